This design comes from an exercise in tuning for small area on the open sky130 flow, not from production work.
Only simulation tests tie the RTL to the original design; equivalence was not proved.
The runs stand in the order in which they began. Some may have run side by side, so a run need not build on the results above it, and the first need not be the original design.
Some runs may be left out. An edit can pass the tests and still lose a function that they never use.

==> design/flow/design.v <==
module sysArr #(parameter COL = 16, bit_width = 8, acc_width = 16 ,data_width = 8 * COL,
   weight_width = 8 * COL, sum_width = 16 * COL)
(
    input clk,
    input active,
    input [data_width-1:0] datain,  
    input [weight_width-1:0] win,  
    input [sum_width-1:0] sumin,
    input [COL-1:0] wwrite,
    output wire [sum_width-1:0] maccout,
    output wire [COL-1:0] wwriteout,
    output wire [COL-1:0] activeout,
    output [data_width-1:0] dataout
);
    reg [2*COL-2:0] act_d;
    always @(posedge clk) act_d <= {act_d[2*COL-3:0], active};
    assign activeout = act_d[2*COL-2:COL-1];
    wire [11:0] s_now;
    reg [11:0] s_d [0:COL-2];
    genvar r, c, k;
    generate
        wire [11:0] tap [0:COL-1];
        for (r = 0; r < COL; r = r + 1) begin : row
            reg [7:0] dd [0:COL-2];    
            reg [7:0] dout;
            always @(posedge clk) begin
                dd[0] <= datain[8*r +: 8];
                if (act_d[COL-2+r]) dout <= dd[COL-2];
            end
            for (k = 1; k < COL-1; k = k + 1) begin : sh
                always @(posedge clk) dd[k] <= dd[k-1];
            end
            assign dataout[8*r +: 8] = dout;
            if (r == COL-1) begin : last
                assign tap[r] = {4'd0, datain[8*r +: 8]};
            end else begin : mid
                assign tap[r] = {4'd0, dd[COL-2-r]};
            end
        end
        wire [11:0] part [0:COL-1];
        assign part[0] = tap[0];
        for (r = 1; r < COL; r = r + 1) begin : acc
            assign part[r] = part[r-1] + tap[r];
        end
        assign s_now = part[COL-1];
        always @(posedge clk) s_d[0] <= s_now;
        for (k = 1; k < COL-1; k = k + 1) begin : sdl
            always @(posedge clk) s_d[k] <= s_d[k-1];
        end
        for (c = 0; c < COL; c = c + 1) begin : col
            reg [COL-1:0] wwr;         
            reg [7:0] w0;              
            reg [7:0] wd [0:COL-2];    
            reg [15:0] acc;
            wire [11:0] s = (c == 0) ? s_now : s_d[(c == 0) ? 0 : c-1];
            wire [15:0] prod = wd[COL-2] * s;
            always @(posedge clk) begin
                wwr <= {wwr[COL-2:0], wwrite[c]};
                if (wwrite[c] | wwr[0]) w0 <= win[8*c +: 8];
                wd[0] <= w0;
                if (act_d[COL-2+c]) acc <= prod;
            end
            for (k = 1; k < COL-1; k = k + 1) begin : sh
                always @(posedge clk) wd[k] <= wd[k-1];
            end
            assign wwriteout[c] = wwr[COL-1];
            assign maccout[16*c +: 16] = acc;
        end
    endgenerate
endmodule
==> design/flow/run.sh <==
#!/bin/bash
# synth_recipe.tcl (not shown) runs the flow's synth.tcl, then flattens the netlist and writes it again
# the make line also repeats each setting of config.mk as NAME=value (left out here)
make -C /OpenROAD-flow-scripts/flow DESIGN_CONFIG=/design/flow/config.mk WORK_HOME=/design/flow/orfs CLKGATE_MAP_FILE= SYNTH_SCRIPT=/design/flow/synth_recipe.tcl finish
==> design/flow/config.mk <==
export PLATFORM = sky130hd
export DESIGN_NAME = sysArr
export DESIGN_NICKNAME = sysArr
export VERILOG_FILES = /design/flow/design.v
export SDC_FILE = /design/flow/constraint.sdc
export NUM_CORES = 8
export LEC_CHECK = 0
export CAP_MARGIN = 20
export CORE_MARGIN = 2
export CORE_UTILIZATION = 50
export SLEW_MARGIN = 20
==> design/flow/constraint.sdc <==
create_clock -name core_clock -period 6.0 [get_ports {clk}]
set_input_delay 1.2000 -clock core_clock [delete_from_list [all_inputs] [get_ports {clk}]]
set_output_delay 1.2000 -clock core_clock [all_outputs]
set_load 0.01 [all_outputs]
==> flow_summary_export.csv, run 1 <==
group,metric,value,unit
outcome,status,"finished with violations",
outcome,so_faults,"negative setup slack",
place,hpwlAfterDp,195000,um
grt,grt_overflow,0,
worst_setup_path,cp_top_family,"adder cells",
synthesis,synth_top_cell_area_share,59.3,%
sta,setup_violations,13,
route,routedWlPerCell,17.5,um
final_layout,nFillCells,22200,
worst_setup_path,cp.required,6680,ps
sta,max_freq,0.113,GHz
worst_setup_path,critical_path.max_fanout,3,
final_layout,layout.nets,13000,
worst_setup_path,cp_slowest_stage_delay,630,ps
sta,hold_violations,0,
route,first_pass_iters,5,
sta,slew_violations,0,
final_layout,regArea,0.102,mm2
synthesis,synth_edf_count,512,
synthesis,syn-num-nets,11900,
worst_setup_path,slowest_stage,"fa_2",
synthesis,synth_commonest_cells,"dfxtp_1, inv_1, fa_1",
synthesis,yosys_most_used_dff,"dfxtp_1",
worst_setup_path,crit_top_cell,"fa_1",
sta,max_slew_margin,33.3,%
synthesis,yosysTopAreaCell,"dfxtp_1",
synthesis,synth_seq_cells,4819,
sta,tightest_slew,1000,ps
synthesis,yosysWarnings,34,
worst_setup_path,cp_data_arrival_time,9530,ps
hold_path,hold_path.class,"register to register",
worst_setup_path,worst_setup_path_start_kind,"input pin",
grt,gr-usage-all-layers,18.4,%
worst_setup_path,crit_type,"input pin to register",
synthesis,synth.avg_cell_area,14.6,um2
flow_run,cap_violations,0,
clock_tree,cts_max_level,5,
clock_tree,clock_path_buffers,4,
synthesis,synth_cells,9957,
worst_setup_path,rrSetupSlack,-2810,ps
sta,fin_ws,-2850,ps
worst_setup_path,endpoint_kind,"register",
floorplan,ios,946,
clock_tree,cts_tree,"built",
place,place.gp.congestion,0.825,
clock_tree,ctsHoldBuffers,0,
grt,grt_max_degree,27,
grt,grt_pass1_vias,72700,
place,dp_cells,14500,
sta,rsz0062_at_grt,"yes",
final_layout,drive_gt1_share,8.65,%
route,drt-initial-drc-count,3020,
synthesis,ys_top_cells_by_area,"dfxtp_1, fa_1, edfxtp_1",
floorplan,start_util,50.1,%
sta,fin_crit,8850,ps
final_layout,area_growth,19.1,%
route,vias,68400,
sta,post-route-period-util,147,%
clock_tree,path_clk_slew,60,ps
synthesis,async_flop_share,0,%
worst_setup_path,cp.buffers_inverters,6,
synthesis,synth_most_common_cell,"dfxtp_1",
floorplan,rows,198,
floorplan,design.die.area,0.295,mm2
sta,clock_skew,67.0,ps
route,viasPerCell,4.46,
clock_tree,cts_sinks,4819,
route,drt.antenna.violating_nets,0,
route,wirelength,269000,um
clock_tree,clk_latency,950,ps
synthesis,ys_seq_area_share,69.8,%
clock_tree,cts_made_buffers,437,
floorplan,die_w,543,um
route,drcViolationCount,0,
grt,grt_pass1_wl,416000,um
floorplan,core_area,0.290,mm2
synthesis,syn_area,0.145,mm2
grt,antenna_found_initial,19,
final_layout,final_cells,15300,
final_layout,multi_input_area,0.0394,mm2
clock_tree,cts-root-buf,"clkbuf_16",
synthesis,synth_cell_types,56,
floorplan,die_h,543,um
place,io_buffers,689,
-- cell usage in the layout (no fill, tap or decap), drive strengths merged, types with 35 or more instances in the layout --
master	n
nor2	114
clkbuf	609
fa	988
bufinv	35
o21ai	73
a21oi	91
nand2	824
inv	1164
and2	711
buf	111
clkdlybuf4s50	682
dfxtp	4307
xor2	42
clkinv	125
edfxtp	512
xnor2	234
nor2b	39
ha	453
-- area by class of cell --
| cell class | instances | share of cell area, % |
|---|---|---|
| Clock inverter | 216 | 1.52 |
| Multi-Input combinational cell | 3853 | 22.7 |
| Inverter | 1126 | 2.44 |
| Sequential cell | 4819 | 58.7 |
| Antenna cell | 10 | 0.0144 |
| Timing Repair Buffer | 797 | 4.48 |
| Clock buffer | 608 | 7.33 |
| Tap cell | 3900 | 2.82 |
-- state kept, by name, indices dropped and copies added (netlist names) --
| signal | count |
|---|---|
| col.wd | 1920 |
| row.dd | 1920 |
| col.acc | 256 |
| col.wwr | 256 |
| s_d | 180 |
| col.w0 | 128 |
| row.dout | 128 |
| act_d | 31 |
-- path summary, 6_finish.rpt --
path | cells after the start | start | end
max | 28 | datain[127] | col[0].acc[15]
min | 0 | col[15].wd[3][3] | col[15].wd[4][3]
max reg2reg | 31 | row[8].dd[6][2] | col[0].acc[15]
min reg2reg | 0 | col[15].wd[3][3] | col[15].wd[4][3]
-- cell families (layout without fill, tap and decap cells) --
kind of cell	after synthesis	count (layout)	share of synthesized area [%]
flops	4819	4819	69.8
simple gates	1821	1821	6.20
fa+ha+maj	1441	1441	17.5
buf+inv	1285	2747	3.40
compound gates	310	310	1.35
xor+xnor	278	278	1.70
mux	3	3	0.0206
other cells	0	10	0
-- worst register-to-register path: cells and delay by family, from the launching register on --
family | cells | cell delay, ps
simple gates | 2 | 240
flops | 1 | 330
xor+xnor | 3 | 520
compound gates | 4 | 790
buf+inv | 9 | 720
fa+ha+maj | 13 | 5990
-- per-layer routing --
metal	track usage [%]	wire length, um
met3	2.65	11400
met1	23.1	113000
met5	0	0
met4	6.78	9240
met2	32.3	135000
-- through the flow --
stage	setup slack, ps	TNS, ps	hold slack, ps	cell area (um2)	util [%]
after floorplan	-3030	-26830	310	146000	-
after global placement	-4680	-52250	310	157000	54.3
after CTS	-2970	-26080	280	173000	59.7
final	-2850	-26390	273	173000	59.7
after global routing	-3140	-28970	281	173000	59.7
after detailed placement	-4690	-51820	312	157000	54.3
-- what timing repair did --
action	4_1_cts	5_1_grt
endpoints found under the setup margin	15	13
buffers inserted	14	7
pin swaps	45	49
resized for setup	78	40
Power of run 1 is left out: the tool's default activity adds up to more than one toggle a clock period on the data nets, which glitch-free logic cannot reach.
==> inputs of run 2 (changes only) <==
--- a/design/flow/design.v
+++ b/design/flow/design.v
@@ -17,3 +17,5 @@
     assign activeout = act_d[2*COL-2:COL-1];
-    wire [11:0] s_now;
+    reg  [11:0] tr;
+    wire [7:0]  x15 = datain[8*(COL-1) +: 8];
+    wire [11:0] s_now = tr + {4'd0, x15};
     reg [11:0] s_d [0:COL-2];
@@ -21,3 +23,3 @@
     generate
-        wire [11:0] tap [0:COL-1];
+        wire [11:0] tap [0:COL-2];
         for (r = 0; r < COL; r = r + 1) begin : row
@@ -33,14 +35,14 @@
             assign dataout[8*r +: 8] = dout;
-            if (r == COL-1) begin : last
+            if (r == COL-2) begin : nx_in
                 assign tap[r] = {4'd0, datain[8*r +: 8]};
-            end else begin : mid
-                assign tap[r] = {4'd0, dd[COL-2-r]};
+            end else if (r < COL-2) begin : nx_reg
+                assign tap[r] = {4'd0, dd[COL-3-r]};
             end
         end
-        wire [11:0] part [0:COL-1];
+        wire [11:0] part [0:COL-2];
         assign part[0] = tap[0];
-        for (r = 1; r < COL; r = r + 1) begin : acc
+        for (r = 1; r < COL-1; r = r + 1) begin : psum
             assign part[r] = part[r-1] + tap[r];
         end
-        assign s_now = part[COL-1];
+        always @(posedge clk) tr <= part[COL-2];
         always @(posedge clk) s_d[0] <= s_now;
@@ -54,4 +56,8 @@
             reg [15:0] acc;
-            wire [11:0] s = (c == 0) ? s_now : s_d[(c == 0) ? 0 : c-1];
-            wire [15:0] prod = wd[COL-2] * s;
+            wire [15:0] prod;
+            if (c == 0) begin : c0
+                assign prod = wd[COL-2] * tr + wd[COL-2] * x15;
+            end else begin : cn
+                assign prod = wd[COL-2] * s_d[c-1];
+            end
             always @(posedge clk) begin
==> run 2 against run 1 <==
  * Critical path depth down 9
  * Sequential share of layout area down 0.84 points
  * Setup slack better by 3000 ps
  * Utilization down 0.31 points
  * Count of clock-buffer cells in the layout up 11
  * Now clean on timing, DRC and antenna
  * Final area up 1.7%
  * Sequential cell count up 12
==> flow_summary_export.csv, run 2 <==
group,metric,value,unit
grt,grt_overflow,0,
sta,hold_violations,0,
final_layout,layout_commonest_cell,"dfxtp_1",
route,drt-initial-drc-count,3554,
floorplan,die_h,550,um
worst_setup_path,slowest_stage,"clkdlybuf4s50_1",
clock_tree,cts_max_level,5,
route,viasPerCell,4.53,
worst_setup_path,cp_slowest_stage_delay,550,ps
place,place.gp.congestion,0.841,
grt,gr-usage-all-layers,18.8,%
worst_setup_path,crit_path_cell_trace,"clkdlybuf4s50_1 > inv_1 > fa_1 > inv_1 > fa_1 > fa_1 > fa_1 > inv_1 > fa_1 > inv_1 > fa_1 > ha_1 > fa_1 > a21o_1 > a21oi_1 > nor2b_1 > o21a_1 > o41a_1 > xor2_1",
final_layout,area_growth,18.4,%
sta,hold_slack,256,ps
clock_tree,ctsHoldBuffers,0,
final_layout,most-common-layout-cells,"dfxtp_1, inv_1, fa_1",
synthesis,synth_edf_count,512,
synthesis,synth_most_common_cell,"dfxtp_1",
route,dr_wl_met3,13000,um
place,io_buffers,689,
clock_tree,cts_tree,"built",
worst_setup_path,cp.required,6790,ps
synthesis,synth_top_cell_area_share,58.1,%
final_layout,drive_gt1_share,7.71,%
sta,rsz0062_at_grt,"no",
route,wirelength,280000,um
synthesis,syn_area,0.149,mm2
floorplan,ios,946,
route,drcViolationCount,0,
route,drt-met1-wl,118000,um
route,met2_wirelength,139000,um
sta,fin_crit,5820,ps
floorplan,die_w,550,um
synthesis,async_flop_share,0,%
synthesis,synth.avg_cell_area,14.4,um2
synthesis,synth_cell_types,66,
worst_setup_path,worst_setup_path_start_kind,"input pin",
grt,antenna_found_initial,34,
grt,grt_pass1_vias,76300,
synthesis,ys_top_cells_by_area,"dfxtp_1, fa_1, edfxtp_1",
worst_setup_path,critical_path.max_fanout,2,
final_layout,top_regs,"col.wd: 1920 flops, row.dd: 1920 flops",
clock_tree,cts_made_buffers,439,
clock_tree,cts-root-buf,"clkbuf_16",
clock_tree,clk_latency,960,ps
worst_setup_path,crit_type,"input pin to register",
sta,clock_skew,92.9,ps
clock_tree,clock_path_buffers,4,
clock_tree,ctsResizeCount,0,
floorplan,start_util,50.2,%
route,routedWlPerCell,17.8,um
synthesis,syn-num-nets,12400,
floorplan,core_area,0.297,mm2
final_layout,final_core_util,59.4,%
clock_tree,post_cts_buffers,0,
worst_setup_path,r2r_cells,19,
synthesis,synth_seq_cells,4831,
floorplan,rows,200,
sta,setup_tns,0,ps
hold_path,whs_path_depth,0,
synthesis,yosysTopAreaCell,"dfxtp_1",
worst_setup_path,crit_top_cell,"fa_1",
grt,grt_pass1_wl,434000,um
sta,max_slew_margin,34.3,%
synthesis,synth_cells,10300,
synthesis,ys_seq_area_share,68.4,%
final_layout,layout.nets,13400,
route,vias,71100,
synthesis,yosys_most_used_dff,"dfxtp_1",
sta,post-route-period-util,97.0,%
place,hpwlAfterDp,204000,um
synthesis,yosysWarnings,34,
sta,setup_violations,0,
sta,slew_violations,0,
worst_setup_path,cp_data_arrival_time,6610,ps
route,highest_layer,"met5",
sta,tightest_slew,986,ps
synthesis,synth_commonest_cells,"dfxtp_1, inv_1, fa_1",
grt,grt_max_degree,27,
route,first_pass_iters,5,
route,drt.antenna.violating_nets,0,
final_layout,nFillCells,23000,
hold_path,hold_path.class,"register to register",
floorplan,design.die.area,0.302,mm2
worst_setup_path,endpoint_kind,"register",
clock_tree,cts_sinks,4831,
outcome,status,"timing/DRC/antenna clean",
flow_run,cap_violations,0,
sta,max_freq,0.172,GHz
clock_tree,path_clk_slew,60,ps
-- run 2: cell types whose count changed in the layout (fill, tap and decap cells not counted), sizes merged, moves of 12 or more --
| cell | change |
|---|---|
| a21boi | -26 |
| a21oi | +34 |
| xor2 | +14 |
| ha | +37 |
| fa | +52 |
| a21o | +13 |
| nor2 | -13 |
| and2 | +16 |
| nor3 | +22 |
| dfxtp | +12 |
| buf | -16 |
| o21a | +43 |
| inv | +46 |
| o31ai | +15 |
-- run 2: cells by family (layout without fill, tap and decap cells) --
logic type	Yosys count	in the layout	share of synthesized area (%)
flip-flops	4831	4831	68.4
AND/OR/NAND/NOR	1881	1881	6.34
adder cells (fa/ha/maj)	1530	1530	18.1
buffers and inverters	1347	2780	3.48
AO/OA/AOI/OAI	421	421	1.92
XOR/XNOR	294	294	1.73
other	0	11	0
-- run 2: worst paths after layout --
check	startpoint	slack, ps	to
setup / recovery	datain[113]	180	tr[10]
hold / removal	col[0].wd[1][4]	260	col[0].wd[2][4]
hold reg to reg	col[0].wd[1][4]	260	col[0].wd[2][4]
setup reg to reg	col[0].wd[14][3]	310	col[0].acc[15]
-- run 2: final cells by class --
cell class / count / area [um2] / share of cell area [%]
Tap cell: 3939 / 4930 / 2.80
Sequential cell: 4831 / 102000 / 57.8
Multi-Input combinational cell: 4126 / 41800 / 23.7
Inverter: 1170 / 4390 / 2.49
Clock inverter: 207 / 2500 / 1.42
Clock buffer: 619 / 13000 / 7.35
Timing Repair Buffer: 784 / 7670 / 4.36
Antenna cell: 11 / 27.5 / 0.0156
-- run 2: per-layer routing --
layer	track usage [%]	vias up
met1	23.6	35100
met5	0	-
li1	-	34000
met3	3.42	518
met4	6.39	14
met2	32.5	1464
-- run 2: worst max-delay path: cells and delay by family --
| family | cells | cell delay [ps] |
|---|---|---|
| fa+ha+maj | 8 | 3450 |
| compound gates | 4 | 880 |
| buf+inv | 5 | 840 |
| xor+xnor | 1 | 150 |
| simple gates | 1 | 70 |
-- run 2: per-stage QoR --
| step | cells | instance area (um2) | setup WS, ps |
|---|---|---|---|
| floorplan | 10300 | 149000 | 10.3 |
| global placement | 14900 | 161000 | -840 |
| detailed placement | 14900 | 161000 | -910 |
| CTS | 15700 | 176000 | 91.5 |
| global route | 15700 | 176000 | 21.3 |
| finish | 15700 | 176000 | 180 |
Power of run 2 is left out for the same reason.
==> inputs of run 3 (changes only) <==
==> design/flow/flow/run.sh (new file) <==
#!/bin/bash
# Standard ORFS flow with smaller port buffers and a clock tree without dummy loads.
set -euo pipefail
export BUFFER_PORTS_ARGS="-buffer_cell sky130_fd_sc_hd__buf_1"
export CTS_ARGS="-sink_clustering_enable -repair_clock_nets -dont_use_dummy_load"
bash standard.sh > standard.log 2>&1
==> design/flow/standard.sh (new file) <==
#!/bin/bash
# synth_recipe.tcl (not shown) runs the flow's synth.tcl, then flattens the netlist and writes it again
# the make line also repeats each setting of config.mk as NAME=value (left out here)
make -C /OpenROAD-flow-scripts/flow DESIGN_CONFIG=/design/flow/config.mk WORK_HOME=/design/flow/orfs CLKGATE_MAP_FILE= SYNTH_SCRIPT=/design/flow/synth_recipe.tcl "${@:-finish}"
removed: design/flow/run.sh
==> run 3 against run 2 <==
  * Global-route usage fell by 0.54 points
  * Sequential cell count did not move
  * Worst hold slack got worse by 5.4 ps
  * Routed wire length fell by 2.6%
  * Maximum frequency rose by 1.7%
  * Die area did not move
  * Critical endpoint is now col[0].acc[15]
  * Via count fell by 1.2%
  * Sequential share of layout area rose by 3.0 points
  * Final area fell by 5.0%
  * Setup slack improved by 100 ps
  * Critical path depth did not move
  * Clock skew rose by 17 ps
==> flow_summary_export.csv, run 3 <==
group,metric,value,unit
clock_tree,cts_tree,"built",
grt,antenna_found_initial,27,
sta,setup_violations,0,
final_layout,final_cells,15300,
route,drt-initial-drc-count,3322,
synthesis,ys_top_cells_by_area,"dfxtp_1, fa_1, edfxtp_1",
final_layout,layout.nets,13400,
final_layout,layout_commonest_cell,"dfxtp_1",
clock_tree,ctsHoldBuffers,0,
sta,post-route-period-util,95.3,%
floorplan,die_w,550,um
hold_path,whs_endpoint,"col[14].wd[5][0]",
synthesis,synth_most_common_cell,"dfxtp_1",
worst_setup_path,endpoint_kind,"register",
synthesis,synth_edf_count,512,
sta,hold_violations,0,
synthesis,synth_commonest_cells,"dfxtp_1, inv_1, fa_1",
worst_setup_path,worst_setup_path_start_kind,"register",
route,routedWlPerCell,17.8,um
flow_run,cap_violations,0,
hold_path,whs_path_depth,0,
worst_setup_path,crit_type,"register to register",
synthesis,async_flop_share,0,%
synthesis,yosysTopAreaCell,"dfxtp_1",
synthesis,yosysWarnings,34,
worst_setup_path,cp.required,6610,ps
sta,rsz0062_at_grt,"no",
final_layout,drive_gt1_share,5.25,%
worst_setup_path,rr_endpoint,"col[0].acc[15]",
final_layout,nFillCells,23900,
synthesis,syn_area,0.149,mm2
clock_tree,cts_max_level,5,
sta,max_slew_margin,30.6,%
final_layout,area_growth,12.4,%
clock_tree,cts_made_buffers,441,
worst_setup_path,critical_path.max_fanout,7,
place,io_buffers,689,
route,drcViolationCount,0,
synthesis,yosys_most_used_dff,"dfxtp_1",
grt,grt_pass1_wl,422000,um
synthesis,ys_seq_area_share,68.4,%
place,place.gp.congestion,0.848,
synthesis,synth_cells,10300,
sta,tightest_slew,1040,ps
grt,grt_pass1_vias,74700,
place,hpwlAfterDp,200000,um
route,first_pass_iters,8,
worst_setup_path,r2r_cells,19,
grt,grt_overflow,0,
route,wirelength,273000,um
clock_tree,path_clk_slew,60,ps
floorplan,ios,946,
synthesis,synth.avg_cell_area,14.4,um2
worst_setup_path,cp_data_arrival_time,6330,ps
synthesis,syn-num-nets,12400,
clock_tree,ctsResizeCount,0,
clock_tree,clock_path_buffers,4,
clock_tree,clk_latency,920,ps
floorplan,start_util,50.2,%
floorplan,die_h,550,um
synthesis,synth_cell_types,66,
hold_path,hold_path.class,"register to register",
grt,grt_max_degree,27,
synthesis,synth_top_cell_area_share,58.1,%
hold_path,hp-start,"col[14].wd[4][0]",
final_layout,most-common-layout-cells,"dfxtp_1, inv_1, fa_1",
sta,clock_skew,110,ps
clock_tree,post_cts_buffers,0,
place,dp_cells,14800,
worst_setup_path,rrSetupSlack,280,ps
outcome,status,"timing/DRC/antenna clean",
worst_setup_path,crit_top_cell,"fa_1",
floorplan,design.die.area,0.302,mm2
clock_tree,cts-root-buf,"clkbuf_16",
floorplan,rows,200,
worst_setup_path,r2r-start,"tr[5]",
synthesis,synth_seq_cells,4831,
route,vias,70200,
worst_setup_path,slowest_stage,"dfxtp_1",
route,viasPerCell,4.59,
sta,fin_crit,5720,ps
sta,max_freq,0.175,GHz
route,drt.antenna.violating_nets,0,
floorplan,core_area,0.297,mm2
clock_tree,cts_sinks,4831,
worst_setup_path,crit_path_cell_trace,"nand2_1 > fa_1 > inv_1 > fa_1 > inv_1 > fa_1 > inv_1 > fa_1 > fa_1 > inv_1 > fa_1 > inv_1 > ha_1 > o21ai_0 > nor2_1 > a41oi_1 > a21o_1 > o21ai_1 > xnor2_1",
final_layout,top_regs,"col.wd: 1920 flops, row.dd: 1920 flops",
worst_setup_path,cp_slowest_stage_delay,670,ps
sta,slew_violations,0,
grt,gr-usage-all-layers,18.2,%
[run 3: worst max-delay path: cells and delay by family, from the launching register on]
family	cells	cell delay, ps
adder cells (fa/ha/maj)	7	3210
flip-flops	1	670
AND/OR/NAND/NOR	2	270
AO/OA/AOI/OAI	4	840
XOR/XNOR	1	140
buffers and inverters	5	300
[run 3: layout make-up]
type,count,area [um2],share of cell area (%)
Sequential cell,4831,102000,60.9
Multi-Input combinational cell,4126,41800,25.0
Clock buffer,441,11000,6.59
Tap cell,3939,4930,2.95
Inverter,1170,4390,2.62
Timing Repair Buffer,777,3280,1.96
Antenna cell,9,22.5,0.0135
[run 3: how the worst max path moves through the flow]
stage	start	end	slack, ps	cells past startpoint
6_report	tr[5]	col[0].acc[15]	280	19
3_5_place_dp	datain[114]	tr[10]	-500	19
5_1_grt	tr[5]	col[0].acc[15]	20	19
4_1_cts	col[0].wd[14][5]	col[0].acc[15]	130	17
3_3_place_gp	datain[114]	tr[10]	-510	19
2_1_floorplan	datain[114]	tr[10]	10	18
[run 3: through the flow]
step,setup TNS [ps],area [um2],utilization (%),hold slack [ps],setup slack (ps)
2_1_floorplan,0,149000,-,310,10.3
3_3_place_gp,-3070,156000,52.7,310,-505
3_5_place_dp,-3180,156000,52.7,312,-498
4_1_cts,0,167000,56.4,237,130
5_1_grt,0,167000,56.4,249,16.2
6_report,0,167000,56.4,250,279
[run 3: per-layer routing]
layer  vias up  GRT usage (%)  share of wire [%]
met2      1463           31.2                 49
met1     34600           23.1                 43
li1      33700              -                  -
met5         -              0              0.030
met3       486           3.03                4.4
met4        12           6.84                3.6
[run 3: cells by family after synthesis]
family          synth area share, %
compound gates                 1.92
simple gates                   6.34
flops                          68.4
xor+xnor                       1.73
fa+ha+maj                      18.1
buf+inv                        3.48
Power of run 3 is left out for the same reason.
==> inputs of run 4 (changes only) <==
==> design/flow/run.sh (new file) <==
#!/bin/bash
# synth_recipe.tcl (not shown) runs the flow's synth.tcl, then flattens the netlist and writes it again
# the make line also repeats each setting of config.mk as NAME=value (left out here)
make -C /OpenROAD-flow-scripts/flow DESIGN_CONFIG=/design/flow/config.mk WORK_HOME=/design/flow/orfs CLKGATE_MAP_FILE= SYNTH_SCRIPT=/design/flow/synth_recipe.tcl finish
--- a/design/flow/config.mk
+++ b/design/flow/config.mk
@@ -10,2 +10,3 @@
 export CORE_UTILIZATION = 50
+export CTS_BUF_LIST = sky130_fd_sc_hd__clkbuf_4 sky130_fd_sc_hd__clkbuf_8
 export SLEW_MARGIN = 20
removed: design/flow/flow/run.sh
removed: design/flow/standard.sh
==> run 4 against run 3 <==
  * Highest routed layer unchanged
  * Maximum frequency down 0.68%
  * Synthesized cell count unchanged
  * Clock skew increased by 4.8 ps
  * Synthesized area stayed put
  * Global-route usage grew 0.74 points
  * Still clean on timing, DRC and antenna
  * Via count increased by 3.5%
  * Worst hold slack improved by 3.7 ps
  * Sequential cell count unchanged
  * Non-clock buffer count up 7
  * Die area unchanged
  * Final cell count grew 5.6%
  * Critical path depth unchanged
==> flow_summary_export.csv, run 4 <==
group,metric,value,unit
grt,grt_max_degree,27,
synthesis,yosysTopAreaCell,"dfxtp_1",
final_layout,top_regs,"col.wd: 1920 flops, row.dd: 1920 flops",
floorplan,core_area,0.297,mm2
clock_tree,path_clk_slew,60,ps
synthesis,synth_most_common_cell,"dfxtp_1",
worst_setup_path,r2r_cells,17,
worst_setup_path,cp.required,7040,ps
synthesis,ys_seq_area_share,68.4,%
synthesis,syn_area,0.149,mm2
route,drt-initial-drc-count,3245,
sta,tightest_slew,1020,ps
floorplan,design.die.area,0.302,mm2
worst_setup_path,cp_top_family,"adder cells",
floorplan,ios,946,
synthesis,synth.avg_cell_area,14.4,um2
clock_tree,clk_latency,1210,ps
hold_path,hp-start,"row[6].dd[11][6]",
worst_setup_path,crit_top_cell,"fa_1",
final_layout,final_cells,16200,
worst_setup_path,rrSetupSlack,340,ps
sta,hold_slack,254,ps
outcome,status,"timing/DRC/antenna clean",
place,dp_cells,14900,
clock_tree,cts_sinks,4831,
synthesis,synth_edf_count,512,
hold_path,whs_path_depth,0,
worst_setup_path,worst_setup_path_start_kind,"input pin",
final_layout,nFillCells,23300,
route,first_pass_iters,5,
route,highest_layer,"met5",
sta,setup_violations,0,
floorplan,die_w,550,um
final_layout,layout.nets,13700,
sta,max_slew_margin,32.2,%
route,drcViolationCount,0,
sta,clock_skew,115,ps
route,vias,72700,
sta,hold_violations,0,
synthesis,yosysWarnings,34,
hold_path,whs_endpoint,"row[6].dd[12][6]",
grt,grt_pass1_wl,440000,um
clock_tree,cts_tree,"built",
synthesis,synth_top_cell_area_share,58.1,%
floorplan,die_h,550,um
synthesis,syn-num-nets,12400,
clock_tree,clock_path_buffers,4,
sta,rsz0062_at_grt,"no",
worst_setup_path,crit_type,"input pin to register",
clock_tree,cts_max_level,6,
route,met2_wirelength,141000,um
worst_setup_path,rr_endpoint,"col[0].acc[15]",
synthesis,synth_cell_types,66,
synthesis,yosys_most_used_dff,"dfxtp_1",
sta,setup_tns,0,ps
route,routedWlPerCell,17.5,um
synthesis,synth_commonest_cells,"dfxtp_1, inv_1, fa_1",
grt,grt_pass1_vias,79200,
synthesis,ys_top_cells_by_area,"dfxtp_1, fa_1, edfxtp_1",
worst_setup_path,cp.buffers_inverters,5,
synthesis,async_flop_share,0,%
final_layout,area_growth,18.6,%
worst_setup_path,endpoint_kind,"register",
synthesis,synth_cells,10300,
flow_run,cap_violations,0,
grt,gr-usage-all-layers,19.0,%
floorplan,rows,200,
sta,post-route-period-util,96.0,%
place,io_buffers,689,
sta,max_freq,0.174,GHz
synthesis,synth_seq_cells,4831,
grt,grt_overflow,0,
worst_setup_path,crit_path_cell_trace,"clkdlybuf4s50_1 > inv_1 > fa_1 > inv_1 > fa_1 > fa_1 > fa_1 > inv_1 > fa_1 > inv_1 > fa_1 > ha_1 > fa_1 > a21o_1 > a21oi_1 > nor2b_1 > o21a_1 > o41a_1 > xor2_1",
route,drt-met1-wl,118000,um
place,place.gp.congestion,0.841,
sta,slew_violations,0,
final_layout,layout_commonest_cell,"dfxtp_1",
sta,fin_crit,5760,ps
worst_setup_path,cp_slowest_stage_delay,620,ps
final_layout,most-common-layout-cells,"dfxtp_1, inv_1, fa_1",
clock_tree,cts_made_buffers,710,
route,drt.antenna.violating_nets,0,
route,dr_wl_met3,13600,um
route,wirelength,283000,um
worst_setup_path,r2r-start,"col[0].wd[14][3]",
grt,antenna_found_initial,31,
final_layout,drive_gt1_share,11.8,%
worst_setup_path,critical_path.max_fanout,2,
floorplan,start_util,50.2,%
worst_setup_path,slowest_stage,"clkdlybuf4s50_1",
worst_setup_path,cp_data_arrival_time,6800,ps
place,hpwlAfterDp,204000,um
hold_path,hold_path.class,"register to register",
clock_tree,cts-root-buf,"clkbuf_8",
route,viasPerCell,4.50,
-- run 4: per-layer routing --
metal | vias up | track usage (%)
met5 | - | 0
met4 | 12 | 7.50
met3 | 613 | 3.83
met2 | 1674 | 32.8
met1 | 35700 | 23.2
li1 | 34700 | -
-- run 4: layout make-up --
cell class                 instances  area (um2)  share of cell area (%)
antenna                           15        37.5                  0.0213
clock buffer                    1100       13600                    7.69
clock inverter                   185        2210                    1.25
inverter                        1170        4390                    2.49
multi-input combinational       4126       41800                    23.7
sequential                      4831      102000                    57.7
tap                             3939        4930                    2.79
timing repair buffer             784        7670                    4.35
-- run 4: timing repair --
item / in CTS / in global routing
setup endpoints to repair: 0 / 1
hold buffers: 0 / 0
endpoints found under the hold margin: 0 / 0
gates resized for setup: 0 / 1
buffers inserted: 0 / 0
-- run 4: worst max-delay path by stage --
stage | startpoint | endpoint | slack, ps | depth (start not counted)
floorplan | datain[114] | tr[10] | 10 | 18
global placement | datain[114] | tr[10] | -840 | 19
detailed placement | datain[114] | tr[10] | -910 | 19
CTS | col[0].wd[14][2] | col[0].acc[15] | 270 | 17
global route | col[0].wd[14][3] | col[0].acc[15] | 20 | 17
finish | datain[114] | tr[10] | 240 | 19
-- run 4: cells by family (layout without fill, tap and decap cells) --
logic type,Yosys count,after routing,share of synthesized area (%)
adders and majority gates,1530,1530,18.1
buffers and inverters,1347,3239,3.48
and+or+nand+nor,1881,1881,6.34
DFF,4831,4831,68.4
other,0,15,0
AOI/OAI and AO/OA,421,421,1.92
xor gates and xnor gates,294,294,1.73
-- run 4: per-stage QoR --
| step | setup WS (ps) | util, % | area [um2] |
|---|---|---|---|
| after detailed placement | -910 | 54.2 | 161000 |
| after global placement | -840 | 54.2 | 161000 |
| after floorplan | 10.3 | - | 149000 |
| after CTS | 274 | 59.5 | 176000 |
| final | 240 | 59.5 | 176000 |
| after global routing | 16.1 | 59.5 | 176000 |
Power of run 4 is left out for the same reason.
==> inputs of run 5 (changes only) <==
==> design/flow/flow/run.sh (new file) <==
#!/bin/bash
# Standard ORFS flow with smaller port buffers and a leaner clock tree.
set -euo pipefail
export BUFFER_PORTS_ARGS="-buffer_cell sky130_fd_sc_hd__buf_1"
export CTS_ARGS="-sink_clustering_enable -repair_clock_nets -dont_use_dummy_load -sink_clustering_size 20 -sink_clustering_max_diameter 50 -buf_list sky130_fd_sc_hd__clkbuf_8"
bash standard.sh > standard.log 2>&1
==> design/flow/standard.sh (new file) <==
#!/bin/bash
# synth_recipe.tcl (not shown) runs the flow's synth.tcl, then flattens the netlist and writes it again
# the make line also repeats each setting of config.mk as NAME=value (left out here)
make -C /OpenROAD-flow-scripts/flow DESIGN_CONFIG=/design/flow/config.mk WORK_HOME=/design/flow/orfs CLKGATE_MAP_FILE= SYNTH_SCRIPT=/design/flow/synth_recipe.tcl "${@:-finish}"
--- a/design/flow/config.mk
+++ b/design/flow/config.mk
@@ -10,3 +10,2 @@
 export CORE_UTILIZATION = 50
-export CTS_BUF_LIST = sky130_fd_sc_hd__clkbuf_4 sky130_fd_sc_hd__clkbuf_8
 export SLEW_MARGIN = 20
removed: design/flow/run.sh
==> run 5 against run 4 <==
  * Still clean on timing, DRC and antenna
  * Sequential share of layout area grew 5.4 points
  * Non-clock buffer count fell by 7
  * Utilization shrank 5.1 points
  * Die area unchanged
  * Worst hold slack got worse by 50 ps
  * Final area decreased by 8.5%
  * Via count down 4.4%
  * Synthesized cell count is the same
  * Clock skew increased by 15 ps
  * Final cell count shrank 5.7%
==> flow_summary_export.csv, run 5 <==
group,metric,value,unit
synthesis,ys_top_cells_by_area,"dfxtp_1, fa_1, edfxtp_1",
clock_tree,cts_tree,"built",
grt,grt_overflow,0,
final_layout,drive_gt1_share,4.73,%
route,drcViolationCount,0,
sta,hold_violations,0,
hold_path,hp-start,"datain[56]",
flow_run,cap_violations,0,
place,place.gp.congestion,0.848,
clock_tree,path_clk_slew,110,ps
route,drt-initial-drc-count,3359,
floorplan,rows,200,
place,io_buffers,689,
synthesis,synth_edf_count,512,
sta,post-route-period-util,95.1,%
place,dp_cells,14800,
final_layout,area_growth,8.50,%
route,first_pass_iters,6,
floorplan,start_util,50.2,%
worst_setup_path,r2r_cells,19,
synthesis,synth_cells,10300,
sta,max_freq,0.175,GHz
final_layout,final_core_util,54.5,%
worst_setup_path,rr_endpoint,"col[0].acc[15]",
place,hpwlAfterDp,200000,um
route,viasPerCell,4.56,
final_layout,layout.nets,13300,
sta,rsz0062_at_grt,"no",
clock_tree,clk_latency,1040,ps
grt,grt_pass1_vias,73400,
final_layout,nFillCells,24500,
worst_setup_path,crit_type,"register to register",
synthesis,ys_seq_area_share,68.4,%
synthesis,yosysWarnings,34,
worst_setup_path,cp.required,6740,ps
final_layout,most-common-layout-cells,"dfxtp_1, inv_1, fa_1",
synthesis,syn-num-nets,12400,
worst_setup_path,cp_data_arrival_time,6440,ps
sta,slew_violations,0,
grt,antenna_found_initial,27,
final_layout,layout_commonest_cell,"dfxtp_1",
synthesis,synth_most_common_cell,"dfxtp_1",
sta,fin_crit,5710,ps
synthesis,synth_cell_types,66,
sta,max_slew_margin,30.9,%
outcome,status,"timing/DRC/antenna clean",
grt,grt_max_degree,27,
hold_path,whs_path_depth,1,
clock_tree,cts-root-buf,"clkbuf_8",
worst_setup_path,endpoint_kind,"register",
floorplan,ios,946,
clock_tree,post_cts_buffers,0,
floorplan,die_h,550,um
place,dp_slack,-498,ps
place,dpl_cell_area,0.156,mm2
grt,grt_pass1_wl,415000,um
clock_tree,ctsHoldBuffers,0,
clock_tree,clock_path_buffers,4,
sta,tightest_slew,1040,ps
synthesis,syn_area,0.149,mm2
hold_path,hold_path.class,"input pin to register",
floorplan,core_area,0.297,mm2
synthesis,yosys_most_used_dff,"dfxtp_1",
synthesis,synth_top_cell_area_share,58.1,%
route,routedWlPerCell,17.6,um
sta,setup_violations,0,
synthesis,async_flop_share,0,%
sta,clock_skew,130,ps
synthesis,yosysTopAreaCell,"dfxtp_1",
synthesis,synth_seq_cells,4831,
final_layout,final_cells,15200,
worst_setup_path,rrSetupSlack,290,ps
floorplan,die_w,550,um
final_layout,final_cell_area,0.161,mm2
grt,gr-usage-all-layers,17.9,%
route,vias,69500,
clock_tree,cts_sinks,4831,
synthesis,synth_commonest_cells,"dfxtp_1, inv_1, fa_1",
sta,fin_ws,295,ps
synthesis,synth.avg_cell_area,14.4,um2
worst_setup_path,critical_path.max_fanout,7,
clock_tree,cts_made_buffers,375,
hold_path,whs_endpoint,"row[7].dd[0][0]",
route,drt.antenna.violating_nets,0,
clock_tree,cts_max_level,5,
floorplan,design.die.area,0.302,mm2
final_layout,top_regs,"col.wd: 1920 flops, row.dd: 1920 flops",
route,wirelength,269000,um
worst_setup_path,worst_setup_path_start_kind,"register",
worst_setup_path,r2r-start,"tr[5]",
## run 5: critical path, cell delays in order (launching register included)
cell and delay, ps:
dfxtp_1 670, nand2_1 160, fa_1 560, inv_1 60
fa_1 530, inv_1 70, fa_1 380, inv_1 70
fa_1 430, fa_1 550, inv_1 50, fa_1 480
inv_1 50, ha_1 280, o21ai_0 260, nor2_1 110
a41oi_1 320, a21o_1 180, o21ai_1 90, xnor2_1 140
## run 5: cell families after synthesis
family	after synthesis	share of synthesized area, %
flops	4831	68.4
simple gates	1881	6.34
fa+ha+maj	1530	18.1
buf+inv	1347	3.48
compound gates	421	1.92
xor+xnor	294	1.73
## run 5: timing repair
action / 4_1_cts / 5_1_grt
setup endpoints to repair: 0 / 5
resized for setup: 0 / 7
hold endpoints to repair: 0 / 0
## run 5: cell type report
type / count / area [um2] / area share (%)
multi-input combinational: 4126 / 41800 / 25.9
clock buffer: 375 / 5160 / 3.20
sequential: 4831 / 102000 / 63.1
antenna: 18 / 45.0 / 0.0279
tap: 3939 / 4930 / 3.05
timing repair buffer: 777 / 3280 / 2.03
inverter: 1170 / 4390 / 2.72
## run 5: worst max-delay path by stage
stage                                 from             end  slack (ps)  cells after the start
after detailed placement       datain[114]          tr[10]        -500                     19
after floorplan                datain[114]          tr[10]          10                     18
after global routing                 tr[5]  col[0].acc[15]          40                     19
after global placement         datain[114]          tr[10]        -510                     19
after CTS                 col[0].wd[14][1]  col[0].acc[15]         140                     17
final                                tr[5]  col[0].acc[15]         290                     19
## run 5: routing by layer
layer  share of wire, %  track usage, %  vias up
li1                   -               -    33400
met1                 43            23.0    34200
met2                 49            30.7     1378
met3                4.4            2.99      474
met4                3.5            6.41       12
met5              0.032               0        -
## run 5: through the flow
stage / hold slack [ps] / setup TNS (ps)
2_1_floorplan: 310 / 0
3_3_place_gp: 310 / -3070
3_5_place_dp: 312 / -3180
4_1_cts: 49.4 / 0
5_1_grt: 82.9 / 0
6_report: 204 / 0
Power of run 5 is left out for the same reason.
==> inputs of run 6 (changes only) <==
==> design/flow/flow/run.sh (replaced) <==
#!/bin/bash
# Standard ORFS flow with smaller port buffers and a leaner clock tree.
set -euo pipefail
export BUFFER_PORTS_ARGS="-buffer_cell sky130_fd_sc_hd__buf_1"
export CTS_ARGS="-sink_clustering_enable -repair_clock_nets -dont_use_dummy_load -sink_clustering_size 10 -sink_clustering_max_diameter 40 -buf_list sky130_fd_sc_hd__clkbuf_4"
bash standard.sh > standard.log 2>&1
==> run 6 against run 5 <==
  * Utilization is 0.71 points higher
  * Sequential cell count stayed put
  * Count of clock-buffer cells in the layout is 233 higher
  * Sequential share of layout area is 0.81 points lower
  * Critical endpoint unchanged
  * Highest routed layer unchanged
==> flow_summary_export.csv, run 6 <==
group,metric,value,unit
synthesis,synth_cell_types,66,
hold_path,hold_path.class,"register to register",
synthesis,synth_commonest_cells,"dfxtp_1, inv_1, fa_1",
floorplan,core_area,0.297,mm2
synthesis,synth_edf_count,512,
synthesis,yosys.area_share.adder,18.1,%
worst_setup_path,crit_top_cell,"fa_1",
synthesis,synth_cells,10300,
sta,max_freq,0.175,GHz
clock_tree,clk_latency,1450,ps
floorplan,die_h,550,um
synthesis,yosys_most_used_dff,"dfxtp_1",
route,viasPerCell,4.58,
synthesis,yosysTopAreaCell,"dfxtp_1",
clock_tree,cts_sinks,4831,
sta,fin_crit,5700,ps
sta,clock_skew,130,ps
route,drt-initial-drc-count,3282,
worst_setup_path,cp.required,7120,ps
synthesis,syn_area,0.149,mm2
sta,hold_slack,223,ps
place,hpwlAfterDp,200000,um
sta,slew_violations,0,
sta,post-route-period-util,95.1,%
grt,grt_max_degree,27,
synthesis,synth_compound_area_share,1.92,%
synthesis,syn-num-nets,12400,
clock_tree,cts-root-buf,"clkbuf_4",
synthesis,synth_seq_cells,4831,
worst_setup_path,slowest_stage,"dfxtp_1",
sta,fin_ws,297,ps
synthesis,synth_xor_area_share,1.73,%
final_layout,multi_input_area,0.0418,mm2
final_layout,layout.nets,13800,
floorplan,ios,946,
floorplan,design.die.area,0.302,mm2
route,drcViolationCount,0,
final_layout,area_growth,9.91,%
floorplan,rows,200,
route,vias,72000,
floorplan,die_w,550,um
place,io_buffers,689,
grt,antenna_found_initial,33,
worst_setup_path,crit_path_cell_trace,"nand2_1 > fa_1 > inv_1 > fa_1 > inv_1 > fa_1 > inv_1 > fa_1 > fa_1 > inv_1 > fa_1 > inv_1 > ha_1 > o21ai_0 > nor2_1 > a41oi_1 > a21o_1 > o21ai_1 > xnor2_1",
synthesis,synth_most_common_cell,"dfxtp_1",
grt,grt_pass1_wl,427000,um
sta,rsz0062_at_grt,"no",
synthesis,synth_top_family_by_area,"adder cells",
grt,gr-usage-all-layers,18.4,%
worst_setup_path,critical_path.max_fanout,7,
synthesis,synth.mux.area_fraction,0,%
route,drt.antenna.violating_nets,0,
synthesis,synth.avg_cell_area,14.4,um2
final_layout,layout_commonest_cell,"dfxtp_1",
place,dp_slack,-498,ps
outcome,status,"timing/DRC/antenna clean",
synthesis,synth_top_cell_area_share,58.1,%
clock_tree,path_clk_slew,90,ps
synthesis,async_flop_share,0,%
final_layout,drive_gt1_share,6.48,%
worst_setup_path,cp_top_family,"adder cells",
clock_tree,cts_tree,"built",
final_layout,nFillCells,24400,
worst_setup_path,worst_setup_path_start_kind,"register",
clock_tree,clock_path_buffers,4,
grt,grt_overflow,0,
final_layout,regArea,0.102,mm2
place,place.gp.congestion,0.848,
sta,setup_violations,0,
final_layout,top_regs,"col.wd: 1920 flops, row.dd: 1920 flops",
final_layout,final_cells,15700,
worst_setup_path,cp_data_arrival_time,6820,ps
final_layout,final_core_util,55.2,%
flow_run,cap_violations,0,
worst_setup_path,endpoint_kind,"register",
sta,hold_violations,0,
route,first_pass_iters,7,
final_layout,most-common-layout-cells,"dfxtp_1, inv_1, fa_1",
floorplan,start_util,50.2,%
sta,max_slew_margin,33.5,%
synthesis,ys_seq_area_share,68.4,%
grt,grt_pass1_vias,77000,
synthesis,synthSimpleGateAreaFrac,6.34,%
worst_setup_path,cp.buffers_inverters,5,
route,wirelength,274000,um
clock_tree,cts_made_buffers,608,
route,routedWlPerCell,17.4,um
sta,tightest_slew,998,ps
synthesis,ys_top_cells_by_area,"dfxtp_1, fa_1, edfxtp_1",
worst_setup_path,crit_type,"register to register",
place,dp_cells,14800,
worst_setup_path,cp_slowest_stage_delay,680,ps
clock_tree,cts_max_level,6,
synthesis,yosysWarnings,34,
[run 6: cell types whose count changed in the layout (fill, tap and decap cells not counted), sizes merged]
cell / delta
dlygate4sd3: +270
clkbuf: +233
[run 6: stage by stage]
stage	instance area, um2	setup TNS [ps]
after floorplan	149000	0
after global placement	156000	-3070
after detailed placement	156000	-3180
after CTS	164000	0
after global routing	164000	0
final	164000	0
[run 6: cell type report]
class / instances / share of cell area [%]
inverters: 1170 / 2.68
flip-flops and latches: 4831 / 62.3
well taps: 3939 / 3.01
repair buffers: 1047 / 3.66
diodes: 18 / 0.0275
clock buffers: 608 / 2.79
multi-input cells: 4126 / 25.6
[run 6: cell families after synthesis]
| group | count (synthesis) |
|---|---|
| AO/OA/AOI/OAI | 421 |
| XOR/XNOR | 294 |
| adder cells (fa/ha/maj) | 1530 |
| buffers and inverters | 1347 |
| flip-flops | 4831 |
| AND/OR/NAND/NOR | 1881 |
[run 6: worst reg2reg max path, stage by stage (launching register included)]
cell and delay [ps]:
dfxtp_1 680, nand2_1 160, fa_1 560, inv_1 60, fa_1 530, inv_1 60
fa_1 380, inv_1 70, fa_1 430, fa_1 550, inv_1 50, fa_1 480
inv_1 50, ha_1 280, o21ai_0 260, nor2_1 110, a41oi_1 310, a21o_1 180
o21ai_1 90, xnor2_1 140
[run 6: what timing repair did]
item	in CTS	in global routing
hold buffers	270	0
hold endpoints to repair	336	0
endpoints found under the setup margin	0	4
buffers inserted	0	0
resized for setup	0	4
[run 6: final timing paths]
path | start | end | slack [ps] | cells after the start
worst max register to register | tr[5] | col[0].acc[15] | 300 | 19
worst min register to register | col[2].wd[2][5] | col[2].wd[3][5] | 220 | 0
worst max-delay path | tr[5] | col[0].acc[15] | 300 | 19
worst min-delay path | col[2].wd[2][5] | col[2].wd[3][5] | 220 | 0
[run 6: metal layers]
| metal | up-vias | GRT usage, % | wire, um |
|---|---|---|---|
| met2 | 1556 | 31.5 | 135000 |
| met1 | 35200 | 23.0 | 117000 |
| met5 | - | 0 | 69 |
| li1 | 34700 | - | - |
| met3 | 576 | 3.33 | 12600 |
| met4 | 10 | 7.35 | 10100 |
Power of run 6 is left out for the same reason.
==> inputs of run 7 (changes only) <==
--- a/design/flow/design.v
+++ b/design/flow/design.v
@@ -60,3 +60,3 @@
             end else begin : cn
-                assign prod = wd[COL-2] * s_d[c-1];
+                mul12x8 u_mul(.a(s_d[c-1]), .b(wd[COL-2]), .p(prod));
             end
@@ -76 +76,148 @@
 endmodule
+module mul12x8(input [11:0] a, input [7:0] b, output [15:0] p);
+    wire n1 = (a[0] & b[2]) ^ (a[1] & b[1]) ^ (a[2] & b[0]);
+    wire n2 = ((a[0] & b[2]) & (a[1] & b[1])) | ((a[2] & b[0]) & ((a[0] & b[2]) ^ (a[1] & b[1])));
+    wire n3 = (a[0] & b[3]) ^ (a[1] & b[2]) ^ (a[2] & b[1]);
+    wire n4 = ((a[0] & b[3]) & (a[1] & b[2])) | ((a[2] & b[1]) & ((a[0] & b[3]) ^ (a[1] & b[2])));
+    wire n5 = (a[3] & b[0]) ^ n2 ^ n3;
+    wire n6 = ((a[3] & b[0]) & n2) | (n3 & ((a[3] & b[0]) ^ n2));
+    wire n7 = (a[0] & b[4]) ^ (a[1] & b[3]) ^ (a[2] & b[2]);
+    wire n8 = ((a[0] & b[4]) & (a[1] & b[3])) | ((a[2] & b[2]) & ((a[0] & b[4]) ^ (a[1] & b[3])));
+    wire n9 = (a[3] & b[1]) ^ (a[4] & b[0]) ^ n4;
+    wire n10 = ((a[3] & b[1]) & (a[4] & b[0])) | (n4 & ((a[3] & b[1]) ^ (a[4] & b[0])));
+    wire n11 = n7 ^ n9 ^ n6;
+    wire n12 = (n7 & n9) | (n6 & (n7 ^ n9));
+    wire n13 = (a[0] & b[5]) ^ (a[1] & b[4]) ^ (a[2] & b[3]);
+    wire n14 = ((a[0] & b[5]) & (a[1] & b[4])) | ((a[2] & b[3]) & ((a[0] & b[5]) ^ (a[1] & b[4])));
+    wire n15 = (a[3] & b[2]) ^ (a[4] & b[1]) ^ (a[5] & b[0]);
+    wire n16 = ((a[3] & b[2]) & (a[4] & b[1])) | ((a[5] & b[0]) & ((a[3] & b[2]) ^ (a[4] & b[1])));
+    wire n17 = n8 ^ n13 ^ n15;
+    wire n18 = (n8 & n13) | (n15 & (n8 ^ n13));
+    wire n19 = n10 ^ n17 ^ n12;
+    wire n20 = (n10 & n17) | (n12 & (n10 ^ n17));
+    wire n21 = (a[0] & b[6]) ^ (a[1] & b[5]) ^ (a[2] & b[4]);
+    wire n22 = ((a[0] & b[6]) & (a[1] & b[5])) | ((a[2] & b[4]) & ((a[0] & b[6]) ^ (a[1] & b[5])));
+    wire n23 = (a[3] & b[3]) ^ (a[4] & b[2]) ^ (a[5] & b[1]);
+    wire n24 = ((a[3] & b[3]) & (a[4] & b[2])) | ((a[5] & b[1]) & ((a[3] & b[3]) ^ (a[4] & b[2])));
+    wire n25 = (a[6] & b[0]) ^ n14 ^ n16;
+    wire n26 = ((a[6] & b[0]) & n14) | (n16 & ((a[6] & b[0]) ^ n14));
+    wire n27 = n21 ^ n23 ^ n18;
+    wire n28 = (n21 & n23) | (n18 & (n21 ^ n23));
+    wire n29 = n25 ^ n27 ^ n20;
+    wire n30 = (n25 & n27) | (n20 & (n25 ^ n27));
+    wire n31 = (a[0] & b[7]) ^ (a[1] & b[6]) ^ (a[2] & b[5]);
+    wire n32 = ((a[0] & b[7]) & (a[1] & b[6])) | ((a[2] & b[5]) & ((a[0] & b[7]) ^ (a[1] & b[6])));
+    wire n33 = (a[3] & b[4]) ^ (a[4] & b[3]) ^ (a[5] & b[2]);
+    wire n34 = ((a[3] & b[4]) & (a[4] & b[3])) | ((a[5] & b[2]) & ((a[3] & b[4]) ^ (a[4] & b[3])));
+    wire n35 = (a[6] & b[1]) ^ (a[7] & b[0]) ^ n22;
+    wire n36 = ((a[6] & b[1]) & (a[7] & b[0])) | (n22 & ((a[6] & b[1]) ^ (a[7] & b[0])));
+    wire n37 = n24 ^ n31 ^ n33;
+    wire n38 = (n24 & n31) | (n33 & (n24 ^ n31));
+    wire n39 = n35 ^ n26 ^ n37;
+    wire n40 = (n35 & n26) | (n37 & (n35 ^ n26));
+    wire n41 = n28 ^ n39 ^ n30;
+    wire n42 = (n28 & n39) | (n30 & (n28 ^ n39));
+    wire n43 = (a[1] & b[7]) ^ (a[2] & b[6]) ^ (a[3] & b[5]);
+    wire n44 = ((a[1] & b[7]) & (a[2] & b[6])) | ((a[3] & b[5]) & ((a[1] & b[7]) ^ (a[2] & b[6])));
+    wire n45 = (a[4] & b[4]) ^ (a[5] & b[3]) ^ (a[6] & b[2]);
+    wire n46 = ((a[4] & b[4]) & (a[5] & b[3])) | ((a[6] & b[2]) & ((a[4] & b[4]) ^ (a[5] & b[3])));
+    wire n47 = (a[7] & b[1]) ^ (a[8] & b[0]) ^ n32;
+    wire n48 = ((a[7] & b[1]) & (a[8] & b[0])) | (n32 & ((a[7] & b[1]) ^ (a[8] & b[0])));
+    wire n49 = n34 ^ n43 ^ n45;
+    wire n50 = (n34 & n43) | (n45 & (n34 ^ n43));
+    wire n51 = n36 ^ n47 ^ n38;
+    wire n52 = (n36 & n47) | (n38 & (n36 ^ n47));
+    wire n53 = n49 ^ n51 ^ n40;
+    wire n54 = (n49 & n51) | (n40 & (n49 ^ n51));
+    wire n55 = (a[2] & b[7]) ^ (a[3] & b[6]) ^ (a[4] & b[5]);
+    wire n56 = ((a[2] & b[7]) & (a[3] & b[6])) | ((a[4] & b[5]) & ((a[2] & b[7]) ^ (a[3] & b[6])));
+    wire n57 = (a[5] & b[4]) ^ (a[6] & b[3]) ^ (a[7] & b[2]);
+    wire n58 = ((a[5] & b[4]) & (a[6] & b[3])) | ((a[7] & b[2]) & ((a[5] & b[4]) ^ (a[6] & b[3])));
+    wire n59 = (a[8] & b[1]) ^ (a[9] & b[0]) ^ n44;
+    wire n60 = ((a[8] & b[1]) & (a[9] & b[0])) | (n44 & ((a[8] & b[1]) ^ (a[9] & b[0])));
+    wire n61 = n46 ^ n55 ^ n57;
+    wire n62 = (n46 & n55) | (n57 & (n46 ^ n55));
+    wire n63 = n48 ^ n59 ^ n50;
+    wire n64 = (n48 & n59) | (n50 & (n48 ^ n59));
+    wire n65 = n61 ^ n52 ^ n63;
+    wire n66 = (n61 & n52) | (n63 & (n61 ^ n52));
+    wire n67 = (a[3] & b[7]) ^ (a[4] & b[6]) ^ (a[5] & b[5]);
+    wire n68 = ((a[3] & b[7]) & (a[4] & b[6])) | ((a[5] & b[5]) & ((a[3] & b[7]) ^ (a[4] & b[6])));
+    wire n69 = (a[6] & b[4]) ^ (a[7] & b[3]) ^ (a[8] & b[2]);
+    wire n70 = ((a[6] & b[4]) & (a[7] & b[3])) | ((a[8] & b[2]) & ((a[6] & b[4]) ^ (a[7] & b[3])));
+    wire n71 = (a[9] & b[1]) ^ (a[10] & b[0]) ^ n56;
+    wire n72 = ((a[9] & b[1]) & (a[10] & b[0])) | (n56 & ((a[9] & b[1]) ^ (a[10] & b[0])));
+    wire n73 = n58 ^ n67 ^ n69;
+    wire n74 = (n58 & n67) | (n69 & (n58 ^ n67));
+    wire n75 = n60 ^ n71 ^ n62;
+    wire n76 = (n60 & n71) | (n62 & (n60 ^ n71));
+    wire n77 = n73 ^ n64 ^ n75;
+    wire n78 = (n73 & n64) | (n75 & (n73 ^ n64));
+    wire n79 = (a[4] & b[7]) ^ (a[5] & b[6]) ^ (a[6] & b[5]);
+    wire n80 = ((a[4] & b[7]) & (a[5] & b[6])) | ((a[6] & b[5]) & ((a[4] & b[7]) ^ (a[5] & b[6])));
+    wire n81 = (a[7] & b[4]) ^ (a[8] & b[3]) ^ (a[9] & b[2]);
+    wire n82 = ((a[7] & b[4]) & (a[8] & b[3])) | ((a[9] & b[2]) & ((a[7] & b[4]) ^ (a[8] & b[3])));
+    wire n83 = (a[10] & b[1]) ^ (a[11] & b[0]) ^ n68;
+    wire n84 = ((a[10] & b[1]) & (a[11] & b[0])) | (n68 & ((a[10] & b[1]) ^ (a[11] & b[0])));
+    wire n85 = n70 ^ n79 ^ n81;
+    wire n86 = (n70 & n79) | (n81 & (n70 ^ n79));
+    wire n87 = n72 ^ n83 ^ n74;
+    wire n88 = (n72 & n83) | (n74 & (n72 ^ n83));
+    wire n89 = n85 ^ n76 ^ n87;
+    wire n90 = (n85 & n76) | (n87 & (n85 ^ n76));
+    wire n91 = (a[5] & b[7]) ^ (a[6] & b[6]) ^ (a[7] & b[5]);
+    wire n92 = ((a[5] & b[7]) & (a[6] & b[6])) | ((a[7] & b[5]) & ((a[5] & b[7]) ^ (a[6] & b[6])));
+    wire n93 = (a[8] & b[4]) ^ (a[9] & b[3]) ^ (a[10] & b[2]);
+    wire n94 = ((a[8] & b[4]) & (a[9] & b[3])) | ((a[10] & b[2]) & ((a[8] & b[4]) ^ (a[9] & b[3])));
+    wire n95 = (a[11] & b[1]) ^ n80 ^ n82;
+    wire n96 = ((a[11] & b[1]) & n80) | (n82 & ((a[11] & b[1]) ^ n80));
+    wire n97 = n91 ^ n93 ^ n84;
+    wire n98 = (n91 & n93) | (n84 & (n91 ^ n93));
+    wire n99 = n86 ^ n95 ^ n97;
+    wire n100 = (n86 & n95) | (n97 & (n86 ^ n95));
+    wire n101 = n88 ^ n99 ^ n90;
+    wire n102 = (n88 & n99) | (n90 & (n88 ^ n99));
+    wire n103 = (a[6] & b[7]) ^ (a[7] & b[6]) ^ (a[8] & b[5]);
+    wire n104 = ((a[6] & b[7]) & (a[7] & b[6])) | ((a[8] & b[5]) & ((a[6] & b[7]) ^ (a[7] & b[6])));
+    wire n105 = (a[9] & b[4]) ^ (a[10] & b[3]) ^ (a[11] & b[2]);
+    wire n106 = ((a[9] & b[4]) & (a[10] & b[3])) | ((a[11] & b[2]) & ((a[9] & b[4]) ^ (a[10] & b[3])));
+    wire n107 = n92 ^ n94 ^ n103;
+    wire n108 = (n92 & n94) | (n103 & (n92 ^ n94));
+    wire n109 = n105 ^ n96 ^ n107;
+    wire n110 = (n105 & n96) | (n107 & (n105 ^ n96));
+    wire n111 = n98 ^ n109 ^ n100;
+    wire n112 = (n98 & n109) | (n100 & (n98 ^ n109));
+    wire n113 = (a[7] & b[7]) ^ (a[8] & b[6]) ^ (a[9] & b[5]);
+    wire n114 = ((a[7] & b[7]) & (a[8] & b[6])) | ((a[9] & b[5]) & ((a[7] & b[7]) ^ (a[8] & b[6])));
+    wire n115 = (a[10] & b[4]) ^ (a[11] & b[3]) ^ n104;
+    wire n116 = ((a[10] & b[4]) & (a[11] & b[3])) | (n104 & ((a[10] & b[4]) ^ (a[11] & b[3])));
+    wire n117 = n106 ^ n113 ^ n115;
+    wire n118 = (n106 & n113) | (n115 & (n106 ^ n113));
+    wire n119 = n108 ^ n117 ^ n110;
+    wire n120 = (n108 & n117) | (n110 & (n108 ^ n117));
+    wire n121 = (a[8] & b[7]) ^ (a[9] & b[6]) ^ (a[10] & b[5]);
+    wire n122 = (a[11] & b[4]) ^ n114 ^ n121;
+    wire n123 = n116 ^ n122 ^ n118;
+    wire n124 = (a[0] & b[1]) ^ (a[1] & b[0]);
+    wire n125 = (a[0] & b[1]) & (a[1] & b[0]);
+    wire n126 = n1 ^ n125;
+    wire n127 = n1 & n125;
+    wire n128 = n5 ^ n127;
+    wire n129 = n5 & n127;
+    wire n130 = n11 ^ n129;
+    wire n131 = n11 & n129;
+    wire n132 = n19 ^ n131;
+    wire n133 = n19 & n131;
+    wire n134 = n29 ^ n133;
+    wire n135 = n29 & n133;
+    wire n136 = n41 ^ n135;
+    wire n137 = n41 & n135;
+    wire n138 = n53 ^ n42 ^ n137;
+    wire n139 = (n53 & n42) | (n137 & (n53 ^ n42));
+    wire n140 = n54 ^ n65 ^ n139;
+    wire n141 = (n54 & n65) | (n139 & (n54 ^ n65));
+    wire [5:0] ra = {n120, n112, n102, n101, n78, n66};
+    wire [5:0] rb = {n123, n119, n111, 1'b0, n89, n77};
+    wire [5:0] hi = ra + rb + n141;
+    assign p = {hi, n140, n138, n136, n134, n132, n130, n128, n126, n124, (a[0] & b[0])};
+endmodule
==> design/flow/flow/run.sh (replaced) <==
#!/bin/bash
# Standard ORFS flow with smaller port buffers and a leaner clock tree.
set -euo pipefail
export BUFFER_PORTS_ARGS="-buffer_cell sky130_fd_sc_hd__buf_1"
export CTS_ARGS="-sink_clustering_enable -repair_clock_nets -dont_use_dummy_load -sink_clustering_size 20 -sink_clustering_max_diameter 50 -buf_list sky130_fd_sc_hd__clkbuf_8"
bash standard.sh > standard.log 2>&1
==> run 7 against run 6 <==
  * Synthesized area decreased by 3.8%
  * Highest routed layer unchanged
  * Count of clock-buffer cells in the layout decreased by 233
  * Setup slack got worse by 28 ps
  * Critical endpoint is now col[6].acc[12]
  * Synthesized cell count decreased by 7.8%
  * Via count decreased by 11%
  * Non-clock buffer count decreased by 177
  * Clock skew decreased by 15 ps
  * Worst hold slack got worse by 3.7 ps
==> flow_summary_export.csv, run 7 <==
group,metric,value,unit
worst_setup_path,cp_data_arrival_time,6480,ps
sta,rsz0062_at_grt,"no",
worst_setup_path,cp.buffers_inverters,3,
route,drcViolationCount,0,
worst_setup_path,crit_path_cell_trace,"nand2_1 > fa_1 > inv_1 > fa_1 > fa_1 > fa_1 > fa_1 > fa_1 > ha_1 > inv_1 > fa_1 > fa_1 > inv_1 > fa_1 > fa_1 > xor2_1",
floorplan,ios,946,
sta,hold_violations,0,
sta,fin_ws,268,ps
flow_run,cap_violations,0,
final_layout,area_growth,9.11,%
synthesis,ys_seq_area_share,71.1,%
route,routedWlPerCell,18.0,um
worst_setup_path,cp_slowest_stage_delay,670,ps
clock_tree,ctsHoldBuffers,0,
sta,max_slew_margin,33.7,%
clock_tree,cts_sinks,4831,
route,wirelength,257000,um
sta,fin_crit,5730,ps
sta,max_freq,0.174,GHz
clock_tree,path_clk_slew,110,ps
worst_setup_path,critical_path.max_fanout,12,
sta,tightest_slew,994,ps
clock_tree,clk_latency,1070,ps
route,drt-initial-drc-count,3165,
clock_tree,cts_max_level,5,
synthesis,synth_top_cell_area_share,60.4,%
synthesis,synth_most_common_cell,"dfxtp_1",
worst_setup_path,cp.required,6740,ps
place,dpl_cell_area,0.151,mm2
synthesis,ys_top_cells_by_area,"dfxtp_1, fa_1, edfxtp_1",
synthesis,synth_cells,9505,
final_layout,final_cell_area,0.156,mm2
clock_tree,cts_tree,"built",
route,viasPerCell,4.46,
clock_tree,cts-root-buf,"clkbuf_8",
floorplan,die_w,539,um
worst_setup_path,endpoint_kind,"register",
worst_setup_path,crit_type,"register to register",
sta,setup_violations,0,
synthesis,async_flop_share,0,%
place,place.gp.congestion,0.835,
final_layout,top_regs,"col.wd: 1920 flops, row.dd: 1920 flops",
worst_setup_path,worst_setup_path_start_kind,"register",
sta,clock_skew,115,ps
clock_tree,ctsResizeCount,0,
floorplan,design.die.area,0.291,mm2
synthesis,synth_cell_types,41,
route,drt.antenna.violating_nets,0,
grt,grt_overflow,0,
final_layout,layout.nets,12500,
grt,grt_max_degree,27,
grt,gr-usage-all-layers,18.0,%
worst_setup_path,cp_top_family,"adder cells",
sta,post-route-period-util,95.5,%
clock_tree,post_cts_buffers,0,
outcome,status,"timing/DRC/antenna clean",
final_layout,drive_gt1_share,5.71,%
synthesis,synth_seq_cells,4831,
grt,grt_pass1_vias,68700,
floorplan,start_util,50.3,%
floorplan,die_h,539,um
synthesis,yosysTopAreaCell,"dfxtp_1",
sta,slew_violations,0,
hold_path,hold_path.class,"input pin to register",
synthesis,syn_area,0.143,mm2
floorplan,core_area,0.285,mm2
worst_setup_path,crit_top_cell,"fa_1",
place,dp_slack,-545,ps
route,first_pass_iters,7,
place,hpwlAfterDp,191000,um
final_layout,layout_commonest_cell,"dfxtp_1",
synthesis,synth_edf_count,512,
floorplan,rows,196,
worst_setup_path,slowest_stage,"dfxtp_1",
place,io_buffers,689,
synthesis,synth.avg_cell_area,15.1,um2
clock_tree,cts_made_buffers,375,
synthesis,yosys_most_used_dff,"dfxtp_1",
final_layout,most-common-layout-cells,"dfxtp_1, fa_1, inv_1",
route,vias,63900,
grt,grt_pass1_wl,397000,um
synthesis,yosysWarnings,67,
synthesis,syn-num-nets,11400,
grt,antenna_found_initial,24,
clock_tree,clock_path_buffers,4,
synthesis,synth_commonest_cells,"dfxtp_1, fa_1, inv_1",
-- run 7: cell types whose count changed after synthesis, moves of 28 or more --
cell / change
and2_1: -288
o21a_1: -42
nor3_1: -46
clkbuf_1: +30
o21ai_0: -55
a21oi_1: -80
a21o_1: -28
xnor2_1: -65
nand2_1: +269
nor2b_1: -35
ha_1: -255
nor2_1: -86
fa_1: +135
-- run 7: cell type report --
cell class              instances  area (um2)
multi-input cells            3317       36200
flip-flops and latches       4831      102000
well taps                    3762        4710
diodes                         13        32.5
repair buffers                870        3980
clock buffers                 375        5160
fillers                     23200      129000
inverters                    1157        4340
-- run 7: metrics by stage --
stage	setup TNS [ps]	cells	hold WS, ps	util (%)
detailed placement	-3740	13900	312	53.0
CTS	0	14300	47.0	54.8
global route	0	14300	69.4	54.8
finish	0	14300	219	54.8
global placement	-4050	13900	310	53.0
floorplan	0	9505	310	-
-- run 7: cells by family after synthesis --
logic type / Yosys count / synth area share [%]
DFF: 4831 / 71.1
and+or+nand+nor: 1585 / 5.00
adders and majority gates: 1410 / 18.5
buffers and inverters: 1357 / 3.64
xor gates and xnor gates: 203 / 1.24
AOI/OAI and AO/OA: 118 / 0.553
muxes: 1 / 0.00699
-- run 7: worst register-to-register path, cell delays in order, from the launching register on --
cell and delay, ps:
dfxtp_1 670, nand2_1 150, fa_1 440, inv_1 100, fa_1 440, fa_1 420, fa_1 390, fa_1 390
fa_1 500, ha_1 140, inv_1 50, fa_1 380, fa_1 380, inv_1 80, fa_1 210, fa_1 220
xor2_1 510
-- run 7: path summary, 6_finish.rpt --
| path | from | endpoint | slack, ps | cells past startpoint |
|---|---|---|---|---|
| max | col[6].wd[14][1] | col[6].acc[12] | 270 | 16 |
| min reg2reg | row[6].dd[11][2] | row[6].dd[12][2] | 230 | 0 |
| max reg2reg | col[6].wd[14][1] | col[6].acc[12] | 270 | 16 |
| min | datain[106] | row[13].dd[0][2] | 220 | 1 |
-- run 7: layer usage --
metal / vias to the layer above / routed length (um) / part of all wire, % / track usage, %
met5: - / 67 / 0.026 / 0
met4: 10 / 7720 / 3.0 / 5.46
met3: 464 / 12900 / 5.0 / 3.23
met2: 1459 / 127000 / 49 / 30.9
met1: 31700 / 110000 / 43 / 23.0
li1: 30300 / - / - / -
Power of run 7 is left out for the same reason.
==> inputs of run 8 (changes only) <==
==> design/flow/flow/run.sh (replaced) <==
#!/bin/bash
# Standard ORFS flow, with three changes:
#  - after the standard synthesis, flow/faflip.py removes the inverters that
#    Yosys' full-adder extraction leaves between adder cells (a full adder is
#    self-dual, so flipping an adder's polarity removes them); registers are
#    untouched;
#  - ports are buffered with buf_1;
#  - the clock tree has no dummy loads, clkbuf_8 buffers and larger clusters.
set -euo pipefail
export BUFFER_PORTS_ARGS="-buffer_cell sky130_fd_sc_hd__buf_1"
export CTS_ARGS="-sink_clustering_enable -repair_clock_nets -dont_use_dummy_load -sink_clustering_size 20 -sink_clustering_max_diameter 50 -buf_list sky130_fd_sc_hd__clkbuf_8"
bash standard.sh synth > synth.log 2>&1
R=orfs/results/sky130hd/sysArr/base
cp $R/1_2_yosys.v $R/1_2_yosys.orig.v
python3 flow/faflip.py $R/1_2_yosys.orig.v $R/1_2_yosys.v > faflip.log 2>&1
rm -f $R/1_synth.odb $R/1_synth.sdc
bash standard.sh > standard.log 2>&1
==> design/flow/flow/faflip.py (new file) <==
#!/usr/bin/env python3
"""Remove inverters around full-adder cells in a flat gate-level netlist.

A full adder is self-dual: FA(~a,~b,~c) = (~sum, ~cout).  Yosys' extract_fa
leaves many inverters between adder cells.  This pass removes every
inverter (each net becomes a signal plus a polarity), chooses for each
adder whether to flip its polarity so that as few signals as possible are
needed in both polarities (local search), and puts back one inverter per
signal that still needs its complement.  Registers are never touched.

usage: faflip2.py in.v out.v [seed]"""
import re, sys, random
from collections import defaultdict

INV = "sky130_fd_sc_hd__inv_1"
INV_TYPES = {"sky130_fd_sc_hd__inv_1", "sky130_fd_sc_hd__inv_2", "sky130_fd_sc_hd__clkinv_1"}
FA_TYPES = {"sky130_fd_sc_hd__fa_1", "sky130_fd_sc_hd__fa_2", "sky130_fd_sc_hd__fa_4"}
OUT_PINS = {"X", "Y", "Q", "Q_N", "SUM", "COUT", "HI", "LO"}
FA_IN = ("A", "B", "CIN")
# gates whose output polarity can be swapped by changing the cell type
SWAP = {}
for a, b in (("and2_1", "nand2_1"), ("or2_1", "nor2_1"), ("xor2_1", "xnor2_1"),
             ("a21o_1", "a21oi_1"), ("o21a_1", "o21ai_1"), ("and3_1", "nand3_1"),
             ("or3_1", "nor3_1"), ("and2_0", "nand2_1"), ("or2_0", "nor2_1")):
    SWAP["sky130_fd_sc_hd__" + a] = "sky130_fd_sc_hd__" + b
    SWAP.setdefault("sky130_fd_sc_hd__" + b, "sky130_fd_sc_hd__" + a)
FA_OUT = ("SUM", "COUT")

src = open(sys.argv[1]).read()
seed = int(sys.argv[3]) if len(sys.argv) > 3 else 1
inst_re = re.compile(r'^(\s*)(sky130_fd_sc_hd__\w+)\s+(\S+)\s*\((.*?)\);\n', re.S | re.M)
pin_re = re.compile(r'\.(\w+)\((.*?)\)\s*(?:,|$)', re.S)

cells = {}
order = []
ms = list(inst_re.finditer(src))
for m in ms:
    typ, name, body = m.group(2), m.group(3), m.group(4)
    pins = {p: n.strip() for p, n in pin_re.findall(body)}
    cells[name] = [typ, pins]
    order.append(name)
head, tail = src[:ms[0].start()], src[ms[-1].end():]

driver = {}
for c, (t, pins) in cells.items():
    for p, n in pins.items():
        if p in OUT_PINS: driver[n] = (c, p)

# canonical signal of each net: follow inverter chains back to a non-inverter
def canon(n):
    pol = 0
    seen = 0
    while True:
        d = driver.get(n)
        if d and cells[d[0]][0] in INV_TYPES and seen < 100:
            n = cells[d[0]][1]["A"]; pol ^= 1; seen += 1
        else:
            return n, pol
invs = [c for c in cells if cells[c][0] in INV_TYPES]
ninv0 = len(invs)
# sinks of each canonical signal: (cell, pin, polarity wanted relative to signal)
sig_sinks = defaultdict(list)
# also nets that are module outputs/ports driven through an inverter: keep as sinks
port_nets = set(re.findall(r'\boutput\s+(?:\[[^\]]*\]\s*)?([^;]+);', head))
outs = set()
for decl in port_nets:
    for x in decl.split(','):
        outs.add(x.strip())
for c, (t, pins) in cells.items():
    if t in INV_TYPES: continue
    for p, n in pins.items():
        if p in OUT_PINS: continue
        s, pol = canon(n)
        sig_sinks[s].append((c, p, pol))
# inverter outputs that are (parts of) ports or feed assigns: keep those inverters
keep_inv = set()
for c in invs:
    y = cells[c][1]["Y"]
    base = y.split('[')[0].strip()
    if base in outs or y in outs:
        keep_inv.add(c)
if re.search(r'\bassign\b', tail) or re.search(r'\bassign\b', head):
    # nets used in assigns: keep inverters driving them
    txt = head + tail
    for c in invs:
        if re.search(re.escape(cells[c][1]["Y"]) + r'\b', txt.split('endmodule')[0][len(head):] if False else ''):
            keep_inv.add(c)
for c in keep_inv:
    s, pol = canon(cells[c][1]["A"])
    sig_sinks[s].append((c, "A", pol))

fas = [c for c in cells if cells[c][0] in FA_TYPES]
fa_idx = {c: i for i, c in enumerate(fas)}
flip = [0] * len(fas)
# signal driven by FA output -> FA index
sig_drv_fa = {}
for c in fas:
    for p in FA_OUT:
        sig_drv_fa[cells[c][1][p]] = fa_idx[c]
def sink_pol(c, p, pol):
    i = fa_idx.get(c)
    if i is not None and p in FA_IN:
        return pol ^ flip[i]
    return pol
def drv_pol(s):
    i = sig_drv_fa.get(s)
    return flip[i] if i is not None else 0
def swappable(s):
    d = driver.get(s)
    return d is not None and cells[d[0]][0] in SWAP
AREA = {"and2_1": 6.256, "nand2_1": 3.754, "or2_1": 6.256, "nor2_1": 3.754,
        "xor2_1": 8.758, "xnor2_1": 8.758, "a21o_1": 7.507, "a21oi_1": 5.005,
        "o21a_1": 7.507, "o21ai_1": 5.005, "and3_1": 6.256, "nand3_1": 5.005,
        "or3_1": 6.256, "nor3_1": 5.005, "and2_0": 6.256}
def area(t): return AREA.get(t.split("__")[-1], 6.0)
INV_A = 3.754
def swap_choice(s, lst):
    """(cost, polarity the swappable driver should give)"""
    t = cells[driver[s][0]][0]
    a = {0: area(t), 1: area(SWAP[t])}
    ps = set(sink_pol(c, p, pol) for c, p, pol in lst)
    if len(ps) == 1:
        q = ps.pop(); return a[q], q
    q = 0 if a[0] <= a[1] else 1
    return a[q] + (INV_A if ps else 0), q
def cost(s):
    lst = sig_sinks.get(s, ())
    if swappable(s):
        return swap_choice(s, lst)[0]
    dp = drv_pol(s)
    for c, p, pol in lst:
        if sink_pol(c, p, pol) != dp: return INV_A
    return 0
# signals touched by each FA
touch = []
for c in fas:
    ss = set(cells[c][1][p] for p in FA_OUT)
    for p in FA_IN:
        ss.add(canon(cells[c][1][p])[0])
    touch.append(list(ss))
allsig = set(sig_sinks) | set(sig_drv_fa)
total = sum(cost(s) for s in allsig)
sys.stderr.write(f"faflip2: inverters {ninv0}, signals needing a complement {total}\n")
import sys as _s
_s.setrecursionlimit(1000000)
par = list(range(len(fas))); rel = [0] * len(fas)
def find(x):
    if par[x] == x: return x, 0
    r, p = find(par[x]); par[x] = r; rel[x] ^= p; return r, rel[x]
for c in fas:
    for p in FA_IN:
        s_, pol = canon(cells[c][1][p])
        u = sig_drv_fa.get(s_)
        if u is None: continue
        v = fa_idx[c]
        ru, pu = find(u); rv, pv = find(v)
        if ru != rv:
            par[ru] = rv; rel[ru] = pu ^ pv ^ pol
groups = defaultdict(list)
for i in range(len(fas)):
    r, p = find(i)
    groups[r].append((i, p))
for r, mem in groups.items():
    best_c = None
    for base in (0, 1):
        for i, p in mem: flip[i] = base ^ p
        sigs = set()
        for i, p in mem: sigs.update(touch[i])
        cst = sum(cost(x) for x in sigs)
        if best_c is None or cst < best_c[0]: best_c = (cst, base)
    for i, p in mem: flip[i] = best_c[1] ^ p
best_flip = flip[:]
total = sum(cost(x) for x in allsig)
best = total
rng = random.Random(seed)
T = 0.5
for it in range(300000):
    i = rng.randrange(len(fas))
    before = sum(cost(x) for x in touch[i])
    flip[i] ^= 1
    after = sum(cost(x) for x in touch[i])
    d = after - before
    if d <= 0 or rng.random() < pow(2.718, -d / (T * INV_A)):
        total += d
        if total < best:
            best = total; best_flip = flip[:]
    else:
        flip[i] ^= 1
    T = max(0.02, T * 0.99998)
flip[:] = best_flip
total = sum(cost(s) for s in allsig)
sys.stderr.write(f"faflip2: after search {total}\n")

# rebuild: delete all inverters except kept ones, re-add one per signal needing it
for c in invs:
    if c not in keep_inv: del cells[c]
new_nets = []
k = [0]
def fresh(prefix):
    k[0] += 1
    n = f"_faflip_{prefix}{k[0]}_"
    return n
# FA outputs: flipped FA drives a new net carrying ~signal
sig_net = {}    # signal -> {pol: net}
for s in allsig:
    sig_net[s] = {}
for c in fas:
    i = fa_idx[c]
    for p in FA_OUT:
        s = cells[c][1][p]
        if flip[i]:
            nn = fresh("n"); new_nets.append(nn)
            cells[c][1][p] = nn
            sig_net[s][1] = nn
        else:
            sig_net[s][0] = s
for s in allsig:
    if s not in sig_drv_fa:
        if swappable(s) and swap_choice(s, sig_sinks.get(s, ()))[1] == 1:
            d = driver[s]
            cells[d[0]][0] = SWAP[cells[d[0]][0]]
            nn = fresh("n"); new_nets.append(nn)
            del cells[d[0]][1][d[1]]
            # inverting cells name their output Y, the others X
            cells[d[0]][1]["Y" if d[1] == "X" else "X"] = nn
            sig_net[s][1] = nn
        else:
            sig_net[s][0] = s
def net_for(s, want):
    d = sig_net[s]
    if want in d: return d[want]
    have = next(iter(d))
    if want == 0:
        y = s  # the signal's own name is free (its driver was flipped)
    else:
        y = fresh("n"); new_nets.append(y)
    ic = fresh("i")
    cells[ic] = [INV, {"A": d[have], "Y": y}]
    order.append(ic)
    d[want] = y
    return y
for s, lst in sig_sinks.items():
    for c, p, pol in lst:
        if c not in cells: continue
        want = sink_pol(c, p, pol)
        cells[c][1][p] = net_for(s, want)
ninv1 = sum(1 for c in cells if cells[c][0] in INV_TYPES)
sys.stderr.write(f"faflip2: inverters {ninv0} -> {ninv1}\n")

wires = "".join(f"  wire {n};\n" for n in new_nets)
m = re.search(r'\n(\s*wire\b[^\n]*\n)', head)
head2 = head[:m.end()] + wires + head[m.end():] if m else head
out = [head2]
for c in order:
    if c not in cells: continue
    t, pins = cells[c]
    body = ",\n".join(f"    .{p}({n}{' ' if n.startswith(chr(92)) else ''})" for p, n in pins.items())
    out.append(f"  {t} {c}{' ' if c.startswith(chr(92)) else ''} (\n{body}\n  );\n")
out.append(tail)
open(sys.argv[2], "w").write("".join(out))
==> run 8 against run 7 <==
  * Synthesized area shrank 2.7%
  * Die area down 2.7%
  * Clock skew grew 5.5 ps
  * Critical endpoint is now col[2].acc[15]
  * Sequential share of layout area grew 1.6 points
  * Synthesized cell count down 8.6%
  * Global-route usage increased by 0.24 points
  * Worst hold slack worse by 5.8 ps
  * Count of clock-buffer cells in the layout shrank 9
  * Critical path type unchanged
  * Highest routed layer unchanged
==> flow_summary_export.csv, run 8 <==
group,metric,value,unit
worst_setup_path,cp_data_arrival_time,6460,ps
hold_path,hold_path.class,"input pin to register",
worst_setup_path,r2r-start,"s_d[1][0]",
floorplan,design.die.area,0.283,mm2
floorplan,ios,946,
synthesis,synth_cells,8684,
final_layout,layout.nets,11700,
sta,max_slew_margin,24.7,%
route,drcViolationCount,0,
place,hpwlAfterDp,189000,um
worst_setup_path,r2r_cells,19,
final_layout,most-common-layout-cells,"dfxtp_1, nand2_1, fa_1",
hold_path,whs_path_depth,1,
sta,tightest_slew,1130,ps
route,routedWlPerCell,18.9,um
worst_setup_path,cp.required,6740,ps
grt,antenna_found_initial,47,
worst_setup_path,rrSetupSlack,280,ps
clock_tree,cts_sinks,4831,
floorplan,start_util,50.3,%
synthesis,synth.avg_cell_area,16.0,um2
worst_setup_path,crit_type,"register to register",
worst_setup_path,rr_endpoint,"col[2].acc[15]",
place,io_buffers,689,
grt,grt_pass1_vias,65400,
final_layout,final_cell_area,0.152,mm2
final_layout,layout_commonest_cell,"dfxtp_1",
clock_tree,clock_path_buffers,4,
floorplan,die_w,532,um
synthesis,yosysWarnings,67,
synthesis,syn-num-nets,10600,
worst_setup_path,endpoint_kind,"register",
clock_tree,cts_tree,"built",
clock_tree,path_clk_slew,110,ps
flow_run,cap_violations,0,
grt,grt_overflow,0,
route,wirelength,254000,um
worst_setup_path,critical_path.max_fanout,9,
clock_tree,post_cts_buffers,0,
clock_tree,cts_made_buffers,366,
final_layout,nFillCells,22400,
floorplan,core_area,0.277,mm2
final_layout,area_growth,9.42,%
route,drt.antenna.violating_nets,0,
clock_tree,cts_max_level,5,
synthesis,syn_area,0.139,mm2
final_layout,multi_input_area,0.0354,mm2
grt,grt_max_degree,27,
worst_setup_path,crit_start,"s_d[1][0]",
outcome,status,"timing/DRC/antenna clean",
sta,setup_violations,0,
clock_tree,ctsHoldBuffers,0,
final_layout,drive_gt1_share,6.52,%
place,place.gp.congestion,0.840,
worst_setup_path,worst_setup_path_start_kind,"register",
route,first_pass_iters,5,
route,viasPerCell,4.54,
sta,fin_crit,5720,ps
sta,slew_violations,0,
route,vias,61100,
sta,max_freq,0.175,GHz
final_layout,top_regs,"col.wd: 1920 flops, row.dd: 1920 flops",
sta,hold_violations,0,
sta,clock_skew,120,ps
sta,hold_slack,214,ps
clock_tree,ctsResizeCount,0,
final_layout,regArea,0.102,mm2
grt,gr-usage-all-layers,18.2,%
grt,grt_pass1_wl,390000,um
sta,rsz0062_at_grt,"no",
clock_tree,cts-root-buf,"clkbuf_8",
clock_tree,clk_latency,1080,ps
sta,post-route-period-util,95.3,%
floorplan,rows,193,
hold_path,whs_endpoint,"row[13].dd[0][3]",
route,drt-initial-drc-count,3071,
hold_path,hp-start,"datain[107]",
place,dpl_cell_area,0.147,mm2
floorplan,die_h,532,um
## run 8: cell type report
| class | instances | area share, % |
|---|---|---|
| Inverter | 336 | 0.827 |
| Antenna cell | 13 | 0.0213 |
| Timing Repair Buffer | 908 | 2.79 |
| Sequential cell | 4831 | 66.8 |
| Clock buffer | 366 | 3.30 |
| Multi-Input combinational cell | 3317 | 23.2 |
| Tap cell | 3705 | 3.04 |
## run 8: metal layers
metal	vias to the layer above	wire length, um	global-route usage [%]
met2	1547	122000	30.1
met1	30400	110000	24.3
met3	454	13400	3.29
li1	28700	-	-
met5	-	80	0
met4	12	8830	6.07
## run 8: stage by stage
stage,std cells,setup slack (ps),utilization (%),setup TNS [ps]
final,13500,281,55.1,0
after global routing,13500,5.35,55.0,0
after CTS,13500,143,55.0,0
after detailed placement,13100,-271,53.2,-1360
after global placement,13100,-257,53.2,-1260
after floorplan,8684,181,-,0
## run 8: critical path: stages, from the launching register on
cell     delay (ps)
dfxtp_1         520
nand2_1         130
fa_1            460
fa_1            470
fa_1            420
fa_1            410
fa_1            390
fa_1            440
inv_1            70
ha_1            140
inv_1            50
fa_1            380
fa_1            400
fa_1            400
inv_1           120
a21o_1          150
a31o_2          170
a21oi_1          70
xnor2_1         140
buf_4           140
## run 8: worst max-delay path by stage
stage                           endpoint  depth (start not counted)
after global placement    col[0].acc[15]                         16
final                     col[2].acc[15]                         19
after global routing      col[2].acc[15]                         19
after CTS                 col[4].acc[14]                         17
after detailed placement  col[0].acc[15]                         15
after floorplan           col[4].acc[15]                         19
Power of run 8 is left out for the same reason.
==> inputs of run 9 (changes only) <==
--- a/design/flow/flow/run.sh
+++ b/design/flow/flow/run.sh
@@ -10,3 +10,3 @@
 export BUFFER_PORTS_ARGS="-buffer_cell sky130_fd_sc_hd__buf_1"
-export CTS_ARGS="-sink_clustering_enable -repair_clock_nets -dont_use_dummy_load -sink_clustering_size 20 -sink_clustering_max_diameter 50 -buf_list sky130_fd_sc_hd__clkbuf_8"
+export CTS_ARGS="-sink_clustering_enable -repair_clock_nets -dont_use_dummy_load -sink_clustering_size 30 -sink_clustering_max_diameter 60 -buf_list sky130_fd_sc_hd__clkbuf_16"
 bash standard.sh synth > synth.log 2>&1
--- a/design/flow/config.mk
+++ b/design/flow/config.mk
@@ -9,3 +9,3 @@
 export CORE_MARGIN = 2
-export CORE_UTILIZATION = 50
+export CORE_UTILIZATION = 65
 export SLEW_MARGIN = 20
==> run 9 against run 8 <==
  * Still clean on timing, DRC and antenna
  * Sequential cell count unchanged
  * Via count decreased by 1.0%
  * Final cell count decreased by 7.9%
  * Setup slack got worse by 22 ps
  * Die area decreased by 23%
  * Sequential share of layout area increased by 0.47 points
  * First-iteration DRC count increased by 19%
  * Critical path depth decreased by 4
  * Non-clock buffer count decreased by 23
  * Maximum frequency decreased by 0.38%
  * Synthesized area unchanged
  * Register-to-register slack got worse by 20 ps
  * Critical path type unchanged
  * Largest cell class unchanged
==> flow_summary_export.csv, run 9 <==
group,metric,value,unit
clock_tree,clock_path_buffers,3,
route,drt-initial-drc-count,3653,
worst_setup_path,r2r_cells,15,
floorplan,ios,946,
floorplan,rows,169,
sta,tightest_slew,1130,ps
clock_tree,cts_made_buffers,210,
worst_setup_path,cp_data_arrival_time,6270,ps
place,dpl_cell_area,0.146,mm2
worst_setup_path,critical_path.max_fanout,12,
final_layout,drive_gt1_share,4.75,%
final_layout,area_growth,8.65,%
sta,slew_violations,0,
final_layout,layout_commonest_cell,"dfxtp_1",
final_layout,final_core_util,71.3,%
route,viasPerCell,4.87,
flow_run,cap_violations,0,
sta,fin_crit,5740,ps
floorplan,die_w,467,um
sta,max_freq,0.174,GHz
clock_tree,path_clk_slew,100,ps
sta,setup_violations,0,
worst_setup_path,endpoint_kind,"register",
worst_setup_path,rrSetupSlack,260,ps
final_layout,top_regs,"col.wd: 1920 flops, row.dd: 1920 flops",
route,wirelength,242000,um
route,routedWlPerCell,19.5,um
clock_tree,clk_latency,870,ps
final_layout,regArea,0.102,mm2
grt,antenna_found_initial,19,
synthesis,syn_area,0.139,mm2
grt,grt_overflow,0,
route,drcViolationCount,0,
hold_path,hold_path.class,"register to register",
final_layout,most-common-layout-cells,"dfxtp_1, nand2_1, fa_1",
synthesis,synth_cells,8684,
final_layout,nFillCells,13900,
clock_tree,cts_tree,"built",
final_layout,final_cell_area,0.151,mm2
final_layout,multi_input_area,0.0354,mm2
sta,hold_violations,0,
worst_setup_path,cp.required,6530,ps
floorplan,core_area,0.213,mm2
place,place.gp.congestion,0.903,
worst_setup_path,worst_setup_path_start_kind,"register",
clock_tree,cts_sinks,4831,
route,first_pass_iters,8,
synthesis,yosysWarnings,67,
route,vias,60500,
sta,clock_skew,84.1,ps
worst_setup_path,crit_type,"register to register",
sta,post-route-period-util,95.7,%
hold_path,whs_path_depth,0,
synthesis,synth.avg_cell_area,16.0,um2
floorplan,design.die.area,0.218,mm2
place,io_buffers,689,
final_layout,layout.nets,11500,
grt,grt_pass1_wl,370000,um
outcome,status,"timing/DRC/antenna clean",
place,hpwlAfterDp,178000,um
route,drt.antenna.violating_nets,0,
clock_tree,cts_max_level,4,
sta,rsz0062_at_grt,"no",
synthesis,syn-num-nets,10600,
floorplan,die_h,467,um
final_layout,final_cells,12400,
grt,grt_pass1_vias,63800,
clock_tree,post_cts_buffers,0,
grt,grt_max_degree,31,
grt,gr-usage-all-layers,22.7,%
clock_tree,cts-root-buf,"clkbuf_16",
place,dp_cells,12200,
sta,max_slew_margin,24.8,%
floorplan,start_util,65.6,%
run 9: through the flow:
step	hold slack, ps	setup TNS (ps)	setup WS (ps)
floorplan	310	0	181
global placement	309	-2130	-383
detailed placement	312	-2260	-381
CTS	260	0	67.8
global route	251	0	27.2
finish	258	0	260
run 9: what timing repair did:
| action | 4_1_cts | 5_1_grt |
|---|---|---|
| hold buffers | 0 | 0 |
| gates resized for setup | 0 | 7 |
| endpoints found under the setup margin | 0 | 7 |
run 9: metal layers:
metal | wire (um) | share of wire, % | track usage [%] | up-vias
met5 | 10 | 0.0041 | 0 | -
li1 | - | - | - | 28400
met2 | 118000 | 49 | 37.7 | 1619
met3 | 12800 | 5.3 | 3.62 | 354
met4 | 7380 | 3.0 | 6.84 | 2
met1 | 104000 | 43 | 31.1 | 30200
run 9: layout make-up:
class | instances | share of cell area [%]
flip-flops and latches | 4831 | 67.3
multi-input cells | 3317 | 23.4
clock buffers | 210 | 3.47
repair buffers | 885 | 2.70
well taps | 2821 | 2.33
inverters | 336 | 0.833
diodes | 10 | 0.0165
run 9: worst max-delay path: stages, from the launching register on:
cell and delay [ps]:
dfxtp_1 720, buf_4 270, nand2_1 90, fa_1 590, fa_1 490, fa_1 530, inv_1 50, fa_1 560
fa_1 440, fa_1 450, ha_1 340, nand2_1 90, a32o_1 260, a31oi_1 250, a31oi_1 150, xnor2_1 140
run 9: worst paths after layout:
path | from | endpoint
max | col[0].wd[14][4] | col[0].acc[15]
min | col[13].wd[10][5] | col[13].wd[11][5]
max reg2reg | col[0].wd[14][4] | col[0].acc[15]
min reg2reg | col[13].wd[10][5] | col[13].wd[11][5]
Power of run 9 is left out for the same reason.
==> inputs of run 10 (changes only) <==
--- a/design/flow/flow/run.sh
+++ b/design/flow/flow/run.sh
@@ -10,3 +10,3 @@
 export BUFFER_PORTS_ARGS="-buffer_cell sky130_fd_sc_hd__buf_1"
-export CTS_ARGS="-sink_clustering_enable -repair_clock_nets -dont_use_dummy_load -sink_clustering_size 30 -sink_clustering_max_diameter 60 -buf_list sky130_fd_sc_hd__clkbuf_16"
+export CTS_ARGS="-sink_clustering_enable -repair_clock_nets -dont_use_dummy_load -sink_clustering_size 20 -sink_clustering_max_diameter 50 -buf_list sky130_fd_sc_hd__clkbuf_8"
 bash standard.sh synth > synth.log 2>&1
--- a/design/flow/config.mk
+++ b/design/flow/config.mk
@@ -9,3 +9,3 @@
 export CORE_MARGIN = 2
-export CORE_UTILIZATION = 65
+export CORE_UTILIZATION = 75
 export SLEW_MARGIN = 20
==> run 10 against run 9 <==
  * Critical path depth is 3 higher
  * Non-clock buffer count is 5 lower
  * Global-route usage is 5.4 points higher
  * Via count is 4.1% higher
  * Critical path type unchanged
  * Highest routed layer unchanged
==> flow_summary_export.csv, run 10 <==
group,metric,value,unit
outcome,status,"timing/DRC/antenna clean",
grt,antenna_found_initial,23,
final_layout,layout_commonest_cell,"dfxtp_1",
flow_run,cap_violations,0,
sta,rsz0062_at_grt,"no",
worst_setup_path,endpoint_kind,"register",
synthesis,synth_cells,8684,
clock_tree,clk_latency,1050,ps
floorplan,die_w,435,um
clock_tree,cts-root-buf,"clkbuf_8",
floorplan,ios,946,
route,drt-initial-drc-count,3967,
hold_path,whs_path_depth,1,
worst_setup_path,worst_setup_path_start_kind,"register",
final_layout,layout.nets,11600,
route,first_pass_iters,6,
route,vias,62900,
hold_path,hold_path.class,"input pin to register",
route,wirelength,260000,um
sta,clock_skew,101,ps
synthesis,yosysWarnings,67,
worst_setup_path,crit_type,"register to register",
sta,hold_violations,0,
place,dp_slack,-336,ps
sta,fin_crit,5820,ps
synthesis,syn_area,0.139,mm2
final_layout,nFillCells,9349,
sta,max_freq,0.172,GHz
route,viasPerCell,5.17,
sta,setup_violations,0,
sta,hold_slack,228,ps
place,io_buffers,689,
floorplan,core_area,0.185,mm2
final_layout,area_growth,7.65,%
worst_setup_path,r2r_cells,18,
floorplan,design.die.area,0.189,mm2
clock_tree,cts_sinks,4831,
floorplan,rows,158,
final_layout,final_cells,12200,
grt,grt_overflow,0,
clock_tree,cts_made_buffers,315,
grt,grt_max_degree,27,
clock_tree,cts_tree,"built",
sta,max_slew_margin,22.6,%
grt,grt_pass1_vias,68600,
place,place.gp.congestion,0.889,
grt,gr-usage-all-layers,28.1,%
clock_tree,path_clk_slew,110,ps
clock_tree,ctsHoldBuffers,0,
route,drt.antenna.violating_nets,0,
final_layout,drive_gt1_share,5.77,%
worst_setup_path,cp_data_arrival_time,6620,ps
final_layout,most-common-layout-cells,"dfxtp_1, nand2_1, fa_1",
grt,grt_pass1_wl,394000,um
worst_setup_path,cp.required,6800,ps
floorplan,start_util,75.3,%
sta,fin_ws,177,ps
sta,slew_violations,0,
place,dpl_cell_area,0.146,mm2
synthesis,syn-num-nets,10600,
place,dp_cells,11800,
synthesis,synth.avg_cell_area,16.0,um2
clock_tree,cts_max_level,5,
floorplan,die_h,435,um
route,drcViolationCount,0,
final_layout,top_regs,"col.wd: 1920 flops, row.dd: 1920 flops",
place,hpwlAfterDp,191000,um
sta,post-route-period-util,97.0,%
clock_tree,clock_path_buffers,4,
final_layout,final_cell_area,0.150,mm2
route,routedWlPerCell,21.4,um
sta,tightest_slew,1160,ps
worst_setup_path,critical_path.max_fanout,9,
-- run 10: changes by cell type in the layout (fill, tap and decap cells not counted), sizes merged --
cell,previous run,this run
buf,885,880
diode,10,14
clkbuf,210,315
-- run 10: routing by layer --
metal | track usage [%] | wire, um
met1 | 34.3 | 97000
met2 | 47.8 | 131000
met3 | 5.07 | 16600
met4 | 15.2 | 15300
met5 | 0 | 73
-- run 10: layout make-up --
cell class,count,area [um2],area share [%]
flip-flops and latches,4831,102000,67.9
multi-input cells,3317,35400,23.6
clock buffers,315,4340,2.89
repair buffers,880,4020,2.68
well taps,2480,3100,2.07
inverters,336,1260,0.841
diodes,14,35.0,0.0234
-- run 10: stage by stage --
step / utilization, % / setup TNS, ps
2_1_floorplan: - / 0
3_3_place_gp: 78.7 / -542
3_5_place_dp: 78.7 / -1040
4_1_cts: 81.0 / 0
5_1_grt: 81.1 / 0
6_report: 81.1 / 0
-- run 10: repair_timing --
item,CTS,global route
endpoints found under the hold margin,0,0
endpoints found under the setup margin,1,13
resized for setup,1,10
setup buffers,0,0
cloned,0,0
-- run 10: final timing paths --
path / from / end / slack (ps)
setup / recovery: s_d[2][0] / col[3].acc[15] / 180
hold / removal: datain[36] / row[4].dd[0][4] / 230
setup reg to reg: s_d[2][0] / col[3].acc[15] / 180
hold reg to reg: row[1].dd[3][1] / row[1].dd[4][1] / 270
-- run 10: worst max-delay path: stages (launching register included) --
cell     delay, ps
dfxtp_2        480
nand2_1        190
fa_1           510
fa_1           490
fa_1           450
fa_1           400
fa_1           410
fa_1           470
inv_1           90
ha_1           170
inv_1           70
fa_1           410
fa_1           420
fa_1           380
inv_1          140
a21o_1         190
a31o_2         170
a21oi_1         80
xnor2_1        130
Power of run 10 is left out for the same reason.
==> inputs of run 11 (changes only) <==
--- a/design/flow/config.mk
+++ b/design/flow/config.mk
@@ -7,5 +7,5 @@
 export LEC_CHECK = 0
-export CAP_MARGIN = 20
+export CAP_MARGIN = 5
 export CORE_MARGIN = 2
-export CORE_UTILIZATION = 75
-export SLEW_MARGIN = 20
+export CORE_UTILIZATION = 65
+export SLEW_MARGIN = 5
==> run 11 against run 10 <==
  * Via count decreased by 2.8%
  * Global-route usage shrank 5.6 points
  * Maximum frequency is 1.1% higher
  * First-iteration DRC count down 10%
  * Sequential share of layout area decreased by 0.39 points
  * Count of clock-buffer cells in the layout is 28 higher
  * Clock skew up 23 ps
  * Worst hold slack got worse by 6.7 ps
  * Non-clock buffer count grew 8
==> flow_summary_export.csv, run 11 <==
group,metric,value,unit
outcome,status,"timing/DRC/antenna clean",
final_layout,area_growth,8.27,%
sta,rsz0062_at_grt,"no",
clock_tree,path_clk_slew,110,ps
worst_setup_path,slowest_stage,"dfxtp_1",
worst_setup_path,worst_setup_path_start_kind,"register",
final_layout,top_regs,"col.wd: 1920 flops, row.dd: 1920 flops",
hold_path,whs_path_depth,1,
synthesis,yosysWarnings,67,
final_layout,drive_gt1_share,6.07,%
flow_run,cap_violations,0,
clock_tree,cts_tree,"built",
sta,clock_skew,124,ps
route,drcViolationCount,0,
sta,tightest_slew,1150,ps
route,viasPerCell,4.88,
floorplan,core_area,0.213,mm2
worst_setup_path,cp.buffers_inverters,2,
route,wirelength,240000,um
worst_setup_path,r2r-start,"col[0].wd[14][4]",
grt,gr-usage-all-layers,22.5,%
place,dp_cells,12200,
worst_setup_path,crit_top_cell,"fa_1",
final_layout,nFillCells,13900,
final_layout,layout_commonest_cell,"dfxtp_1",
worst_setup_path,cp_slowest_stage_delay,700,ps
worst_setup_path,endpoint_kind,"register",
sta,fin_crit,5760,ps
grt,grt_pass1_wl,367000,um
synthesis,syn-num-nets,10600,
place,place.gp.congestion,0.901,
final_layout,layout.nets,11700,
worst_setup_path,crit_start,"col[0].wd[14][4]",
floorplan,start_util,65.6,%
route,drt-initial-drc-count,3568,
worst_setup_path,cp.required,6670,ps
worst_setup_path,critical_path.max_fanout,12,
worst_setup_path,crit_path_cell_trace,"buf_4 > nand2_1 > fa_1 > fa_1 > fa_1 > inv_1 > fa_1 > fa_1 > fa_1 > ha_1 > nand2_1 > a32o_1 > a31oi_1 > a31oi_1 > xnor2_1",
hold_path,hold_path.class,"input pin to register",
hold_path,hp-start,"datain[70]",
sta,slew_violations,0,
sta,max_slew_margin,23.2,%
worst_setup_path,crit_type,"register to register",
hold_path,whs_endpoint,"row[8].dd[0][6]",
clock_tree,cts_sinks,4831,
floorplan,ios,946,
grt,antenna_found_initial,24,
floorplan,die_h,467,um
place,io_buffers,689,
synthesis,synth.avg_cell_area,16.0,um2
grt,grt_pass1_vias,64700,
floorplan,design.die.area,0.218,mm2
worst_setup_path,r2r_cells,15,
grt,grt_overflow,0,
worst_setup_path,rr_endpoint,"col[0].acc[15]",
final_layout,final_core_util,71.0,%
clock_tree,cts_max_level,5,
route,first_pass_iters,6,
sta,post-route-period-util,96.0,%
clock_tree,cts-root-buf,"clkbuf_8",
route,vias,61200,
clock_tree,ctsHoldBuffers,0,
floorplan,die_w,467,um
place,hpwlAfterDp,179000,um
clock_tree,clk_latency,1040,ps
floorplan,rows,169,
synthesis,synth_cells,8684,
worst_setup_path,rrSetupSlack,240,ps
sta,setup_violations,0,
route,drt.antenna.violating_nets,0,
worst_setup_path,cp_top_family,"adder cells",
clock_tree,clock_path_buffers,4,
sta,max_freq,0.174,GHz
grt,grt_max_degree,27,
synthesis,syn_area,0.139,mm2
final_layout,most-common-layout-cells,"dfxtp_1, nand2_1, fa_1",
clock_tree,cts_made_buffers,343,
final_layout,final_cells,12500,
sta,hold_violations,0,
worst_setup_path,cp_data_arrival_time,6420,ps
route,routedWlPerCell,19.1,um
## run 11: cell count changes in the layout (fill, tap and decap cells not counted)
cell and change:
buf_12 +2, buf_4 +6, clkbuf_8 +28, dfxtp_1 +2
dfxtp_2 -1, dfxtp_4 -1, diode_2 -7, fa_1 +2
fa_2 -2
## run 11: worst max-delay path by stage
| stage | cells past startpoint | to |
|---|---|---|
| 2_1_floorplan | 19 | col[4].acc[15] |
| 3_3_place_gp | 16 | col[0].acc[15] |
| 3_5_place_dp | 16 | col[0].acc[15] |
| 4_1_cts | 18 | col[4].acc[15] |
| 5_1_grt | 15 | col[0].acc[15] |
| 6_report | 15 | col[0].acc[15] |
## run 11: cell type report
class                           count  area, um2  area share [%]
Antenna cell                        7       17.5          0.0116
Sequential cell                  4831     102000            67.5
Timing Repair Buffer              888       4110            2.72
Multi-Input combinational cell   3317      35400            23.5
Inverter                          336       1260           0.836
Clock buffer                      343       4720            3.13
Tap cell                         2821       3530            2.34
## run 11: worst reg2reg max path, delay by kind of cell, from the launching register on
kind	cells	cell delay, ps
adder cells (fa/ha/maj)	7	3410
flip-flops	1	700
AO/OA/AOI/OAI	3	650
buffers and inverters	2	320
AND/OR/NAND/NOR	2	170
XOR/XNOR	1	140
## run 11: repair_timing
item	CTS	global route
setup buffers	0	0
gates resized for setup	0	6
hold endpoints to repair	0	0
setup endpoints to repair	0	6
## run 11: layer usage
metal	GRT usage (%)	routed length, um	vias up
met4	8.60	9230	2
li1	-	-	28600
met1	30.5	103000	30400
met2	36.7	115000	1720
met5	0	13	-
met3	3.85	13000	435
## run 11: through the flow
step / area [um2] / setup WS (ps) / setup TNS, ps / hold slack (ps)
after floorplan: 139000 / 181 / 0 / 310
after global placement: 146000 / -363 / -1970 / 309
after detailed placement: 146000 / -346 / -1870 / 312
after CTS: 151000 / 71.0 / 0 / 100
after global routing: 151000 / 5.53 / 0 / 105
final: 151000 / 242 / 0 / 221
Power of run 11 is left out for the same reason.
==> inputs of run 12 (changes only) <==
--- a/design/flow/config.mk
+++ b/design/flow/config.mk
@@ -7,5 +7,5 @@
 export LEC_CHECK = 0
-export CAP_MARGIN = 5
+export CAP_MARGIN = 20
 export CORE_MARGIN = 2
 export CORE_UTILIZATION = 65
-export SLEW_MARGIN = 5
+export SLEW_MARGIN = 20
==> run 12 against run 11 <==
  * Sequential cell count unchanged
  * Via count is essentially flat
  * Synthesized cell count is the same
  * Setup slack better by 52 ps
  * Non-clock buffer count fell by 8
  * Global-route usage is 0.083 points higher
  * Routed wire length hardly changed
  * Maximum frequency rose by 0.92%
  * Die area unchanged
  * Final area about the same
  * Highest routed layer unchanged
==> flow_summary_export.csv, run 12 <==
group,metric,value,unit
outcome,status,"timing/DRC/antenna clean",
sta,max_slew_margin,28.7,%
worst_setup_path,cp.required,6770,ps
worst_setup_path,cp_data_arrival_time,6480,ps
clock_tree,cts_max_level,5,
final_layout,most-common-layout-cells,"dfxtp_1, nand2_1, fa_1",
hold_path,whs_path_depth,0,
grt,met1_usage,30.5,%
floorplan,core_area,0.213,mm2
route,routedWlPerCell,19.1,um
final_layout,final_cells,12500,
clock_tree,cts-root-buf,"clkbuf_8",
flow_run,cap_violations,0,
place,dp_cells,12200,
floorplan,start_util,65.6,%
clock_tree,cts_tree,"built",
synthesis,synth.avg_cell_area,16.0,um2
worst_setup_path,crit_type,"register to register",
sta,fin_crit,5710,ps
route,wirelength,240000,um
hold_path,hp-start,"row[15].dd[0][5]",
synthesis,synth_cells,8684,
floorplan,rows,169,
worst_setup_path,r2r-start,"col[4].wd[14][1]",
grt,grt_most_used_layer,"met2",
worst_setup_path,worst_setup_path_start_kind,"register",
sta,setup_violations,0,
route,first_pass_iters,6,
worst_setup_path,rr_endpoint,"col[4].acc[15]",
worst_setup_path,r2r_cells,18,
grt,grt_pass1_wl,369000,um
clock_tree,clk_latency,1050,ps
route,drt.antenna.violating_nets,0,
final_layout,layout_commonest_cell,"dfxtp_1",
synthesis,syn_area,0.139,mm2
sta,rsz0062_at_grt,"no",
clock_tree,ctsHoldBuffers,0,
sta,clock_skew,128,ps
synthesis,yosysWarnings,67,
hold_path,whs_endpoint,"row[15].dd[1][5]",
clock_tree,cts_made_buffers,341,
worst_setup_path,critical_path.max_fanout,3,
route,vias,61100,
clock_tree,clock_path_buffers,4,
floorplan,design.die.area,0.218,mm2
floorplan,ios,946,
place,hpwlAfterDp,178000,um
place,dp_slack,-333,ps
sta,tightest_slew,1070,ps
sta,hold_violations,0,
clock_tree,cts_sinks,4831,
grt,grt_max_degree,27,
synthesis,syn-num-nets,10600,
route,viasPerCell,4.88,
grt,antenna_found_initial,20,
place,dpl_cell_area,0.146,mm2
floorplan,die_w,467,um
grt,gr-usage-all-layers,22.6,%
sta,max_freq,0.175,GHz
grt,grt_pass1_vias,64600,
worst_setup_path,endpoint_kind,"register",
sta,setup_tns,0,ps
final_layout,area_growth,8.23,%
sta,fin_ws,294,ps
grt,grtUsageMet2,37.2,%
route,drt-initial-drc-count,3291,
place,io_buffers,689,
floorplan,die_h,467,um
final_layout,final_cell_area,0.151,mm2
route,drcViolationCount,0,
clock_tree,path_clk_slew,110,ps
sta,slew_violations,0,
worst_setup_path,rrSetupSlack,290,ps
hold_path,hold_path.class,"register to register",
place,place.gp.congestion,0.889,
grt,grt_overflow,0,
grt,met3_usage,3.99,%
final_layout,layout.nets,11600,
sta,post-route-period-util,95.1,%
final_layout,top_regs,"col.wd: 1920 flops, row.dd: 1920 flops",
final_layout,drive_gt1_share,6.02,%
## run 12: metrics by stage
step	hold slack, ps	utilization (%)
3_5_place_dp	312	68.7
5_1_grt	144	71.0
4_1_cts	113	71.0
2_1_floorplan	310	-
6_report	206	71.0
3_3_place_gp	309	68.7
## run 12: final cells by class
type	instances	area [um2]
Antenna cell	12	30.0
Clock buffer	341	4690
Fill cell	14000	61700
Inverter	336	1260
Multi-Input combinational cell	3317	35400
Sequential cell	4831	102000
Tap cell	2821	3530
Timing Repair Buffer	880	4050
## run 12: critical path: stages (launching register included)
cell,delay (ps)
dfxtp_2,350
nand2_1,80
fa_1,500
fa_1,470
fa_1,480
fa_2,430
fa_1,450
fa_1,490
inv_1,70
ha_1,130
inv_1,50
fa_1,450
fa_1,460
fa_1,430
inv_1,110
a21o_1,140
a31o_2,150
a21oi_1,80
xnor2_1,130
## run 12: what timing repair did
item                                    in CTS  in global routing
endpoints found under the setup margin       0                  6
setup buffers                                0                  0
resized for setup                            0                 11
hold endpoints to repair                     0                  0
## run 12: per-layer routing
| metal | routed length [um] | up-vias |
|---|---|---|
| met3 | 13100 | 463 |
| met1 | 103000 | 30400 |
| li1 | - | 28600 |
| met4 | 8350 | 8 |
| met2 | 116000 | 1695 |
| met5 | 52 | - |
## run 12: worst max-delay path by stage
stage / start / endpoint / cells after the start
2_1_floorplan: col[4].wd[14][1] / col[4].acc[15] / 19
3_3_place_gp: datain[123] / col[0].acc[15] / 16
3_5_place_dp: datain[123] / col[0].acc[14] / 15
4_1_cts: s_d[3][2] / col[4].acc[15] / 18
5_1_grt: s_d[10][0] / col[11].acc[15] / 18
6_report: col[4].wd[14][1] / col[4].acc[15] / 18
Power of run 12 is left out for the same reason.

## afterwards: timing with drivers on the ports
How much do the figures lean on ideal ports? The routed layouts below were timed once more, with nothing changed but the port constraints. Step 1 (the two cells are an assumption about what drives the block):
set clk [get_ports {clk}]
set_driving_cell -lib_cell sky130_fd_sc_hd__clkbuf_16 $clk
set_driving_cell -lib_cell sky130_fd_sc_hd__buf_2 [delete_from_list [all_inputs] $clk]
Step 2, shift: input delay + t, output delay - t, t = (earliest + latest rising clock arrival at the registers) / 2. This alone moves slack from input paths to output paths. Three values: ideal ports, drivers, drivers and shift; two values: the first two.
run	shift t [ns]	setup slack, ns	worst setup path after step 2
run 1	1.013	-2.847 / -2.810 / -3.779	input to register
run 2	1.018	0.180 / 0.248 / -0.771	input to register
run 3	0.972	0.279 / 0.279 / -0.519	input to register
run 4	1.248	0.240 / 0.310 / -0.938	input to register
run 5	1.088	0.295 / 0.295 / -0.526	input to register
run 6	1.474	0.297 / 0.297 / -1.081	input to register
run 7	1.092	0.268 / 0.268 / -0.531	input to register
run 8	1.105	0.281 / 0.281 / -0.323	input to register
run 9	0.923	0.260 / 0.260 / -0.446	input to register
run 10	1.084	0.177 / 0.177 / -0.341	input to register
run 11	1.075	0.242 / 0.242 / -0.421	input to register
run 12	1.075	0.294 / 0.294 / -0.330	input to register
Met with ideal ports but missed after step 2: setup timing in 11 of these runs. For run 6, which loses most, drivers alone change the setup slack by 0.000 ns; drivers and shift together by -1.378 ns.
